Context: an optimization exercise on an open-source flow, tuned for a short achievable clock period and few clock cycles per item. The choices shown serve that exercise and are no tape-out recipe. RTL that was checked went through simulation tests only; none was proved equivalent to the original. Runs are listed by start time; runs that overlapped did not see each other's results, and the first one shown may already differ from the original design. Not every run is shown, and edits may drop behaviour that the tests do not exercise. No functional check of the RTL was part of run 2. No activity file was given, so power comes from the tool's default toggle rates.

===== flow/design.v =====
module ALU_Control (
  input  [2:0] io_ALU_OP,
  input  [2:0] io_Func3,
  input        io_Func7,
  output [4:0] io_ALU_CTRL_OUT
);
  wire op0 = io_ALU_OP[0];
  wire op1 = io_ALU_OP[1];
  wire op2 = io_ALU_OP[2];
  wire [8:0] priEin;
  assign priEin[0] = op0 & op1 & ~op2;
  assign priEin[1] = ~op0 & op1 & ~op2;
  assign priEin[2] = ~op0 & ~op1 & ~op2 & ~io_Func7;
  assign priEin[3] = ~op0 & ~op1 & ~op2 & io_Func7;
  assign priEin[4] = ~op0 & ~op1 & ~op2;
  assign priEin[8] = op0 & ~op1 & ~op2;
  assign priEin[7] = priEin[8] & io_Func3[0] & ~io_Func3[1] & io_Func3[2];
  assign priEin[5] = priEin[7] & ~io_Func7;
  assign priEin[6] = priEin[7] & io_Func7;
  reg [3:0] PriEnc;
  always @(*) begin
    if      (priEin[0]) PriEnc = 4'd0;
    else if (priEin[1]) PriEnc = 4'd1;
    else if (priEin[2]) PriEnc = 4'd2;
    else if (priEin[3]) PriEnc = 4'd3;
    else if (priEin[4]) PriEnc = 4'd4;
    else if (priEin[5]) PriEnc = 4'd5;
    else if (priEin[6]) PriEnc = 4'd6;
    else if (priEin[7]) PriEnc = 4'd7;
    else if (priEin[8]) PriEnc = 4'd8;
    else                PriEnc = 4'd9;
  end
  wire [4:0] tempA = {2'b00, io_Func3};
  wire [4:0] tempB = {2'b01, io_Func3};
  reg  [4:0] out;
  always @(*) begin
    case (PriEnc)
      4'd0: out = 5'h1f;
      4'd1: out = {2'b10, io_Func3};
      4'd2: out = tempA;
      4'd3: out = tempB;
      4'd4: out = tempA;
      4'd5: out = tempA;
      4'd6: out = tempB;
      4'd7: out = tempA;
      4'd8: out = tempA;
      default: out = 5'd0;
    endcase
  end
  assign io_ALU_CTRL_OUT = out;
endmodule
module R5_ALU (
  input  [31:0] io_inA,
  input  [31:0] io_inB,
  input  [4:0]  io_ALU_CTRL,
  output        io_Branch_Out,
  output [31:0] io_OUT
);
  wire signed [31:0] sA = io_inA;
  wire signed [31:0] sB = io_inB;
  wire [4:0]  sh = io_inB[4:0];
  wire [31:0] add_addi = io_inA + io_inB;
  wire [31:0] sll_slli = io_inA << sh;
  wire [31:0] slt_slti = {31'd0, sA < sB};
  wire [31:0] sltu_sltui_bltu = {31'd0, io_inA < io_inB};
  wire [31:0] xor_xori = io_inA ^ io_inB;
  wire [31:0] srl_srli = io_inA >> sh;
  wire [31:0] or_ori = io_inA | io_inB;
  wire [31:0] and_andi = io_inA & io_inB;
  wire [31:0] sub = io_inA - io_inB;
  wire [31:0] sra_srai = sA >>> sh;
  wire [31:0] beq = {31'd0, io_inA == io_inB};
  wire [31:0] bne = {31'd0, io_inA != io_inB};
  wire [31:0] blt = slt_slti;
  wire [31:0] bge = {31'd0, sA >= sB};
  wire [31:0] bgeu = {31'd0, io_inA >= io_inB};
  wire [31:0] jal_jalr = io_inA;
  reg [31:0] out;
  always @(*) begin
    case (io_ALU_CTRL)
      5'd0:  out = add_addi;
      5'd1:  out = sll_slli;
      5'd2:  out = slt_slti;
      5'd3:  out = sltu_sltui_bltu;
      5'd4:  out = xor_xori;
      5'd5:  out = srl_srli;
      5'd6:  out = or_ori;
      5'd7:  out = and_andi;
      5'd8:  out = sub;
      5'd13: out = sra_srai;
      5'd16: out = beq;
      5'd17: out = bne;
      5'd20: out = blt;
      5'd21: out = bge;
      5'd22: out = sltu_sltui_bltu;
      5'd23: out = bgeu;
      5'd31: out = jal_jalr;
      default: out = 32'd0;
    endcase
  end
  assign io_OUT = out;
  assign io_Branch_Out = (out == 32'd1) & (io_ALU_CTRL[4:3] == 2'd2);
endmodule
module R5_Control (
  input  [6:0] io_INS,
  output       io_operand_B_sel,
  output [1:0] io_operand_A_sel,
  output       io_RegWrite,
  output       io_MemWrite,
  output       io_MemToReg,
  output [1:0] io_Extend_sel,
  output       io_MemRead,
  output       io_Branch,
  output [1:0] io_Next_PC_sel,
  output [2:0] io_ALU_OP
);
  wire R_type = io_INS == 7'h33;
  wire Load   = io_INS == 7'h03;
  wire Store  = io_INS == 7'h23;
  wire Branch = io_INS == 7'h63;
  wire I_type = io_INS == 7'h13;
  wire JALR   = io_INS == 7'h67;
  wire JAL    = io_INS == 7'h6f;
  wire LUI    = io_INS == 7'h37;
  assign io_operand_B_sel = Load | Store | I_type | LUI;
  assign io_operand_A_sel = {(~LUI & ~JALR & JAL) | (~LUI & JALR & ~JAL) | (LUI & ~JALR & ~JAL),
                             LUI & ~JALR & ~JAL};
  assign io_RegWrite   = LUI | JAL | JALR | I_type | Load | R_type;
  assign io_MemWrite   = Store;
  assign io_MemToReg   = Load;
  assign io_Extend_sel = {Store, LUI};
  assign io_MemRead    = Load;
  assign io_Branch     = Branch;
  assign io_Next_PC_sel = {(~Branch & ~JAL & JALR) | (~Branch & JAL & ~JALR),
                           (~Branch & ~JAL & JALR) | (Branch & ~JAL & ~JALR)};
  assign io_ALU_OP = {~R_type & ~Branch & ~I_type & ~JALR & ~JAL,
                      ~R_type & ~Load & ~Store & ~I_type,
                      ~R_type & ~Load & ~Branch & ~LUI};
endmodule
module IM_GEN (
  input  [31:0] io_INS,
  input  [31:0] io_PC,
  output [31:0] io_S_imm,
  output [31:0] io_SB_imm,
  output [31:0] io_U_imm,
  output [31:0] io_UJ_type,
  output [31:0] io_I_imm
);
  wire [6:0] highV = io_INS[31:25];
  wire [4:0] lowV  = io_INS[11:7];
  assign io_I_imm = {{20{io_INS[31]}}, io_INS[31:20]};
  assign io_S_imm = {{20{highV[6]}}, highV, lowV};
  assign io_U_imm = {io_INS[31:12], 12'd0};
  wire [12:0] temp1 = {highV[6], lowV[0], highV[5:0], lowV[4:1], 1'b0};
  assign io_SB_imm = {{19{temp1[12]}}, temp1} + io_PC;
  wire [20:0] temp2 = {io_INS[31], io_INS[19:12], io_INS[20], io_INS[30:21], 1'b0};
  assign io_UJ_type = {{11{temp2[20]}}, temp2} + io_PC;
endmodule
module JALR (
  input  [31:0] io_IM_mux_Out,
  input  [31:0] io_REG_rd1,
  output [31:0] io_out
);
  assign io_out = 32'hfffffffe & (io_REG_rd1 + io_IM_mux_Out);
endmodule
module R5_PC (
  input         clock,
  input         reset,
  input  [1:0]  io_NextPC_sel,
  input         io_ALU_branch,
  input         io_CTRL_branch,
  input  [31:0] io_JALR_target,
  input  [31:0] io_IM_SBtype,
  input  [31:0] io_IM_UJtype,
  output [31:0] io_NextPC_out,
  output [31:0] io_PC_out
);
  reg [31:0] PC_REG;
  assign io_NextPC_out = PC_REG + 32'd4;
  reg [31:0] nxt;
  always @(*) begin
    case (io_NextPC_sel)
      2'd0: nxt = io_NextPC_out;
      2'd1: nxt = (io_ALU_branch & io_CTRL_branch) ? io_IM_SBtype : io_NextPC_out;
      2'd2: nxt = io_IM_UJtype;
      default: nxt = io_JALR_target;
    endcase
  end
  always @(posedge clock) begin
    if (reset) PC_REG <= 32'd0;
    else       PC_REG <= nxt;
  end
  assign io_PC_out = PC_REG;
endmodule
module REG_32bit (
  input         clock,
  input         reset,
  input  [4:0]  io_REG_Write_Addr,
  input  [4:0]  io_REG_Read1_Addr,
  input  [4:0]  io_REG_Read2_Addr,
  input         io_REG_Write,
  input  [31:0] io_REG_WRITE_DATA,
  output [31:0] io_REG_READ1,
  output [31:0] io_REG_READ2
);
  wire [31:0] rf [0:31];
  assign rf[0] = 32'd0;
  genvar g;
  generate
    for (g = 1; g < 32; g = g + 1) begin : r
      reg [31:0] q;
      always @(posedge clock) begin
        if (reset)
          q <= 32'd0;
        else if (io_REG_Write && io_REG_Write_Addr == g)
          q <= io_REG_WRITE_DATA;
      end
      assign rf[g] = q;
    end
  endgenerate
  assign io_REG_READ1 = rf[io_REG_Read1_Addr];
  assign io_REG_READ2 = rf[io_REG_Read2_Addr];
endmodule
module RiscV_Main (
  input         clock,
  input         reset,
  output [19:0] imem_addr,
  input  [31:0] imem_data,
  output [7:0]  dmem_addr,
  output        dmem_re,
  input  [31:0] dmem_rdata,
  output        dmem_we,
  output [31:0] dmem_wdata,
  output        ret_valid,
  output [31:0] ret_pc,
  output        ret_we,
  output [4:0]  ret_rd,
  output [31:0] ret_wdata
);
  wire [31:0] PC_out, NextPC_out, JALR_out;
  wire [31:0] S_imm, SB_imm, U_imm, UJ_type, I_imm;
  wire        operand_B_sel, RegWrite, MemWrite, MemToReg, MemRead, Branch;
  wire [1:0]  operand_A_sel, Extend_sel, Next_PC_sel;
  wire [2:0]  ALU_OP;
  wire [4:0]  ALU_CTRL_OUT;
  wire [31:0] REG_READ1, REG_READ2, ALU_OUT;
  wire        Branch_Out;
  wire [31:0] INS = imem_data;
  reg [31:0] IM_MUX;
  always @(*) begin
    case (Extend_sel)
      2'd0: IM_MUX = I_imm;
      2'd1: IM_MUX = U_imm;    
      2'd2: IM_MUX = S_imm;    
      default: IM_MUX = 32'd0;
    endcase
  end
  reg [31:0] OP_MUX_A;
  always @(*) begin
    case (operand_A_sel)
      2'd0: OP_MUX_A = REG_READ1;
      2'd1: OP_MUX_A = PC_out;
      2'd2: OP_MUX_A = NextPC_out;
      default: OP_MUX_A = 32'd0;   
    endcase
  end
  wire [31:0] WRITE_DATA = MemToReg ? dmem_rdata : ALU_OUT;
  R5_PC PC (
    .clock(clock), .reset(reset),
    .io_NextPC_sel(Next_PC_sel), .io_ALU_branch(Branch_Out), .io_CTRL_branch(Branch),
    .io_JALR_target(JALR_out), .io_IM_SBtype(SB_imm), .io_IM_UJtype(UJ_type),
    .io_NextPC_out(NextPC_out), .io_PC_out(PC_out));
  JALR JALR (.io_IM_mux_Out(IM_MUX), .io_REG_rd1(REG_READ1), .io_out(JALR_out));
  IM_GEN IMGEN (.io_INS(INS), .io_PC(PC_out), .io_S_imm(S_imm), .io_SB_imm(SB_imm),
    .io_U_imm(U_imm), .io_UJ_type(UJ_type), .io_I_imm(I_imm));
  R5_Control CTRL (.io_INS(INS[6:0]), .io_operand_B_sel(operand_B_sel),
    .io_operand_A_sel(operand_A_sel), .io_RegWrite(RegWrite), .io_MemWrite(MemWrite),
    .io_MemToReg(MemToReg), .io_Extend_sel(Extend_sel), .io_MemRead(MemRead),
    .io_Branch(Branch), .io_Next_PC_sel(Next_PC_sel), .io_ALU_OP(ALU_OP));
  ALU_Control ALU_CTRL (.io_ALU_OP(ALU_OP), .io_Func3(INS[14:12]), .io_Func7(INS[30]),
    .io_ALU_CTRL_OUT(ALU_CTRL_OUT));
  REG_32bit REG (.clock(clock), .reset(reset),
    .io_REG_Write_Addr(INS[11:7]), .io_REG_Read1_Addr(INS[19:15]),
    .io_REG_Read2_Addr(INS[24:20]), .io_REG_Write(RegWrite),
    .io_REG_WRITE_DATA(WRITE_DATA), .io_REG_READ1(REG_READ1), .io_REG_READ2(REG_READ2));
  R5_ALU ALU (.io_inA(OP_MUX_A), .io_inB(operand_B_sel ? IM_MUX : REG_READ2),
    .io_ALU_CTRL(ALU_CTRL_OUT), .io_Branch_Out(Branch_Out), .io_OUT(ALU_OUT));
  assign imem_addr  = PC_out[21:2];
  assign dmem_addr  = ALU_OUT[9:2];
  assign dmem_we    = MemWrite;
  assign dmem_re    = MemRead;
  assign dmem_wdata = REG_READ2;
  assign ret_valid = ~reset;
  assign ret_pc    = PC_out;
  assign ret_we    = RegWrite & (INS[11:7] != 5'd0);
  assign ret_rd    = INS[11:7];
  assign ret_wdata = WRITE_DATA;
endmodule

===== flow/constraint.sdc =====
create_clock -name core_clock -period 12.0 [get_ports {clock}]
set_input_delay 2.4000 -clock core_clock [delete_from_list [all_inputs] [get_ports {clock}]]
set_output_delay 2.4000 -clock core_clock [all_outputs]
set_load 0.01 [all_outputs]

===== flow/run.sh =====
#!/bin/bash
# synth_recipe.tcl (not shown) runs the flow's synth.tcl, then flattens the netlist and writes it again
# the make line also repeats each setting of config.mk as NAME=value (left out here)
make -C /OpenROAD-flow-scripts/flow DESIGN_CONFIG=/design/flow/config.mk WORK_HOME=/design/flow/orfs CLKGATE_MAP_FILE= SYNTH_SCRIPT=/design/flow/synth_recipe.tcl finish

===== flow/config.mk =====
export PLATFORM = sky130hd
export DESIGN_NAME = RiscV_Main
export DESIGN_NICKNAME = RiscV_Main
export VERILOG_FILES = /design/flow/design.v
export SDC_FILE = /design/flow/constraint.sdc
export NUM_CORES = 4
export LEC_CHECK = 0
export CAP_MARGIN = 20
export CORE_MARGIN = 2
export CORE_UTILIZATION = 30
export PLACE_DENSITY = 0.5
export SETUP_SLACK_MARGIN = 0.5
export SLEW_MARGIN = 20

==> impl_summary.log, run 1 <==
[metrics] CTS tree: yes
[metrics] PortBufs: 197
[metrics] Worst EP required: 9.60 ns
[metrics] initial antenna violation count: 58
[metrics] distinct cell type count after synthesis: 131
[metrics] WS Path Type: in2out
[metrics] DRC violation total after the first TritonRoute iteration: 15300
[metrics] post-detailed-route wirelength per cell: 43.4 µm
[metrics] area inside the core boundary: 221000 µm²
[metrics] total of flip-flops plus latches after synthesis: 1023
[metrics] # Max-Cap Violations: 0
[metrics] DIE HEIGHT: 475 µm
[metrics] Final Cycle Share: 97.3%
[metrics] Clock Skew: 0.0961 ns
[metrics] number of hold-slack violations in the final timing report: 0
[metrics] IR drop worst, VDD: 0.130 mV
[metrics] switching part of the total: 28.3%
[metrics] Switch Pwr: 0.00240 W
[metrics] area share of the leading cell type in the synthesized netlist: 30.7%
[metrics] initial core utilization: 30.1%
[metrics] layout cell share with drive strength beyond 1: 16.4%
[metrics] residual antenna-violating net count after detailed routing: 0
[metrics] area leader, netlist: dfxtp_1
[metrics] routability congestion estimate: 1.05
[metrics] fmax: 85.6 MHz
[metrics] unrepaired setup endpoints after global routing: true
[metrics] Post-Syn Area per Cell: 7.59 µm²
[metrics] Clock H-tree levels: 3
[metrics] netlist area before placement: 66600 µm²
[metrics] Worst Path Arrival: 9.28 ns
[metrics] Pwr per Cell Area: 106 nW/µm²
[metrics] combinational group share of total power: 10.5%
[metrics] area added between synthesis and finish: 20.4%
[metrics] sequential fraction of design power: 40.0%
[metrics] Post-synth top cells: 1023 x dfxtp_1, 855 x nand3_1, 844 x nand2_1, 572 x clkbuf_1, 530 x o21ai_0
[metrics] final core utilization: 36.2%
[metrics] CTS max path bufs: 3
[metrics] final setup violating endpoints: 0
[metrics] CTS Hold Bufs: 0
[metrics] # clock sinks: 1023
[metrics] Post-Route WL: 523 mm
[metrics] relative slew slack: 10.0%
[metrics] CP endpoint kind: output pin
[metrics] clock latency reported for the late side of the worst-skew pair: 0.84 ns
[metrics] number of placement rows: 173
[metrics] cells after synthesis: 8784
[metrics] Main synth FF type: dfxtp_1
[metrics] most repeated cell in the gate-level netlist after synthesis: dfxtp_1
[metrics] chip width: 475 µm
[metrics] number of enable flip-flop cells after synthesis: 0
[metrics] DIE AREA: 226000 µm²
[metrics] Final Max Slew Viols: 0
[metrics] DRC violations left: 0
[metrics] global-route wire length before repair: 687 mm
[metrics] root buffer cell: clkbuf_16
[metrics] number of nets in the layout: 9170
[metrics] Worst-Margin Slew: 1.35 ns
[metrics] CTS clk-pin slew, worst paths: 0.06 ns
[metrics] net count after synthesis: 9026
[metrics] Static Leakage: 31.1 nW
[metrics] critical-path maximum fanout: 13
[metrics] internal power consumption: 0.00610 W
[metrics] count of non-filler cells in the finished layout: 12000
[metrics] GRT Util Overall: 44.2%
[metrics] Hold Path Class: reg2reg
[metrics] routed via count divided by cell count: 6.94
[metrics] startpoint types: input port
[metrics] top-level I/O count: 199
[metrics] clock buffers created by TritonCTS: 120
[metrics] total overflow reported by the global router: 0
[metrics] pin count of the biggest net entering global routing: 198
[metrics] total via count after detailed routing: 83600
[metrics] Initial DRT Pass Iterations: 9
[metrics] status: no timing/DRC/antenna violations
[metrics] worst hold-check slack: 0.470 ns
[metrics] fill cell total of the finished layout: 23200
[metrics] Async SR Flop Fraction: 0%
[metrics] post-DP HPWL: 365 mm
[metrics] number of warnings printed during yosys synthesis: 5
[metrics] portion of total power attributed to the clock network: 49.4%
[metrics] cell total after placement: 11700
[metrics] number of global-route vias before repair: 75200
[metrics] leading post-synthesis cells by cell area: dfxtp_1 31%, nand3_1 6.4%, a22oi_1 5.0%
[metrics] post-layout min period: 11.68 ns
[metrics] share of synthesized area occupied by flip-flops and latches: 30.7%
critical path, cell delays in order:
cell and delay, ns:
clkbuf_4 0.26, buf_4 0.26, nand2_2 0.29, nor2_2 0.12, buf_4 0.25, buf_4 0.26
a2111oi_1 0.75, nand4_1 0.17, buf_4 0.22, o21a_1 0.31, nor2_1 0.36, inv_1 0.13
ha_1 0.50, nand4_1 0.24, nor3_2 0.32, buf_4 0.17, nand4_1 0.20, buf_4 0.22
nand3_1 0.07, o21a_1 0.14, o22ai_1 0.07, a31oi_1 0.18, o211ai_1 0.14, a31oi_2 0.34
a31oi_4 0.23, clkdlybuf4s50_1 0.57
routing by layer:
layer  vias up  GRT usage (%)  share of wire (%)
met2      7612           63.3                 40
met1     40500           53.6                 37
met4        23           36.6                 10
met3      2149           14.4                 13
li1      33300              -                  -
met5         -          0.554              0.067
cell usage in the layout (no fill, tap or decap), drive strengths merged, types with 49 or more instances in the layout:
master         Yosys  final
a21o              97     97
a31o             165    165
nor2             514    514
o31ai             52     52
a221oi            81     81
buf              331    743
xnor2             73     73
nor4              56     56
inv              145    156
clkbuf           584    169
nor3             218    218
mux2i             71     71
nand4            158    158
a211oi            83     83
ha               171    171
a22o              67     67
a21oi            526    526
a311oi            70     70
nand2            846    846
clkdlybuf4s50      0    185
a22oi            441    441
o21a              64     64
and3             500    501
nand3            856    856
and2              49     50
xor2              49     49
a2111oi          106    106
o21ai            703    703
o211ai            49     49
dfxtp           1023   1023
a31oi             56     56
state kept, by name, indices dropped and copies added, names as in the netlist:
signal     count
PC.PC_REG     31
REG.r.q      992
cell families after synthesis:
kind of cell             share of synthesized area (%)
AND/OR/NAND/NOR                                   26.2
multiplexers                                      1.39
XOR/XNOR                                          1.60
AO/OA/AOI/OAI                                     29.6
other                                          0.00563
buffers and inverters                             7.17
adder cells (fa/ha/maj)                           3.36
flip-flops                                        30.7
final timing paths:
check                                     start         endpoint  slack (ns)  cells past startpoint
worst min-delay path            REG.r[23].q[31]  REG.r[23].q[31]        0.47                      2
worst max-delay path              imem_data[15]     ret_wdata[0]        0.32                     26
worst min register to register  REG.r[23].q[31]  REG.r[23].q[31]        0.47                      2
worst max register to register     PC.PC_REG[2]    PC.PC_REG[27]        4.26                     25
layout make-up:
class | count | area, µm² | area share, %
timing repair buffer | 932 | 8270 | 10.3
clock buffer | 166 | 3460 | 4.31
inverter | 147 | 562 | 0.700
antenna | 43 | 108 | 0.134
tap | 2975 | 3720 | 4.64
multi-input combinational | 6704 | 42700 | 53.2
clock inverter | 59 | 963 | 1.20
sequential | 1023 | 20500 | 25.5
through the flow:
stage	setup WS (ns)	area, µm²	power (W)	setup TNS [ns]
after global routing	0.472	80100	0.00861	0
after detailed placement	-0.0364	74900	0.00431	-0.0364
final	0.324	80200	0.00851	0
after global placement	-0.0822	74900	0.00431	-0.152
after floorplan	1.40	66600	0.00388	0
after CTS	0.453	79600	0.00842	0
timing repair:
action | 4_1_cts | 5_1_grt
resized for setup | 16 | 69
pin swaps | 8 | 12
setup endpoints to repair | 14 | 21
setup buffers | 14 | 21
cloned | 0 | 5
power groups by stage:
stage	registers [W]	logic (W)	clock network, W
3_5_place_dp	0.00348	0.000824	0
2_1_floorplan	0.00348	0.000401	0
4_1_cts	0.00341	0.000831	0.00419
3_3_place_gp	0.00348	0.000826	0
5_1_grt	0.00341	0.000887	0.00432
6_report	0.00341	0.000894	0.00421
Testbench counts, summed over its fixed seeds: cycles 48,000, instrs 48,000.
==> run 2, diff against run 1 <==
==> flow/design.v (replaced) <==
module RiscV_Main (
  input         clock,
  input         reset,
  output [19:0] imem_addr,
  input  [31:0] imem_data,
  output [7:0]  dmem_addr,
  output        dmem_re,
  input  [31:0] dmem_rdata,
  output        dmem_we,
  output [31:0] dmem_wdata,
  output        ret_valid,
  output [31:0] ret_pc,
  output        ret_we,
  output [4:0]  ret_rd,
  output [31:0] ret_wdata
);
  reg [31:0] pc_f;
  reg        rst_q;              
  reg        d_v;
  reg [31:0] d_ir, d_pc;
  reg        d_hit, d_ftk;       
  reg [1:0]  d_ctr;              
  reg        bt_v   [0:63];
  reg [5:0]  bt_tag [0:63];      
  reg [15:0] bt_tgt [0:63];      
  reg        bt_j   [0:63];      
  reg [1:0]  bt_ctr [0:63];
  reg        x_v;
  reg [31:0] x_pc, x_a, x_b, x_pre, x_alt;
  reg [4:0]  x_rd;
  reg        x_we, x_fa, x_fb, x_ld, x_br, x_jalr, x_pred;
  reg [1:0]  x_ctr;
  reg        u_v, u_tk;          
  reg [5:0]  u_idx;
  reg [1:0]  u_ctr;
  reg [2:0]  x_f3;
  reg        x_add, x_sub, x_sll, x_srl, x_sra, x_slt, x_sltu, x_xor, x_or, x_and, x_pres;
  reg        w_v, w_we;
  reg [31:0] w_pc, w_res;
  reg [4:0]  w_rd;
  reg [7:0]  m_addr;
  reg        m_re, m_we;
  reg [31:0] m_wdata;
  wire [31:0] rf [0:31];
  assign rf[0] = 32'd0;
  genvar g;
  generate
    for (g = 1; g < 32; g = g + 1) begin : r
      reg [31:0] q;
      always @(posedge clock) begin
        if (rst_q)
          q <= 32'd0;
        else if (w_v && w_we && w_rd == g)
          q <= w_res;
      end
      assign rf[g] = q;
    end
  endgenerate
  wire [5:0]  f_idx = pc_f[7:2];
  wire        f_hit = bt_v[f_idx] & (bt_tag[f_idx] == pc_f[13:8]) & ~rst_q;
  wire [1:0]  f_ctr = bt_ctr[f_idx];
  wire        f_tk  = f_hit & (bt_j[f_idx] | f_ctr[1]);
  wire [31:0] f_tgt = {pc_f[31:16], bt_tgt[f_idx]};
  wire [6:0] d_op  = d_ir[6:0];
  wire [4:0] d_rd  = d_ir[11:7];
  wire [4:0] d_rs1 = d_ir[19:15];
  wire [4:0] d_rs2 = d_ir[24:20];
  wire [2:0] d_f3  = d_ir[14:12];
  wire       d_f7  = d_ir[30];
  wire d_isR   = d_op == 7'h33;
  wire d_isI   = d_op == 7'h13;
  wire d_isLUI = d_op == 7'h37;
  wire d_isLD  = d_op == 7'h03;
  wire d_isST  = d_op == 7'h23;
  wire d_isBR  = d_op == 7'h63;
  wire d_isJAL = d_op == 7'h6f;
  wire d_isJR  = d_op == 7'h67;
  wire d_regw  = d_isR | d_isI | d_isLUI | d_isLD | d_isJAL | d_isJR;
  wire d_we    = d_regw & (d_rd != 5'd0);
  wire d_use1  = d_isR | d_isI | d_isLD | d_isST | d_isBR | d_isJR;
  wire d_use2  = d_isR | d_isST | d_isBR;
  wire [31:0] d_immI = {{20{d_ir[31]}}, d_ir[31:20]};
  wire [31:0] d_immS = {{20{d_ir[31]}}, d_ir[31:25], d_ir[11:7]};
  wire [31:0] d_immB = {{19{d_ir[31]}}, d_ir[31], d_ir[7], d_ir[30:25], d_ir[11:8], 1'b0};
  wire [31:0] d_immU = {d_ir[31:12], 12'd0};
  wire [31:0] d_immJ = {{11{d_ir[31]}}, d_ir[31], d_ir[19:12], d_ir[20], d_ir[30:21], 1'b0};
  wire [31:0] rf1 = rf[d_rs1];
  wire [31:0] rf2 = rf[d_rs2];
  wire d_w1 = w_v & w_we & (w_rd == d_rs1);
  wire d_w2 = w_v & w_we & (w_rd == d_rs2);
  wire [31:0] d_r1 = d_w1 ? w_res : rf1;
  wire [31:0] d_r2 = d_w2 ? w_res : rf2;
  wire d_x1 = x_v & x_we & (x_rd == d_rs1);
  wire d_x2 = x_v & x_we & (x_rd == d_rs2);
  wire d_mem   = d_isLD | d_isST;
  wire stall_d = d_v & ((d_mem & d_x1) | (d_isST & d_x2));
  wire [9:0] d_agu = d_r1[9:0] + (d_isST ? d_immS[9:0] : d_immI[9:0]);
  wire [31:0] d_pc4  = d_pc + 32'd4;
  wire [31:0] d_tgtB = d_pc + d_immB;
  wire [31:0] d_tgtJ = d_pc + d_immJ;
  wire d_stat  = d_ir[31] | (d_f3 == 3'b001);    
  wire [1:0] d_cnt = d_hit ? d_ctr : {d_stat, ~d_stat};
  wire d_bpred = d_cnt[1];
  wire d_take  = d_isJAL | (d_isBR & d_bpred);
  wire [31:0] d_tgt = d_isJAL ? d_tgtJ : d_tgtB;
  wire d_bad   = d_v & ~d_isJR & (d_ftk ? (~d_take | (pc_f != d_tgt)) : d_take);
  wire d_alloc = d_v & (d_isBR | d_isJAL) & ~d_hit;
  wire d_sh    = d_f3 == 3'b101;
  wire d_alu   = d_isR | d_isI;
  wire d_r30   = d_isR & d_f7;
  wire d_add   = (d_alu & (d_f3 == 3'b000) & ~d_r30);
  wire d_sub   = d_alu & (d_f3 == 3'b000) & d_r30;
  wire d_sll   = d_alu & (d_f3 == 3'b001) & ~d_r30;
  wire d_slt   = d_alu & (d_f3 == 3'b010) & ~d_r30;
  wire d_sltu  = d_alu & (d_f3 == 3'b011) & ~d_r30;
  wire d_xor   = d_alu & (d_f3 == 3'b100) & ~d_r30;
  wire d_srl   = d_alu & d_sh & ~d_f7;
  wire d_sra   = d_alu & d_sh & d_f7;
  wire d_or    = d_alu & (d_f3 == 3'b110) & ~d_r30;
  wire d_and   = d_alu & (d_f3 == 3'b111) & ~d_r30;
  wire d_pres  = d_isLUI | d_isJAL | d_isJR;
  wire [31:0] d_bval = d_isR ? d_r2 : d_immI;
  wire [31:0] xa = x_fa ? w_res : x_a;
  wire [31:0] xb = x_fb ? w_res : x_b;
  wire [31:0] x_sum  = xa + xb;
  wire [31:0] x_dif  = xa - xb;
  wire        x_eq   = xa == xb;
  wire signed [31:0] sxa = xa;
  wire signed [31:0] sxb = xb;
  wire        x_lt   = sxa < sxb;
  wire        x_ltu  = xa < xb;
  wire [4:0]  x_sh   = xb[4:0];
  wire [31:0] x_shl  = xa << x_sh;
  wire [31:0] x_shr  = xa >> x_sh;
  wire [31:0] x_shra = sxa >>> x_sh;
  wire [31:0] x_res =
      ({32{x_add}}  & x_sum)  |
      ({32{x_sub}}  & x_dif)  |
      ({32{x_sll}}  & x_shl)  |
      ({32{x_srl}}  & x_shr)  |
      ({32{x_sra}}  & x_shra) |
      ({32{x_slt}}  & {31'd0, x_lt})  |
      ({32{x_sltu}} & {31'd0, x_ltu}) |
      ({32{x_xor}}  & (xa ^ xb)) |
      ({32{x_or}}   & (xa | xb)) |
      ({32{x_and}}  & (xa & xb)) |
      ({32{x_pres}} & x_pre);
  reg x_taken;
  always @(*) begin
    case (x_f3)
      3'b000: x_taken = x_eq;
      3'b001: x_taken = ~x_eq;
      3'b100: x_taken = x_lt;
      3'b101: x_taken = ~x_lt;
      3'b110: x_taken = x_ltu;
      3'b111: x_taken = ~x_ltu;
      default: x_taken = 1'b0;
    endcase
  end
  wire flush_x = x_v & (x_jalr | (x_br & (x_taken ^ x_pred)));
  wire [31:0] x_tgt = x_jalr ? {x_sum[31:1], 1'b0} : x_alt;
  wire redir_d = d_bad & ~flush_x;
  wire hold_d  = stall_d & ~flush_x;
  always @(posedge clock) rst_q <= reset;
  always @(posedge clock) begin
    if (reset) begin
      pc_f <= 32'd0;
      d_v  <= 1'b0;
      x_v  <= 1'b0;
      w_v  <= 1'b0;
      m_re <= 1'b0;
      m_we <= 1'b0;
      u_v  <= 1'b0;
    end else begin
      if (flush_x)      pc_f <= x_tgt;
      else if (hold_d)  pc_f <= pc_f;
      else if (redir_d) pc_f <= d_take ? d_tgt : d_pc4;
      else if (f_tk)    pc_f <= f_tgt;
      else              pc_f <= pc_f + 32'd4;
      if (!stall_d) begin
        d_ir <= imem_data;
        d_pc <= pc_f;
        d_hit <= f_hit;
        d_ftk <= f_tk;
        d_ctr <= f_ctr;
      end
      d_v <= hold_d ? d_v : ~(flush_x | redir_d);
      x_v    <= d_v & ~hold_d & ~flush_x;
      x_pc   <= d_pc;
      x_rd   <= d_rd;
      x_we   <= d_we;
      x_fa   <= d_use1 & d_x1;
      x_fb   <= (d_isR | d_isBR) & d_x2;
      x_a    <= d_r1;
      x_b    <= d_isBR ? d_r2 : d_bval;
      x_pre  <= d_isLUI ? d_immU : d_pc4;
      x_alt  <= d_bpred ? d_pc4 : d_tgtB;
      x_pred <= d_bpred;
      x_ctr  <= d_cnt;
      x_ld   <= d_isLD;
      x_br   <= d_isBR;
      x_jalr <= d_isJR;
      x_f3   <= d_f3;
      x_add  <= d_add;  x_sub <= d_sub;  x_sll <= d_sll;  x_srl <= d_srl;
      x_sra  <= d_sra;  x_slt <= d_slt;  x_sltu <= d_sltu; x_xor <= d_xor;
      x_or   <= d_or;   x_and <= d_and;  x_pres <= d_pres;
      m_re    <= d_v & d_isLD & ~hold_d & ~flush_x;
      m_we    <= d_v & d_isST & ~hold_d & ~flush_x;
      m_addr  <= d_agu[9:2];
      m_wdata <= d_r2;
      w_v   <= x_v;
      w_pc  <= x_pc;
      w_rd  <= x_rd;
      w_we  <= x_we;
      w_res <= x_ld ? dmem_rdata : x_res;
      u_v   <= x_v & x_br;
      u_tk  <= x_taken;
      u_idx <= x_pc[7:2];
      u_ctr <= x_ctr;
    end
  end
  genvar e;
  generate
    for (e = 0; e < 64; e = e + 1) begin : bt
      always @(posedge clock) begin
        if (rst_q)
          bt_v[e] <= 1'b0;
        else if (d_alloc && d_pc[7:2] == e)
          bt_v[e] <= 1'b1;
        if (d_alloc && d_pc[7:2] == e) begin
          bt_tag[e] <= d_pc[13:8];
          bt_tgt[e] <= d_tgt[15:0];
          bt_j[e]   <= d_isJAL;
        end
        if (d_alloc && d_pc[7:2] == e)
          bt_ctr[e] <= d_cnt;
        else if (u_v && u_idx == e)
          bt_ctr[e] <= u_tk ? (u_ctr == 2'd3 ? 2'd3 : u_ctr + 2'd1)
                            : (u_ctr == 2'd0 ? 2'd0 : u_ctr - 2'd1);
      end
    end
  endgenerate
  assign imem_addr  = pc_f[21:2];
  assign dmem_addr  = m_addr;
  assign dmem_re    = m_re;
  assign dmem_we    = m_we;
  assign dmem_wdata = m_wdata;
  assign ret_valid = w_v;
  assign ret_pc    = w_pc;
  assign ret_we    = w_we;
  assign ret_rd    = w_rd;
  assign ret_wdata = w_res;
endmodule
==> flow/flow/run.sh (new file) <==
#!/bin/bash
set -o pipefail
MARGIN=${MARGIN:-8.6}
sed -E "s/SETUP_SLACK_MARGIN=[-0-9.]+/SETUP_SLACK_MARGIN=${MARGIN}/" standard.sh > standard_margin.sh
bash standard_margin.sh > standard.log 2>&1
==> flow/standard.sh (new file) <==
#!/bin/bash
# synth_recipe.tcl (not shown) runs the flow's synth.tcl, then flattens the netlist and writes it again
# the make line also repeats each setting of config.mk as NAME=value (left out here)
make -C /OpenROAD-flow-scripts/flow DESIGN_CONFIG=/design/flow/config.mk WORK_HOME=/design/flow/orfs CLKGATE_MAP_FILE= SYNTH_SCRIPT=/design/flow/synth_recipe.tcl "${@:-finish}"
--- a/flow/config.mk
+++ b/flow/config.mk
@@ -9,5 +9,6 @@
 export CORE_MARGIN = 2
-export CORE_UTILIZATION = 30
-export PLACE_DENSITY = 0.5
-export SETUP_SLACK_MARGIN = 0.5
+export CORE_UTILIZATION = 55
+export PLACE_DENSITY = 0.65
+export SETUP_SLACK_MARGIN = 5
 export SLEW_MARGIN = 20
+export TNS_END_PERCENT = 100
removed: flow/run.sh
==> run 2 against run 1 <==
The run now fails in 5_1_grt. Area after synthesis increased by 110%. Synthesized cell count rose by 53%.
==> impl_summary.log, run 2 <==
[metrics] initial core utilization: 55.3% (+25 points)
[metrics] # clock sinks: 3062 (+200%)
[metrics] Clock H-tree levels: 5 (+2)
[metrics] total of flip-flops plus latches after synthesis: 3062 (+200%)
[metrics] clock buffers created by TritonCTS: 321 (+170%)
[metrics] number of warnings printed during yosys synthesis: 6 (+1)
[metrics] routability congestion estimate: 1.05 (-0.68%)
[metrics] pin count of the biggest net entering global routing: 182
[metrics] Error: [ERROR GRT-0232] Routing congestion too high. Check the congestion heatmap in the GUI.
[metrics] Async SR Flop Fraction: 0% (unchanged)
[metrics] post-synthesis compound-gate area fraction: 19.2% (-10 points)
[metrics] Post-synth top cells: 2597 x nand2_1, 1967 x edfxtp_1, 1324 x a21oi_1, 1095 x dfxtp_1, 1007 x clkbuf_1
[metrics] cell total after placement: 16300 (+38%)
[metrics] dominant combinational cell family by area after synthesis: compound AO/OA/AOI/OAI gates
[metrics] CTS Hold Bufs: 0 (unchanged)
[metrics] cells after synthesis: 13400 (+53%)
[metrics] post-synthesis xor/xnor area fraction: 1.27% (-0.34 points)
[metrics] Main synth FF type: edfxtp_1
[metrics] post-synthesis share of cell area spent on full adders, half adders and majority gates: 1.52% (-1.8 points)
[metrics] number of enable flip-flop cells after synthesis: 1967 (+1967)
[metrics] leading post-synthesis cells by cell area: edfxtp_1 43%, dfxtp_1 16%, nand2_1 7.0%
[metrics] multiplexer fraction of the synthesized cell area: 1.57% (+0.18 points)
[metrics] GRT Util Overall: 66.1%
[metrics] total overflow reported by the global router: 1
[metrics] CTS max path bufs: 4 (+1)
[metrics] post-DP HPWL: 429 mm (+17%)
[metrics] number of placement rows: 184 (+6.4%)
[metrics] share of synthesized area occupied by flip-flops and latches: 58.4% (+28 points)
[metrics] Post-Syn Area per Cell: 10.3 µm² (+36%)
[metrics] area leader, netlist: edfxtp_1
[metrics] root buffer cell: clkbuf_16
[metrics] distinct cell type count after synthesis: 114 (-13%)
[metrics] DIE HEIGHT: 506 µm (+6.5%)
[metrics] netlist area before placement: 139000 µm² (+110%)
[metrics] fraction of the mapped netlist area in simple logic gates: 14.2% (-12 points)
[metrics] net count after synthesis: 13600 (+51%)
[metrics] chip width: 506 µm (+6.5%)
[metrics] PortBufs: 198 (+0.51%)
[metrics] Failed at: 5_1_grt
[metrics] top-level I/O count: 199 (unchanged)
[metrics] area share of the leading cell type in the synthesized netlist: 42.6% (+12 points)
[metrics] most repeated cell in the gate-level netlist after synthesis: nand2_1
[metrics] status: aborted with a tool error
-- run 2: cell count changes after synthesis, moves of 338 or more --
cell,before,now
edfxtp_1,0,1967
nand2_1,844,2597
a21oi_1,492,1324
nand3_1,855,392
clkbuf_1,572,1007
and3_1,496,62
a22oi_1,440,808
a221oi_1,80,418
-- run 2: how the worst min path moves through the flow --
stage,start,end
CTS,x_pc[14],w_pc[14]
detailed placement,x_pc[10],w_pc[10]
global placement,x_pc[11],w_pc[11]
floorplan,x_ctr[0],u_ctr[0]
-- run 2: power by group through the flow --
stage | sequential (W) | clock (W) | combinational [W]
after global placement | 0.0120 | 0 | 0.00299
after CTS | 0.0117 | 0.0103 | 0.00398
after detailed placement | 0.0120 | 0 | 0.00301
after floorplan | 0.0119 | 0 | 0.00164
-- run 2: per-stage QoR --
stage,instance area (µm²),setup WS [ns],power (W),utilization [%],hold slack [ns]
3_3_place_gp,146000,5.22,0.0150,58.1,0.401
2_1_floorplan,139000,6.53,0.0136,-,0.400
3_5_place_dp,146000,5.15,0.0150,58.1,0.406
4_1_cts,170000,7.20,0.0260,67.7,0.394
-- run 2: per-layer routing --
metal	GRT usage (%)	GRT overflow
met1	68.7	1
met2	82.6	0
met4	66.2	0
met3	46.0	0
met5	22.5	0
-- run 2: timing repair --
action,in CTS
setup buffers,521
setup endpoints to repair,3011
resized for setup,2140
cloned,96
pin swaps,250
-- run 2: cells by family after synthesis --
group | after synthesis
and+or+nand+nor | 4498
AOI/OAI and AO/OA | 3893
buffers and inverters | 1376
xor gates and xnor gates | 191
DFF | 3062
muxes | 213
adders and majority gates | 166
==> run 3, diff against run 2 <==
==> flow/design.v (replaced) <==
module RiscV_Main (
  input         clock,
  input         reset,
  output [19:0] imem_addr,
  input  [31:0] imem_data,
  output [7:0]  dmem_addr,
  output        dmem_re,
  input  [31:0] dmem_rdata,
  output        dmem_we,
  output [31:0] dmem_wdata,
  output        ret_valid,
  output [31:0] ret_pc,
  output        ret_we,
  output [4:0]  ret_rd,
  output [31:0] ret_wdata
);
  reg [31:0] pc_fn;              
  wire [31:0] pc_f = ~pc_fn;
  reg        rst_q;              
  reg        d_v;
  reg [31:0] d_ir, d_pc;
  reg [31:0] d_pc4;
  reg [11:0] d_loB, d_loJ;
  reg        d_cB, d_cJ, d_ncB, d_ncJ;
  reg [19:0] d_hip, d_him;       
  reg [31:0] d_rf1, d_rf2;
  reg        l_v;
  reg [4:0]  l_rd;
  reg [31:0] l_val;
  reg        d_hit, d_ftk;       
  reg [1:0]  d_ctr;              
  reg        x_v;
  reg [31:0] x_pc, x_a, x_b, x_pre, x_alt;
  reg [4:0]  x_rd;
  reg        x_we, x_ld, x_br;
  reg [2:0]  x_f3;
  reg [1:0]  x_ctr;
  reg        x_add, x_sub, x_sll, x_srl, x_sra, x_slt, x_sltu, x_xor, x_or, x_and, x_pres;
  reg        x_c_eq, x_c_ne, x_c_lt, x_c_ge, x_c_ltu, x_c_geu, x_c_all;
  reg        x_jr;               
  reg        j_pend;             
  reg [31:0] j_tgt;
  reg        w_vn, w_wen;
  wire       w_v  = ~w_vn;
  wire       w_we = ~w_wen;
  reg [4:0]  w_rdn;
  wire [4:0] w_rd = ~w_rdn;
  reg [31:0] w_res;              
  reg [31:0] w_pc;
  reg [19:0] o_ia;               
  reg        o_v, o_we;          
  reg [4:0]  o_rd;               
  reg [31:0] o_wd;               
  reg        u_v, u_tk;          
  reg [4:0]  u_idx;
  reg [1:0]  u_ctr;
  reg [7:0]  m_addr;
  reg        m_re, m_we;
  reg [31:0] m_wdata;
  reg        bt_v   [0:31];
  reg [4:0]  bt_tag [0:31];      
  reg [11:0] bt_tgt [0:31];      
  reg        bt_j   [0:31];      
  reg        bt_tk  [0:31];      
  reg [1:0]  bt_ctr [0:31];
  wire [31:0] rf [0:31];
  assign rf[0] = 32'd0;
  genvar g;
  generate
    for (g = 1; g < 32; g = g + 1) begin : r
      reg [31:0] q;
      always @(posedge clock) begin
        if (rst_q)
          q <= 32'd0;
        else if (w_v && w_we && w_rd == g)
          q <= w_res;
      end
      assign rf[g] = q;
    end
  endgenerate
  wire [4:0]  f_idx = pc_f[6:2];
  wire [31:0] f_dec = 32'd1 << f_idx;
  wire [31:0] f_vm, f_tm;
  genvar fe;
  generate
    for (fe = 0; fe < 32; fe = fe + 1) begin : fm
      wire m = bt_tag[fe] == pc_f[11:7];
      assign f_vm[fe] = bt_v[fe] & m;
      assign f_tm[fe] = bt_tk[fe] & m;
    end
  endgenerate
  wire        f_hit = |(f_dec & f_vm) & ~rst_q;
  wire        f_tk  = |(f_dec & f_tm) & ~rst_q;
  wire [1:0]  f_ctr = bt_ctr[f_idx];
  wire [31:0] f_tgt = {pc_f[31:12], bt_tgt[f_idx]};
  wire [31:0] f_pc4 = {pc_f[31:2] + 30'd1, pc_f[1:0]};
  wire [11:0] f_immB = {imem_data[7], imem_data[30:25], imem_data[11:8], 1'b0};
  wire [11:0] f_immJ = {imem_data[20], imem_data[30:21], 1'b0};
  wire [12:0] f_loB  = {1'b0, pc_f[11:0]} + {1'b0, f_immB};
  wire [12:0] f_loJ  = {1'b0, pc_f[11:0]} + {1'b0, f_immJ};
  wire        f_sB   = imem_data[31];                        
  wire [8:0]  f_hJ   = {imem_data[31], imem_data[19:12]};    
  wire        f_ncB  = f_loB[12] == f_sB;
  wire        f_ncJ  = f_loJ[12] ? (f_hJ == 9'h1ff) : (f_hJ == 9'h000);
  wire [31:0] f_rf1 = rf[imem_data[19:15]];
  wire [31:0] f_rf2 = rf[imem_data[24:20]];
  wire [6:0] d_op  = d_ir[6:0];
  wire [4:0] d_rd  = d_ir[11:7];
  wire [4:0] d_rs1 = d_ir[19:15];
  wire [4:0] d_rs2 = d_ir[24:20];
  wire [2:0] d_f3  = d_ir[14:12];
  wire       d_f7  = d_ir[30];
  wire d_isR   = d_op == 7'h33;
  wire d_isI   = d_op == 7'h13;
  wire d_isLUI = d_op == 7'h37;
  wire d_isLD  = d_op == 7'h03;
  wire d_isST  = d_op == 7'h23;
  wire d_isBR  = d_op == 7'h63;
  wire d_isJAL = d_op == 7'h6f;
  wire d_isJR  = d_op == 7'h67;
  wire d_regw  = d_isR | d_isI | d_isLUI | d_isLD | d_isJAL | d_isJR;
  wire d_we    = d_regw & (d_rd != 5'd0);
  wire [31:0] d_immI = {{20{d_ir[31]}}, d_ir[31:20]};
  wire [31:0] d_immS = {{20{d_ir[31]}}, d_ir[31:25], d_ir[11:7]};
  wire [31:0] d_immU = {d_ir[31:12], 12'd0};
  wire d_w1 = w_v & w_we & (w_rd == d_rs1);
  wire d_w2 = w_v & w_we & (w_rd == d_rs2);
  wire d_l1 = l_v & (l_rd == d_rs1);
  wire d_l2 = l_v & (l_rd == d_rs2);
  wire [31:0] d_r1 = d_w1 ? w_res : d_l1 ? l_val : d_rf1;
  wire [31:0] d_r2 = d_w2 ? w_res : d_l2 ? l_val : d_rf2;
  wire d_x1 = x_v & x_we & (x_rd == d_rs1);
  wire d_x2 = x_v & x_we & (x_rd == d_rs2);
  wire d_mem   = d_isLD | d_isST;
  wire stall_d = d_v & d_mem & d_x1;
  wire [9:0] d_agu = d_r1[9:0] + (d_isST ? d_immS[9:0] : d_immI[9:0]);
  wire d_stat  = d_ir[31] | (d_f3 == 3'b001);    
  wire [1:0] d_cnt = d_hit ? d_ctr : {d_stat, ~d_stat};
  wire d_bpred = d_cnt[1];
  wire d_take  = d_isJAL | (d_isBR & d_bpred);
  wire [19:0] d_hiB  = d_cB ? (d_ir[31] ? d_pc[31:12] : d_hip) : (d_ir[31] ? d_him : d_pc[31:12]);
  wire [19:0] d_hiJ  = d_pc[31:12] + {{11{d_ir[31]}}, d_ir[19:12]} + {19'd0, d_cJ};
  wire [31:0] d_tgtB = {d_hiB, d_loB};
  wire [31:0] d_tgtJ = {d_hiJ, d_loJ};
  wire [31:0] d_tgt  = d_isJAL ? d_tgtJ : d_tgtB;
  wire        d_same = d_isJAL ? (d_ncJ & (pc_f[11:0] == d_loJ)) : (d_ncB & (pc_f[11:0] == d_loB));
  wire d_bad   = d_v & ~d_isJR & (d_ftk ? (~d_take | ~d_same) : d_take);
  wire d_alloc = d_v & (d_isBR | d_isJAL) & ~d_hit;
  wire d_sh    = d_f3 == 3'b101;
  wire d_alu   = d_isR | d_isI;
  wire d_r30   = d_isR & d_f7;
  wire d_add   = d_alu & (d_f3 == 3'b000) & ~d_r30;
  wire d_sub   = d_alu & (d_f3 == 3'b000) & d_r30;
  wire d_sll   = d_alu & (d_f3 == 3'b001) & ~d_r30;
  wire d_slt   = d_alu & (d_f3 == 3'b010) & ~d_r30;
  wire d_sltu  = d_alu & (d_f3 == 3'b011) & ~d_r30;
  wire d_xor   = d_alu & (d_f3 == 3'b100) & ~d_r30;
  wire d_srl   = d_alu & d_sh & ~d_f7;
  wire d_sra   = d_alu & d_sh & d_f7;
  wire d_or    = d_alu & (d_f3 == 3'b110) & ~d_r30;
  wire d_and   = d_alu & (d_f3 == 3'b111) & ~d_r30;
  wire d_pres  = d_isLUI | d_isJAL;
  wire [2:0] d_mc = d_bpred ? {d_f3[2:1], ~d_f3[0]} : d_f3;    
  wire signed [31:0] sxa = x_a;
  wire signed [31:0] sxb = x_b;
  wire [31:0] x_sum  = x_a + x_b;
  wire [31:0] x_dif  = x_a - x_b;
  wire        x_eq   = x_a == x_b;
  wire        x_ltu  = x_a < x_b;
  wire        x_lt   = sxa < sxb;
  wire [4:0]  x_sh   = x_b[4:0];
  wire [31:0] x_shl  = x_a << x_sh;
  wire [31:0] x_shr  = x_a >> x_sh;
  wire [31:0] x_shra = sxa >>> x_sh;
  wire [31:0] x_res =
      ({32{x_add}}  & x_sum)  |
      ({32{x_sub}}  & x_dif)  |
      ({32{x_sll}}  & x_shl)  |
      ({32{x_srl}}  & x_shr)  |
      ({32{x_sra}}  & x_shra) |
      ({32{x_slt}}  & {31'd0, x_lt})  |
      ({32{x_sltu}} & {31'd0, x_ltu}) |
      ({32{x_xor}}  & (x_a ^ x_b)) |
      ({32{x_or}}   & (x_a | x_b)) |
      ({32{x_and}}  & (x_a & x_b)) |
      ({32{x_pres}} & x_pre);
  reg x_taken;
  always @(*) begin
    case (x_f3)
      3'b000: x_taken = x_eq;
      3'b001: x_taken = ~x_eq;
      3'b100: x_taken = x_lt;
      3'b101: x_taken = ~x_lt;
      3'b110: x_taken = x_ltu;
      3'b111: x_taken = ~x_ltu;
      default: x_taken = 1'b0;
    endcase
  end
  wire flush_x = x_v & ((x_c_eq & x_eq) | (x_c_ne & ~x_eq) | (x_c_lt & x_lt) | (x_c_ge & ~x_lt) |
                        (x_c_ltu & x_ltu) | (x_c_geu & ~x_ltu) | x_c_all | x_jr);
  wire [31:0] w_nxt = x_ld ? dmem_rdata : x_res;
  wire kill_d = flush_x | j_pend;
  wire go_d   = d_v & ~stall_d & ~kill_d;
  reg [31:0] pc_e;               
  always @(*) begin
    if (stall_d)      pc_e = d_pc;
    else if (d_bad)   pc_e = d_take ? d_tgt : d_pc4;
    else if (f_tk)    pc_e = f_tgt;
    else              pc_e = f_pc4;
  end
  wire [31:0] pc_n = j_pend ? j_tgt : flush_x ? x_alt : pc_e;
  always @(posedge clock) rst_q <= reset;
  always @(posedge clock) begin
    if (reset) begin
      pc_fn  <= 32'hffffffff;
      o_ia   <= 20'd0;
      d_v    <= 1'b0;
      x_v    <= 1'b0;
      w_vn   <= 1'b1;
      o_v    <= 1'b0;
      m_re   <= 1'b0;
      m_we   <= 1'b0;
      u_v    <= 1'b0;
      j_pend <= 1'b0;
      l_v    <= 1'b0;
    end else begin
      pc_fn  <= ~pc_n;
      o_ia   <= pc_n[21:2];
      d_v    <= ~(kill_d | stall_d | d_bad);
      x_v    <= go_d;
      w_vn   <= ~x_v;
      o_v    <= x_v;
      m_re   <= go_d & d_isLD;
      m_we   <= go_d & d_isST;
      u_v    <= x_v & x_br;
      j_pend <= x_v & x_jr;
      l_v    <= w_v & w_we;
    end
  end
  always @(posedge clock) begin
    d_ir   <= imem_data;
    d_pc   <= pc_f;
    d_pc4  <= f_pc4;
    d_loB  <= f_loB[11:0];
    d_loJ  <= f_loJ[11:0];
    d_cB   <= f_loB[12];
    d_cJ   <= f_loJ[12];
    d_ncB  <= f_ncB;
    d_ncJ  <= f_ncJ;
    d_hip  <= pc_f[31:12] + 20'd1;
    d_him  <= pc_f[31:12] - 20'd1;
    d_rf1  <= rst_q ? 32'd0 : f_rf1;
    d_rf2  <= rst_q ? 32'd0 : f_rf2;
    l_rd   <= w_rd;
    l_val  <= w_res;
    d_hit  <= f_hit;
    d_ftk  <= f_tk;
    d_ctr  <= f_ctr;
    x_pc   <= d_pc;
    x_rd   <= d_rd;
    x_we   <= d_we;
    x_a    <= d_x1 ? w_nxt : d_r1;
    x_b    <= (d_isR | d_isBR) ? (d_x2 ? w_nxt : d_r2) : d_immI;
    x_pre  <= d_isLUI ? d_immU : d_pc4;
    x_alt  <= d_bpred ? d_pc4 : d_tgtB;
    x_ctr  <= d_cnt;
    x_ld   <= d_isLD;
    x_br   <= d_isBR;
    x_jr   <= d_isJR;
    x_c_eq  <= d_isBR & (d_mc == 3'b000);
    x_c_ne  <= d_isBR & (d_mc == 3'b001);
    x_c_all <= d_isBR & (d_mc[2:1] == 2'b01) & d_bpred;
    x_c_lt  <= d_isBR & (d_mc == 3'b100);
    x_c_ge  <= d_isBR & (d_mc == 3'b101);
    x_c_ltu <= d_isBR & (d_mc == 3'b110);
    x_c_geu <= d_isBR & (d_mc == 3'b111);
    x_f3   <= d_f3;
    x_add  <= d_add;  x_sub <= d_sub;  x_sll <= d_sll;  x_srl <= d_srl;
    x_sra  <= d_sra;  x_slt <= d_slt;  x_sltu <= d_sltu; x_xor <= d_xor;
    x_or   <= d_or;   x_and <= d_and;  x_pres <= d_pres | d_isJR;
    m_addr  <= d_agu[9:2];
    m_wdata <= d_x2 ? w_nxt : d_r2;
    w_pc  <= x_pc;
    w_rdn <= ~x_rd;
    w_wen <= ~x_we;
    if (x_we) w_res <= w_nxt;
    o_wd  <= w_nxt;
    o_we  <= x_we;
    o_rd  <= x_rd;
    j_tgt <= {x_sum[31:1], 1'b0};
    u_tk  <= x_taken;
    u_idx <= x_pc[6:2];
    u_ctr <= x_ctr;
  end
  genvar e;
  generate
    for (e = 0; e < 32; e = e + 1) begin : bt
      always @(posedge clock) begin
        if (rst_q)
          bt_v[e] <= 1'b0;
        else if (d_alloc && d_pc[6:2] == e)
          bt_v[e] <= 1'b1;
        if (rst_q)
          bt_tk[e] <= 1'b0;
        else if (d_alloc && d_pc[6:2] == e)
          bt_tk[e] <= d_isJAL | d_cnt[1];
        else if (u_v && u_idx == e)
          bt_tk[e] <= bt_v[e] & (bt_j[e] | (u_tk ? (u_ctr != 2'd0) : (u_ctr == 2'd3)));
        if (d_alloc && d_pc[6:2] == e) begin
          bt_tag[e] <= d_pc[11:7];
          bt_tgt[e] <= d_tgt[11:0];
          bt_j[e]   <= d_isJAL;
        end
        if (d_alloc && d_pc[6:2] == e)
          bt_ctr[e] <= d_cnt;
        else if (u_v && u_idx == e)
          bt_ctr[e] <= u_tk ? (u_ctr == 2'd3 ? 2'd3 : u_ctr + 2'd1)
                            : (u_ctr == 2'd0 ? 2'd0 : u_ctr - 2'd1);
      end
    end
  endgenerate
  assign imem_addr  = o_ia;
  assign dmem_addr  = m_addr;
  assign dmem_re    = m_re;
  assign dmem_we    = m_we;
  assign dmem_wdata = m_wdata;
  assign ret_valid = o_v;
  assign ret_pc    = w_pc;
  assign ret_we    = o_we;
  assign ret_rd    = o_rd;
  assign ret_wdata = o_wd;
endmodule
==> flow/flow/run.sh (replaced) <==
#!/bin/bash
set -o pipefail
export BUFFER_PORTS_ARGS="-buffer_cell sky130_fd_sc_hd__buf_6"
sed -E "s/SETUP_SLACK_MARGIN=[-0-9.]+/SETUP_SLACK_MARGIN=8.2/" standard.sh > standard_a.sh
sed -E "s/SETUP_SLACK_MARGIN=[-0-9.]+/SETUP_SLACK_MARGIN=7.5/" standard.sh > standard_b.sh
bash standard_a.sh synth floorplan place cts > standard_a.log 2>&1 || exit 1
bash standard_b.sh > standard_b.log 2>&1
--- a/flow/config.mk
+++ b/flow/config.mk
@@ -8,5 +8,7 @@
 export CAP_MARGIN = 20
+export CELL_PAD_IN_SITES_DETAIL_PLACEMENT = 1
 export CORE_MARGIN = 2
-export CORE_UTILIZATION = 55
-export PLACE_DENSITY = 0.65
+export CORE_UTILIZATION = 35
+export GPL_ROUTABILITY_DRIVEN = 1
+export PLACE_DENSITY = 0.5
 export SETUP_SLACK_MARGIN = 5
==> run 3 against run 2 <==
Now clean on timing, DRC and antenna. Area after synthesis shrank 22%. Synthesized cell count shrank 13%.
==> impl_summary.log, run 3 <==
[metrics] PortBufs: 198 (unchanged)
[metrics] clock buffers created by TritonCTS: 277 (-14%)
[metrics] Post-Syn Area per Cell: 9.17 µm² (-11%)
[metrics] number of placement rows: 203 (+10%)
[metrics] sum of negative setup slack: 0 ns
[metrics] busiest grt layer: met2
[metrics] Pwr per Cell Area: 145 nW/µm²
[metrics] Clock H-tree levels: 5 (unchanged)
[metrics] number of global-route vias before repair: 103000
[metrics] Post-Route WL: 614 mm
[metrics] Hold Path Class: reg2reg
[metrics] cells after synthesis: 11700 (-13%)
[metrics] total via count after detailed routing: 107000
[metrics] met3 Use GR: 13.4%
[metrics] area added between synthesis and finish: 18.8%
[metrics] area leader, netlist: dfxtp_1
[metrics] met2 demand-to-capacity share in global routing: 53.8%
[metrics] Initial DRT Pass Iterations: 10
[metrics] # Max-Cap Violations: 0
[metrics] CTS clk-pin slew, worst paths: 0.07 ns
[metrics] most repeated cell in the gate-level netlist after synthesis: nand2_1
[metrics] GRT Util Overall: 38.0%
[metrics] area inside the core boundary: 306000 µm²
[metrics] layout cell share with drive strength beyond 1: 14.9%
[metrics] clock latency reported for the late side of the worst-skew pair: 0.93 ns
[metrics] CTS Hold Bufs: 0 (unchanged)
[metrics] CTS max path bufs: 4 (unchanged)
[metrics] DRC violations left: 0
[metrics] WS Path Type: reg2reg
[metrics] Final Max Slew Viols: 0
[metrics] DIE HEIGHT: 558 µm (+10%)
[metrics] largest register by flop count: r.q
[metrics] Final Total Pwr: 0.0185 W
[metrics] most common cell after layout, fill and taps aside: nand2_1
[metrics] root buffer cell: clkbuf_16
[metrics] Worst EP required: 12.87 ns
[metrics] initial antenna violation count: 59
[metrics] CTS tree: yes
[metrics] net count after synthesis: 11900 (-12%)
[metrics] residual antenna-violating net count after detailed routing: 0
[metrics] distinct cell type count after synthesis: 103 (-9.6%)
[metrics] Static Leakage: 43.6 nW
[metrics] number of nets in the layout: 11900
[metrics] worst hold-check slack: 0.323 ns
[metrics] CP endpoint kind: flop
[metrics] max reg flops: 992
[metrics] initial core utilization: 35.2% (-20 points)
[metrics] status: no timing/DRC/antenna violations
[metrics] startpoint types: flop
[metrics] unrepaired setup endpoints after global routing: false
[metrics] post-layout min period: 4.07 ns
[metrics] number of hold-slack violations in the final timing report: 0
[metrics] Clock Skew: 0.0575 ns
[metrics] relative slew slack: 13.6%
[metrics] total of flip-flops plus latches after synthesis: 2396 (-22%)
[metrics] share of synthesized area occupied by flip-flops and latches: 50.9% (-7.5 points)
[metrics] netlist area before placement: 108000 µm² (-22%)
[metrics] Post-synth top cells: 2568 x nand2_1, 1724 x dfxtp_1, 1274 x a21oi_1, 824 x clkbuf_1, 672 x edfxtp_1
[metrics] top-level I/O count: 199 (unchanged)
[metrics] area share of the leading cell type in the synthesized netlist: 32.1% (-10 points)
[metrics] routability congestion estimate: 0.969 (-7.4%)
[metrics] DRC violation total after the first TritonRoute iteration: 17700
[metrics] chip width: 558 µm (+10%)
[metrics] Worst Path Arrival: 4.94 ns
[metrics] fmax: 245 MHz
[metrics] fill cell total of the finished layout: 34400
[metrics] post-detailed-route wirelength per cell: 38.3 µm
[metrics] DIE AREA: 312000 µm²
[metrics] pin count of the biggest net entering global routing: 226
[metrics] global-route track usage on met1: 48.8%
[metrics] total overflow reported by the global router: 0
[metrics] Async SR Flop Fraction: 0% (unchanged)
[metrics] number of enable flip-flop cells after synthesis: 672 (-66%)
[metrics] # clock sinks: 2396 (-22%)
[metrics] Main synth FF type: dfxtp_1
[metrics] critical-path maximum fanout: 43
[metrics] Worst-Margin Slew: 1.30 ns
[metrics] global-route wire length before repair: 833 mm
[metrics] Final Cycle Share: 33.9%
[metrics] post-DP HPWL: 360 mm (-16%)
[metrics] most used cells in the layout excluding fill and tap cells: 2533 x nand2_1, 1624 x dfxtp_1, 1243 x a21oi_1
[metrics] registers with the most flip-flops: r.q: 992 flops, bt_tgt: 384 flops, bt_tag: 160 flops
[metrics] leading post-synthesis cells by cell area: dfxtp_1 32%, edfxtp_1 19%, nand2_1 9.0%
[metrics] number of warnings printed during yosys synthesis: 7 (+1)
[metrics] IR drop worst, VDD: 0.0939 mV
[metrics] routed via count divided by cell count: 6.69
[metrics] final setup violating endpoints: 0
## run 3: cell count changes after synthesis, moves of 61 or more
cell      previous run  this run
nor2_1             644       581
mux4_2               1        62
a211oi_1            37       110
clkbuf_1          1007       824
xor2_1              69       134
a22oi_1            808       466
edfxtp_1          1967       672
o21ai_0            335       255
nand4_1            282       147
dfxtp_1           1095      1724
xnor2_1            116       229
nand3_1            392       228
## run 3: repair_timing
action | CTS | global route
hold endpoints to repair | 0 | 0
gates resized for setup | 508 | 0
endpoints found under the setup margin | 843 | 0
setup buffers | 98 | 0
## run 3: per-layer routing
layer / wire [µm] / vias to the layer above
met5: 833 / -
met4: 46400 / 36
met3: 81100 / 2566
met2: 249000 / 8524
met1: 237000 / 54000
li1: - / 42200
## run 3: worst paths after layout
| check | endpoint | slack, ns | cells after the start | from |
|---|---|---|---|---|
| worst max-delay path | x_b[13] | 7.93 | 12 | x_b[1] |
| worst min-delay path | w_pc[6] | 0.32 | 0 | x_pc[6] |
| worst max register to register | x_b[13] | 7.93 | 12 | x_b[1] |
| worst min register to register | w_pc[6] | 0.32 | 0 | x_pc[6] |
## run 3: logic make-up after synthesis
family	share of synthesized area, %
simple gates	15.4
flops	50.9
mux	3.21
xor+xnor	2.96
compound gates	21.1
fa+ha+maj	1.87
buf+inv	4.52
## run 3: cell type report
class	count	area [µm²]	share of cell area [%]
clock buffers	388	7850	6.14
inverters	269	1050	0.822
multi-input cells	8095	51000	39.9
repair buffers	633	6440	5.04
diodes	43	108	0.0842
clock inverters	110	1240	0.972
well taps	4100	5130	4.02
flip-flops and latches	2396	54900	43.0
## run 3: worst max-delay path, stage by stage (launching register included)
cell,delay (ns)
dfxtp_4,0.37
buf_12,0.13
buf_12,0.24
mux2i_1,0.18
o21ai_0,0.56
a32oi_2,0.20
o22ai_1,0.30
o21a_1,0.17
nor2_1,0.04
a21oi_1,0.71
o32ai_2,0.26
mux2i_1,0.61
o21ba_2,0.24
## run 3: report_power, final
| group | total [W] | switching [W] | internal (W) |
|---|---|---|---|
| Combinational | 0.00123 | 0.000872 | 0.000354 |
| Sequential | 0.00861 | 0.000139 | 0.00847 |
| Clock | 0.00868 | 0.00372 | 0.00496 |
## run 3: through the flow
step,util [%],setup WS (ns),area (µm²),cells
finish,41.8,7.93,128000,16000
global route,41.7,7.91,128000,16000
CTS,41.7,8.06,128000,16000
detailed placement,37.7,6.42,115000,15400
global placement,37.7,6.43,115000,15400
floorplan,-,7.73,109000,11700
Testbench counts for the RTL of run 3, summed over its fixed seeds: cycles 50,391, instrs 48,000.
==> run 4, diff against run 3 <==
--- a/flow/design.v
+++ b/flow/design.v
@@ -22,4 +22,5 @@
   reg [31:0] d_pc4;
-  reg [11:0] d_loB, d_loJ;
-  reg        d_cB, d_cJ, d_ncB, d_ncJ;
+  reg [11:0] d_lo;               
+  reg        d_c, d_nc;
+  reg        d_pJAL, d_pBR, d_pJR, d_pstat;    
   reg [19:0] d_hip, d_him;       
@@ -103,2 +104,3 @@
   wire        f_ncB  = f_loB[12] == f_sB;
+  wire        f_jal  = imem_data[6:0] == 7'h6f;
   wire        f_ncJ  = f_loJ[12] ? (f_hJ == 9'h1ff) : (f_hJ == 9'h000);
@@ -136,13 +138,11 @@
   wire [9:0] d_agu = d_r1[9:0] + (d_isST ? d_immS[9:0] : d_immI[9:0]);
-  wire d_stat  = d_ir[31] | (d_f3 == 3'b001);    
-  wire [1:0] d_cnt = d_hit ? d_ctr : {d_stat, ~d_stat};
+  wire [1:0] d_cnt = d_hit ? d_ctr : {d_pstat, ~d_pstat};
   wire d_bpred = d_cnt[1];
-  wire d_take  = d_isJAL | (d_isBR & d_bpred);
-  wire [19:0] d_hiB  = d_cB ? (d_ir[31] ? d_pc[31:12] : d_hip) : (d_ir[31] ? d_him : d_pc[31:12]);
-  wire [19:0] d_hiJ  = d_pc[31:12] + {{11{d_ir[31]}}, d_ir[19:12]} + {19'd0, d_cJ};
-  wire [31:0] d_tgtB = {d_hiB, d_loB};
-  wire [31:0] d_tgtJ = {d_hiJ, d_loJ};
-  wire [31:0] d_tgt  = d_isJAL ? d_tgtJ : d_tgtB;
-  wire        d_same = d_isJAL ? (d_ncJ & (pc_f[11:0] == d_loJ)) : (d_ncB & (pc_f[11:0] == d_loB));
-  wire d_bad   = d_v & ~d_isJR & (d_ftk ? (~d_take | ~d_same) : d_take);
+  wire d_take  = d_pJAL | (d_pBR & d_bpred);
+  wire [19:0] d_hiB  = d_c ? (d_ir[31] ? d_pc[31:12] : d_hip) : (d_ir[31] ? d_him : d_pc[31:12]);
+  wire [19:0] d_hiJ  = d_pc[31:12] + {{11{d_ir[31]}}, d_ir[19:12]} + {19'd0, d_c};
+  wire [31:0] d_tgtB = {d_hiB, d_lo};
+  wire [31:0] d_tgt  = {d_pJAL ? d_hiJ : d_hiB, d_lo};
+  wire        d_same = d_nc & (pc_f[11:0] == d_lo);
+  wire d_bad   = d_v & ~d_pJR & (d_ftk ? (~d_take | ~d_same) : d_take);
   wire d_alloc = d_v & (d_isBR | d_isJAL) & ~d_hit;
@@ -243,8 +243,9 @@
     d_pc4  <= f_pc4;
-    d_loB  <= f_loB[11:0];
-    d_loJ  <= f_loJ[11:0];
-    d_cB   <= f_loB[12];
-    d_cJ   <= f_loJ[12];
-    d_ncB  <= f_ncB;
-    d_ncJ  <= f_ncJ;
+    d_lo   <= f_jal ? f_loJ[11:0] : f_loB[11:0];
+    d_c    <= f_jal ? f_loJ[12] : f_loB[12];
+    d_nc   <= f_jal ? f_ncJ : f_ncB;
+    d_pJAL <= f_jal;
+    d_pBR  <= imem_data[6:0] == 7'h63;
+    d_pJR  <= imem_data[6:0] == 7'h67;
+    d_pstat <= imem_data[31] | (imem_data[14:12] == 3'b001);    
     d_hip  <= pc_f[31:12] + 20'd1;
--- a/flow/flow/run.sh
+++ b/flow/flow/run.sh
@@ -3,2 +3,5 @@
 export BUFFER_PORTS_ARGS="-buffer_cell sky130_fd_sc_hd__buf_6"
+# clock tree: smaller sink clusters and no extra buffers along its wires, so
+# that it has one level fewer (same settings for every register)
+export CTS_ARGS="-sink_clustering_enable -repair_clock_nets -sink_clustering_size 25 -sink_clustering_max_diameter 100 -distance_between_buffers 1000 -branching_point_buffers_distance 1000"
 sed -E "s/SETUP_SLACK_MARGIN=[-0-9.]+/SETUP_SLACK_MARGIN=8.2/" standard.sh > standard_a.sh
==> run 4 against run 3 <==
Largest power group is now registers. Register-to-register slack gained 0.05 ns. Area after synthesis shrank 0.19%. Critical path depth is 3 lower. Utilization is 1.9 points lower. Design area shrank 4.6%. Synthesized cell count is 1.2% lower.
==> impl_summary.log, run 4 <==
[metrics] area inside the core boundary: 306000 µm² (about the same)
[metrics] Worst Path Arrival: 4.91 ns (-0.03 ns)
[metrics] hold wc startpoint: x_pc[15]
[metrics] clock latency reported for the late side of the worst-skew pair: 0.95 ns (+0.02 ns)
[metrics] Hold Path Class: reg2reg
[metrics] root buffer cell: clkbuf_16
[metrics] routed via count divided by cell count: 6.78 (+1.3%)
[metrics] CTS clk-pin slew, worst paths: 0.10 ns (+0.03 ns)
[metrics] number of cells on the critical path: 9 (-3)
[metrics] Most Frequent Cell on Critical Path: nor2_1
[metrics] Post-Route WL: 620 mm (+0.82%)
[metrics] Top delay family on crit path: simple AND/OR/NAND/NOR gates
[metrics] Initial DRT Pass Iterations: 13 (+3)
[metrics] post-DP HPWL: 380 mm (+5.7%)
[metrics] status: no timing/DRC/antenna violations
[metrics] number of enable flip-flop cells after synthesis: 672 (unchanged)
[metrics] PortBufs: 198 (unchanged)
[metrics] cell total after placement: 15300 (-0.78%)
[metrics] IR drop worst, VDD: 0.171 mV (+82%)
[metrics] Post-Syn Area per Cell: 9.26 µm² (+1.0%)
[metrics] total overflow reported by the global router: 0 (unchanged)
[metrics] max reg flops: 992 (unchanged)
[metrics] share of synthesized area occupied by flip-flops and latches: 50.8% (-0.069 points)
[metrics] fmax: 244 MHz (-0.71%)
[metrics] chip width: 558 µm (about the same)
[metrics] cells after synthesis: 11600 (-1.2%)
[metrics] area added between synthesis and finish: 13.6%
[metrics] CP Cell Sequence: buf_6 > nor2_1 > nand2_1 > nor2_4 > buf_4 > a222oi_1 > nand3_1 > nor3_1 > nor2_1
[metrics] Async SR Flop Fraction: 0% (unchanged)
[metrics] register area: 54800 µm² (-0.21%)
[metrics] Clock Skew: 0.0817 ns (+0.0242 ns)
[metrics] standard cell with the maximum stage delay on the critical path: buf_4
[metrics] startpoint types: input port
[metrics] endpoint of the lowest-slack register-to-register path: pc_fn[12]
[metrics] most used cells in the layout excluding fill and tap cells: 2363 x nand2_1, 1594 x dfxtp_1, 1238 x a21oi_1
[metrics] Main synth FF type: dfxtp_1
[metrics] Final Cycle Share: 34.2% (+0.24 points)
[metrics] residual antenna-violating net count after detailed routing: 0 (unchanged)
[metrics] relative slew slack: 15.1% (+1.6 points)
[metrics] total of flip-flops plus latches after synthesis: 2387 (-0.38%)
[metrics] layout cell share with drive strength beyond 1: 13.5% (-1.4 points)
[metrics] flop-to-flop setup slack: 7.98 ns (+0.05 ns)
[metrics] DRC violation total after the first TritonRoute iteration: 19100 (+8.1%)
[metrics] pin count of the biggest net entering global routing: 94 (-58%)
[metrics] number of placement rows: 203 (unchanged)
[metrics] CTS tree: yes
[metrics] CTS max path bufs: 3 (-1)
[metrics] sum of negative setup slack: 0 ns (unchanged)
[metrics] post-detailed-route wirelength per cell: 39.6 µm (+3.4%)
[metrics] Worst EP required: 12.81 ns (-0.06 ns)
[metrics] hold-critical path depth: 0 (unchanged)
[metrics] Final Max Slew Viols: 0 (unchanged)
[metrics] final core utilization: 39.9% (-1.9 points)
[metrics] count of non-filler cells in the finished layout: 15600 (-2.5%)
[metrics] largest register by flop count: r.q
[metrics] number of hold-slack violations in the final timing report: 0 (unchanged)
[metrics] Hold Path End: w_pc[15]
[metrics] number of buffers and inverters on the critical path: 2 (unchanged)
[metrics] initial core utilization: 35.1% (-0.039 points)
[metrics] Worst-Margin Slew: 1.27 ns (-0.0236 ns)
[metrics] total via count after detailed routing: 106000 (-1.3%)
[metrics] WS Path Type: in2reg
[metrics] netlist area before placement: 107000 µm² (-0.19%)
[metrics] DIE AREA: 311000 µm² (-0.19%)
[metrics] leading post-synthesis cells by cell area: dfxtp_1 32%, edfxtp_1 19%, nand2_1 8.4%
[metrics] DIE HEIGHT: 558 µm (about the same)
[metrics] top-level I/O count: 199 (unchanged)
[metrics] routability congestion estimate: 0.970 (+0.13%)
[metrics] Static Leakage: 40.9 nW (-6.2%)
[metrics] distinct cell type count after synthesis: 98 (-4.9%)
[metrics] most repeated cell in the gate-level netlist after synthesis: nand2_1
[metrics] Pwr per Cell Area: 118 nW/µm² (-19%)
[metrics] final setup violating endpoints: 0 (unchanged)
[metrics] # Max-Cap Violations: 0 (unchanged)
[metrics] net count after synthesis: 11800 (-1.2%)
[metrics] multi-input gate area in the final layout: 50600 µm² (-0.80%)
[metrics] Post-synth top cells: 2393 x nand2_1, 1715 x dfxtp_1, 1256 x a21oi_1, 827 x clkbuf_1, 672 x edfxtp_1
[metrics] unrepaired setup endpoints after global routing: false
[metrics] Clock H-tree levels: 3 (-2)
[metrics] launch instance of the worst register-to-register path: x_a[16]
[metrics] number of warnings printed during yosys synthesis: 7 (unchanged)
[metrics] DRC violations left: 0 (unchanged)
[metrics] slowest stage delay, CP: 0.79 ns (+0.08 ns)
[metrics] post-layout min period: 4.10 ns (+0.0289 ns)
[metrics] CTS Hold Bufs: 0 (unchanged)
[metrics] initial antenna violation count: 53 (-10%)
[metrics] critical-path maximum fanout: 26 (-40%)
[metrics] area share of the leading cell type in the synthesized netlist: 32.0% (-0.11 points)
[metrics] global-route wire length before repair: 839 mm (+0.69%)
[metrics] number of global-route vias before repair: 102000 (-0.98%)
[metrics] GRT Util Overall: 38.5% (+0.49 points)
[metrics] fill cell total of the finished layout: 34200 (-0.58%)
[metrics] # clock sinks: 2387 (-0.38%)
[metrics] clock buffers created by TritonCTS: 119 (-57%)
[metrics] area leader, netlist: dfxtp_1
[metrics] number of nets in the layout: 11600 (-2.2%)
[metrics] registers with the most flip-flops: r.q: 992 flops, bt_tgt: 384 flops, bt_tag: 160 flops
[metrics] Worst R2R Path Depth: 16 (+4)
[metrics] CP endpoint kind: flop
[metrics] most common cell after layout, fill and taps aside: nand2_1
[run 4: worst max path at each step]
stage | from | end
after floorplan | imem_data[22] | d_nc
after global placement | x_a[24] | o_ia[11]
after detailed placement | x_a[24] | o_ia[18]
after CTS | imem_data[22] | d_nc
after global routing | d_ir[19] | m_addr[7]
final | imem_data[16] | d_rf1[31]
[run 4: stage by stage]
| stage | worst slack, ns | instance area (µm²) | total power, W | hold slack [ns] |
|---|---|---|---|---|
| after global routing | 7.81 | 122000 | 0.0147 | 0.320 |
| after global placement | 6.43 | 115000 | 0.00944 | 0.310 |
| after floorplan | 7.85 | 108000 | 0.00902 | 0.310 |
| after CTS | 8.03 | 122000 | 0.0143 | 0.327 |
| after detailed placement | 6.38 | 115000 | 0.00946 | 0.313 |
| final | 7.90 | 122000 | 0.0144 | 0.333 |
[run 4: cells by family (layout without fill, tap and decap cells)]
| logic type | count (synthesis) | after routing | share of synthesized area, % |
|---|---|---|---|
| buffers and inverters | 1215 | 1114 | 4.42 |
| muxes | 302 | 302 | 3.76 |
| other | 0 | 47 | 0 |
| AOI/OAI and AO/OA | 3292 | 3292 | 20.8 |
| adders and majority gates | 157 | 157 | 1.87 |
| DFF | 2387 | 2387 | 50.8 |
| and+or+nand+nor | 3883 | 3885 | 15.5 |
| xor gates and xnor gates | 345 | 345 | 2.82 |
[run 4: routing by layer]
layer	GRT usage (%)	share of wire, %
met5	1.70	0.16
met4	23.6	7.5
met3	14.1	13
met2	54.6	41
met1	49.2	38
[run 4: area by class of cell]
type                    instances  share of cell area (%)
repair inverters                1                 0.00411
flip-flops and latches       2387                    45.0
inverters                     245                   0.807
clock buffers                 156                    2.60
well taps                    4100                    4.21
clock inverters                42                   0.443
multi-input cells            7981                    41.5
diodes                         47                  0.0965
repair buffers                670                    5.37
[run 4: repair_timing]
action | in CTS | in global routing
setup buffers | 112 | 0
hold endpoints to repair | 0 | 0
resized for setup | 544 | 0
setup endpoints to repair | 1417 | 0
[run 4: worst reg2reg max path, stage by stage (launching register included)]
cell and delay [ns]:
dfxtp_1 0.32, buf_4 0.20, inv_1 0.10, ha_4 0.31, nor4_4 0.37, nand4_1 0.14
buf_4 0.19, nor3_4 0.22, buf_12 0.14, mux2i_1 0.25, nand2_1 0.08, o41a_1 0.40
and2_4 0.21, bufbuf_16 0.29, nand2b_1 0.09, a21oi_1 0.07, or4_1 0.53
[run 4: power by group]
| group | internal [W] | leakage (nW) | switching [W] |
|---|---|---|---|
| combinational | 0.000269 | 19.1 | 0.000661 |
| clock | 0.00194 | 1.77 | 0.00304 |
| sequential | 0.00835 | 20.1 | 0.000107 |
Testbench counts for the RTL of run 4, summed over its fixed seeds: cycles 50,391, instrs 48,000.

## afterwards: timing with drivers on the ports
No port has a modelled driver above. Below, the same layouts with a new extraction and two added sets of constraints. Step 1 assumes that a clkbuf_16 drives the clock port and a buf_2 every other input. Step 2 adds t to the input delays and takes it off the output delays; t is the mean of the earliest and latest rising clock arrival at the registers after step 1. Input paths then give back, and output paths get back, about the clock's delay inside the block. Slacks: no drivers / after step 1 / after step 2; pairs: no drivers / after step 1.
| run | t, ns | slack for setup (ns) | worst setup path after step 2 | pins driven straight from the clock port |
|---|---|---|---|---|
| run 1 | 0.895 | 0.324 / 0.296 / 0.296 | input to output | 1 |
| run 3 | 1.012 | 7.926 / 7.704 / 6.692 | input to register | 1 |
| run 4 | 1.008 | 7.897 / 7.882 / 6.875 | input to register | 1 |
After both steps setup and hold are still met in every run listed. For run 3, which loses most, drivers alone change the setup slack by -0.222 ns; drivers and shift together by -1.234 ns.
